What follows belongs to an exercise in optimizing a design on an open flow for small area; a production flow would make more cautious choices. The RTL was checked by simulation tests, not by an equivalence proof against the original design. Order is by start time. A run may have started before the one above it ended, and the first run may already hold edits. The series may have gaps, and a smaller design here may also do less where the tests do not look. Power figures rest on the tool's default switching activity, not on a simulated workload. The clock port is modelled as an ideal driver; clocking choices that lean on that would not hold on a real chip.

**config.mk**
```make
export PLATFORM = sky130hd
export DESIGN_NAME = reg_file
export DESIGN_NICKNAME = reg_file
export VERILOG_FILES = /design/flow/design.v
export SDC_FILE = /design/flow/constraint.sdc
export NUM_CORES = 4
export LEC_CHECK = 0
export CAP_MARGIN = 20
export CORE_MARGIN = 2
export CORE_UTILIZATION = 40
export SLEW_MARGIN = 20
```
**constraint.sdc**
```tcl
create_clock -name core_clock -period 5.0 [get_ports {clk}]
set_input_delay 1.0000 -clock core_clock [delete_from_list [all_inputs] [get_ports {clk}]]
set_output_delay 1.0000 -clock core_clock [all_outputs]
set_load 0.01 [all_outputs]
```
**design.v**
```verilog
module reg_file (
rst_n,
clk, 
debug_in,
debug_out,
ram_addr,
ram_we,
ram_datain,
ram_enable,
ram_dataout
);
input rst_n;
input clk; 
input   [255:0]   debug_in;
output  [255:0]   debug_out;
input [15:0]    ram_addr;
input           ram_we;
input [31:0]     ram_datain;
input           ram_enable;
output  [31:0]   ram_dataout;
reg [255:0] debug_out;
reg [31:0] ram_dataout;
reg [31:0] ram_dataout_sel;
reg   [255:0]   debug_in_reg1;
reg   [255:0]   debug_in_reg2;
wire wr_sel0 = ram_we && ram_enable && (ram_addr == (16'h8+16'h0));
wire wr_sel1 = ram_we && ram_enable && (ram_addr == (16'h8+16'h1));
wire wr_sel2 = ram_we && ram_enable && (ram_addr == (16'h8+16'h2));
wire wr_sel3 = ram_we && ram_enable && (ram_addr == (16'h8+16'h3));
wire wr_sel4 = ram_we && ram_enable && (ram_addr == (16'h8+16'h4));
wire wr_sel5 = ram_we && ram_enable && (ram_addr == (16'h8+16'h5));
wire wr_sel6 = ram_we && ram_enable && (ram_addr == (16'h8+16'h6));
wire wr_sel7 = ram_we && ram_enable && (ram_addr == (16'h8+16'h7));
always @ (posedge clk)
begin
  if (!rst_n)
    debug_out[32*0+31:32*0] <= 0;
  else if(wr_sel0)
    debug_out[32*0+31:32*0] <= ram_datain;
end
always @ (posedge clk)
begin
  if (!rst_n)
    debug_out[32*1+31:32*1] <= 0;
  else if(wr_sel1)
    debug_out[32*1+31:32*1] <= ram_datain;
end
always @ (posedge clk)
begin
  if (!rst_n)
    debug_out[32*2+31:32*2] <= 0;
  else if(wr_sel2)
    debug_out[32*2+31:32*2] <= ram_datain;
end
always @ (posedge clk)
begin
  if (!rst_n)
    debug_out[32*3+31:32*3] <= 0;
  else if(wr_sel3)
    debug_out[32*3+31:32*3] <= ram_datain;
end
always @ (posedge clk)
begin
  if (!rst_n)
    debug_out[32*4+31:32*4] <= 0;
  else if(wr_sel4)
    debug_out[32*4+31:32*4] <= ram_datain;
end
always @ (posedge clk)
begin
  if (!rst_n)
    debug_out[32*5+31:32*5] <= 0;
  else if(wr_sel5)
    debug_out[32*5+31:32*5] <= ram_datain;
end
always @ (posedge clk)
begin
  if (!rst_n)
    debug_out[32*6+31:32*6] <= 0;
  else if(wr_sel6)
    debug_out[32*6+31:32*6] <= ram_datain;
end
always @ (posedge clk)
begin
  if (!rst_n)
    debug_out[32*7+31:32*7] <= 32'h7;
  else if(wr_sel7)
    debug_out[32*7+31:32*7] <= ram_datain;
end
always @ (posedge clk)
begin
  if (!rst_n)
    debug_in_reg1 <= 0;
  else
    debug_in_reg1 <= debug_in;
end
always @ (posedge clk)
begin
  if (!rst_n)
    debug_in_reg2 <= 0;
  else 
    debug_in_reg2 <= debug_in_reg1;
end
always @ (*)
begin
  case (ram_addr)
    16'h0: ram_dataout_sel = debug_in_reg2[32*0+31:32*0];
    16'h1: ram_dataout_sel = debug_in_reg2[32*1+31:32*1];
    16'h2: ram_dataout_sel = debug_in_reg2[32*2+31:32*2];
    16'h3: ram_dataout_sel = debug_in_reg2[32*3+31:32*3];
    16'h4: ram_dataout_sel = debug_in_reg2[32*4+31:32*4];
    16'h5: ram_dataout_sel = debug_in_reg2[32*5+31:32*5];
    16'h6: ram_dataout_sel = debug_in_reg2[32*6+31:32*6];
    16'h7: ram_dataout_sel = debug_in_reg2[32*7+31:32*7];
    16'd8: ram_dataout_sel = debug_out[32*0+31:32*0];
    16'd9: ram_dataout_sel = debug_out[32*1+31:32*1];
    16'd10: ram_dataout_sel = debug_out[32*2+31:32*2];
    16'd11: ram_dataout_sel = debug_out[32*3+31:32*3];
    16'd12: ram_dataout_sel = debug_out[32*4+31:32*4];
    16'd13: ram_dataout_sel = debug_out[32*5+31:32*5];
    16'd14: ram_dataout_sel = debug_out[32*6+31:32*6];
    16'd15: ram_dataout_sel = debug_out[32*7+31:32*7];
	default: ram_dataout_sel = 32'h0;
	endcase	
end
always @ (posedge clk)
begin
  if (!rst_n)
    ram_dataout <= 0;
  else if(ram_enable)
    ram_dataout <= ram_dataout_sel;
end
endmodule
```
**run.sh**
```bash
#!/bin/bash
# synth_recipe.tcl (not shown) runs the flow's synth.tcl, then flattens the netlist and writes it again
# the make line also repeats each setting of config.mk as NAME=value (left out here)
make -C /OpenROAD-flow-scripts/flow DESIGN_CONFIG=/design/flow/config.mk WORK_HOME=/design/flow/orfs CLKGATE_MAP_FILE= SYNTH_SCRIPT=/design/flow/synth_recipe.tcl finish
```
==> results of run 1 <==
-- state kept, by name (all words and copies together) (netlist names) --
signal and cells:
debug_in_reg1 256, debug_in_reg2 256, debug_out 256, ram_dataout 32
-- worst min path at each step --
stage	cells after the start	start	to	slack [ps]
6_report	1	debug_in_reg1[188]$_SDFF_PN0_	debug_in_reg2[188]$_SDFF_PN0_	420
5_1_grt	1	debug_in_reg1[188]$_SDFF_PN0_	debug_in_reg2[188]$_SDFF_PN0_	420
4_1_cts	1	debug_in_reg1[188]$_SDFF_PN0_	debug_in_reg2[188]$_SDFF_PN0_	430
3_5_place_dp	1	debug_in_reg1[200]$_SDFF_PN0_	debug_in_reg2[200]$_SDFF_PN0_	420
3_3_place_gp	1	debug_in_reg1[188]$_SDFF_PN0_	debug_in_reg2[188]$_SDFF_PN0_	420
2_1_floorplan	1	debug_in_reg1[0]$_SDFF_PN0_	debug_in_reg2[0]$_SDFF_PN0_	410
-- power by group --
part | switching [mW] | total, mW | internal, mW
sequential | 0.0624 | 6.63 | 6.57
clock | 2.71 | 6.89 | 4.18
combinational | 0.321 | 0.690 | 0.369
total | 3.09 | 14.2 | 11.1
-- cell usage after synthesis, drive strengths merged (13+ instances only) --
cell type	n	area [sq um]
a21boi	254	1910
a21oi	37	185
a222oi	41	410
a22o	36	315
a22oi	61	458
a31oi	25	156
a32oi	13	114
and2	523	3270
and3	27	169
buf	107	708
clkbuf	138	519
dfxtp	800	16000
mux2	37	417
mux2i	26	260
nand2	584	2190
nor4	19	245
o21ai	13	65.1
-- cell families (layout without fill, tap and decap cells) --
| logic type | Yosys count | after routing |
|---|---|---|
| simple gates | 1248 | 1248 |
| flops | 800 | 800 |
| compound gates | 527 | 527 |
| buf+inv | 247 | 816 |
| mux | 63 | 63 |
| other cells | 0 | 4 |
-- metal layers --
layer	share of wire	wire length [um]	GRT usage
met2	0.43	46700	0.421
met3	0.093	10200	0.0725
met1	0.44	48200	0.401
met4	0.035	3790	0.106
met5	0	0	0
-- layout make-up --
class,instances,area [sq um]
Fill cell,6315,32800
Sequential cell,800,16000
Multi-Input combinational cell,1838,11400
Timing Repair Buffer,657,6530
Clock buffer,118,2480
Tap cell,950,1190
Clock inverter,39,643
Antenna cell,4,10.0
Inverter,2,7.51
==> summary.txt, run 1 <==
Setup path
  – Worst path top cell family by delay: simple AND/OR/NAND/NOR gates
  – Critical R2R Launch: debug_out[213]$_SDFFE_PN0P_
  – Critical Path Stages: 8
  – Slowest CP cell: or4_2
  – Max stage delay on crit path: 900 ps
  – Startpoint types: input port
  – Crit end category: flop
  – Kind of critical path: input port to flop
  – R2R cell count: 5
  – CP Data Required Time: 5540 ps
  – Setup crit end: debug_out[121]$_SDFFE_PN0P_
  – Critical Path AT: 4270 ps
  – R2R Path End: ram_dataout[21]$_SDFFE_PN0P_
  – Most used cell, CP: buf_4
  – Crit-path cells: clkdlybuf4s50_1 -> or4_2 -> buf_4 -> nor4_4 -> and2_1 -> buf_4 -> nand2_1 -> a21boi_0
  – Buf/Inv on CP: 3
  – CP max FO: 21
  – R2r setup slk: 3050 ps
  – Worst Setup SP: ram_addr[8]

Global routing
  – Largest net degree at the start of global routing: 263
  – GR Util All Layers: 0.286
  – Global-route wire length before repair: 155 mm
  – Initial antenna violation count: 6
  – Overflow after GRT: 0
  – Vias in the first global route: 22200

Layout
  – Layout Nets: about 3700
  – Final instance area: 0.0383 sq mm
  – Final Core Density: 0.538
  – Area grow syn2layout: 33.9%
  – Final std cells w/o fill: 4408
  – Layout cells sized above 1: 0.0816
  – Commonest non-fill, non-tap cell in the layout: dfxtp_1
  – Most frequent cells in the layout: dfxtp_1, clkdlybuf4s50_1, nand2_1

Die
  – Die Footprint: 0.0736 sq mm
  – Site row count: 98
  – DIE WIDTH: 271 um
  – Core Area: about 0.071 sq mm
  – Initial Util: 0.402
  – Die Height: 271 um
  – # IOs: a little under 600

Synth
  – Yosys cell types: 64
  – Syn_area_per_cell: around 9.9 sq um
  – Seq cells post-synth: 800
  – Net Count, Synth: about 3200
  – Synth Area in Simple Gates: 0.232
  – Combinational family with the most area after synthesis: simple AND/OR/NAND/NOR gates
  – Synth Warn #: 1
  – Proportion of synthesized area in mux cells: 0.0237
  – Area of the mapped netlist: 0.0286 sq mm
  – Post-synthesis adder-cell area fraction: 0
  – Number of flops mapped to enable cells by yosys: 0
  – Post-synthesis sequential area ratio: 0.560
  – Asr flop ratio synth: 0
  – Compound-Gate Fraction of Synth Area: 0.141
  – Top_reg_cell synth: dfxtp_1
  – Mapped Cells: 2885
  – Synth Area in XOR/XNOR: 0

Timing
  – Final hold viol count: 0
  – Max Transition Viols Final: 0
  – RSZ-0062 raised after global routing: no
  – Max-slew headroom: 0.292
  – Clock skew: about 25 ps
  – Final critical-path required period: 3720 ps
  – Max Fclk: 269 MHz
  – Post-route setup TNS: 0 ps
  – Worst Tran Pin Value: 1060 ps
  – Final Setup Violations: 0
  – Crit share post-route: 0.745
  – Final Worst Setup Slack: ~1300 ps
  – Hold_ws: 424 ps

Clocking
  – Resize count post-CTS: 0
  – Deepest clock path buffer count: 3
  – Clock Tree Root: clkbuf_16
  – H-tree Lvls: 3
  – Post-CTS Repair Setup Buffers: 0
  – Reg clk slew, reported paths: around 60 ps
  – CTS tree: yes
  – Clock sink count: 800
  – Hold_buf cts: 0
  – Worst-skew pair later-pin latency: 650 ps
  – Num CTS Buffers: 86

Detailed routing
  – DRT Pass-1 Iters: 9
  – Via density: roughly 5.2
  – Detailed Route WL: 109 mm
  – Routed vias: 23100
  – DRC: 0
  – Drt initial violations: 2266
  – Routed wire per std cell: 24.7 um
  – Post-route ant nets: 0

Placed design
  – Pre-CTS WS: 698 ps
  – DP HPWL: 82.8 mm
  – Placed cell count: 4247
  – IO Port Bufs: 595
  – GPL Wtd Cong: roughly 0.98
  – Placed Area: 0.0352 sq mm

Job
  – Maxcap violations: 0

Hold path
  – Tightest Hold Check Type: flop to flop

Power
  – Total power: around 14 mW
  – Pwr per Cell Area: roughly 370 mW/mm^2
  – Lkg Pwr: 13.9 nW
  – Peak VDD IR: 229 uV

Status
  – Status: complete, no violations
==> run 2: changes to the inputs <==
==> design.v (replaced) <==
module reg_file (
rst_n,
clk,
debug_in,
debug_out,
ram_addr,
ram_we,
ram_datain,
ram_enable,
ram_dataout
);
input rst_n;
input clk;
input   [255:0]   debug_in;
output  [255:0]   debug_out;
input [15:0]    ram_addr;
input           ram_we;
input [31:0]     ram_datain;
input           ram_enable;
output  [31:0]   ram_dataout;
reg [255:0] debug_out;
reg [31:0] ram_dataout;
reg   [255:0]   debug_in_reg1;
reg   [255:0]   debug_in_reg2;
reg clr1;
reg clr2;
wire hi_zero = ~|ram_addr[15:4];
wire [31:0] wdata0 = ram_datain & {32{rst_n}};
wire [31:0] wdata7 = {ram_datain[31:3] & {29{rst_n}}, ram_datain[2:0] | {3{~rst_n}}};
wire wr_any = ram_we & ram_enable & hi_zero & ram_addr[3];
genvar gi;
generate
  for (gi = 0; gi < 8; gi = gi + 1) begin : g_word
    wire wr_en = ~rst_n | (wr_any & (ram_addr[2:0] == gi));
    always @ (posedge clk)
      if (wr_en)
        debug_out[32*gi +: 32] <= (gi == 7) ? wdata7 : wdata0;
  end
endgenerate
always @ (posedge clk)
begin
  clr1 <= ~rst_n;
  clr2 <= ~rst_n | clr1;
  debug_in_reg1 <= debug_in;
  debug_in_reg2 <= debug_in_reg1;
end
wire rd_ok = rst_n & hi_zero;
wire [15:0] rsel;
generate
  for (gi = 0; gi < 16; gi = gi + 1) begin : g_rsel
    if (gi < 8) begin : g_lo
      assign rsel[gi] = rd_ok & ~clr2 & (ram_addr[3:0] == gi);
    end else begin : g_hi
      assign rsel[gi] = rd_ok & (ram_addr[3:0] == gi);
    end
  end
endgenerate
reg [31:0] rdata;
integer k;
always @ (*)
begin
  rdata = 32'h0;
  for (k = 0; k < 8; k = k + 1)
    rdata = rdata | ({32{rsel[k]}} & debug_in_reg2[32*k +: 32])
                  | ({32{rsel[k+8]}} & debug_out[32*k +: 32]);
end
wire rd_en = ram_enable | ~rst_n;
always @ (posedge clk)
  if (rd_en)
    ram_dataout <= rdata;
endmodule
==> summary.txt, run 2 <==
Synth
  – Net Count, Synth: 1443 (-55%)
  – Synth Warn #: 1 (unchanged)
  – Post-synthesis adder-cell area fraction: 0 (unchanged)
  – Proportion of synthesized area in mux cells: 0.152 (+0.128)
  – Commonest cells in the netlist: dfxtp_1, edfxtp_1, mux4_2
  – Top_reg_cell synth: dfxtp_1
  – Synth Area in XOR/XNOR: 0 (unchanged)
  – Compound-Gate Fraction of Synth Area: 0.0103 (-0.130)
  – Synth Area in Simple Gates: 0.0145 (-0.218)
  – Syn_area_per_cell: 20.6 sq um (+110%)
  – Mapped Cells: 1135 (-61%)
  – Asr flop ratio synth: 0 (unchanged)
  – Post-synthesis sequential area ratio: 0.811 (+0.251)
  – Top-count cell post-synth: dfxtp_1
  – Synth area leaders: dfxtp_1, edfxtp_1, mux4_2, mux2i_1, and2_1
  – Seq cells post-synth: 802 (+0.25%)
  – Area of the mapped netlist: 0.0233 sq mm (-18%)
  – Top cell type's share of synthesized area: 0.441 (-0.119)
  – Combinational family with the most area after synthesis: multiplexers
  – Number of flops mapped to enable cells by yosys: 288 (+288)
  – Dominant cell type by area after synthesis: dfxtp_1
  – Yosys cell types: 27 (-58%)

Setup path
  – Critical Path AT: 3390 ps (-880 ps)
  – CP Data Required Time: 5290 ps (-250 ps)
  – R2r setup slk: 3330 ps (+280 ps)
  – CP max FO: 32 (+52%)
  – Crit-path cells: clkdlybuf4s50_1 -> or4_4 -> nor4_1 -> buf_4 -> nand2_1 -> o21ai_4 -> buf_12
  – Critical R2R Launch: debug_out[162]$_DFFE_PP_
  – Startpoint types: input port
  – Slowest CP cell: or4_4
  – Crit end category: flop
  – Worst Setup SP: ram_addr[11]
  – Kind of critical path: input port to flop
  – R2R cell count: 3 (-2)
  – Buf/Inv on CP: 3 (unchanged)
  – R2R Path End: ram_dataout[2]$_DFFE_PP_
  – Worst path top cell family by delay: simple AND/OR/NAND/NOR gates
  – Max stage delay on crit path: 580 ps (-320 ps)

Clocking
  – Clock Tree Root: clkbuf_16
  – CTS tree: yes
  – Clock sink count: 802 (+0.25%)
  – Worst-skew pair later-pin latency: 630 ps (-20 ps)
  – Hold_buf cts: 0 (unchanged)
  – H-tree Lvls: 3 (unchanged)
  – Num CTS Buffers: 79 (-8.1%)
  – Reg clk slew, reported paths: 70 ps (about the same)
  – Deepest clock path buffer count: 3 (unchanged)
  – Resize count post-CTS: 0 (unchanged)
  – Post-CTS Repair Setup Buffers: 0 (unchanged)

Hold path
  – HP Start: debug_in_reg1[16]$_DFF_P_
  – Worst Hold Depth: 0 (-1)
  – Tightest Hold Check Type: flop to flop
  – Worst Hold End: debug_in_reg2[16]$_DFF_P_

Die
  – Core Area: 0.0577 sq mm (-19%)
  – Initial Util: 0.405 (+0.00254)
  – DIE WIDTH: 246 um (-9.5%)
  – Site row count: 88 (-10%)
  – Die Height: 246 um (-9.5%)
  – # IOs: 596 (unchanged)
  – Die Footprint: 0.0603 sq mm (-18%)

Global routing
  – Initial antenna violation count: 6 (unchanged)
  – Largest net degree at the start of global routing: 68 (-74%)
  – Global-route wire length before repair: 91.7 mm (-41%)
  – Vias in the first global route: 13400 (-40%)
  – GR Util All Layers: 0.214 (-0.0711)
  – Overflow after GRT: 0 (unchanged)

Status
  – Status: complete, no violations

Layout
  – Layout cells sized above 1: 0.159 (+0.0770)
  – Top flop regs: debug_in_reg1 x256, debug_in_reg2 x256, debug_out x256
  – Filler cells: 4468 (-29%)
  – Most frequent cells in the layout: clkdlybuf4s50_1, dfxtp_1, edfxtp_1
  – Layout Nets: 2090 (-43%)
  – Commonest non-fill, non-tap cell in the layout: clkdlybuf4s50_1
  – Area grow syn2layout: 41.8%

Placed design
  – IO Port Bufs: 595 (unchanged)
  – GPL Wtd Cong: 0.801 (-18%)
  – Pre-CTS WS: 1230 ps (+536 ps)
  – DP HPWL: 46.4 mm (-44%)

Power
  – Pwr per Cell Area: 444 mW/mm^2 (+20%)
  – Peak VDD IR: 315 uV (+37%)
  – Lkg Pwr: 12.4 nW (-11%)

Detailed routing
  – Routed wire per std cell: 25.1 um (+1.7%)
  – DRC: 0 (unchanged)
  – DRT Pass-1 Iters: 5 (-4)
  – Detailed Route WL: 65.6 mm (-40%)
  – Via density: 4.79 (-8.8%)
  – Routed vias: 12500 (-46%)
  – Post-route ant nets: 0 (unchanged)
  – Drt initial violations: 893 (-61%)

Timing
  – Final critical-path required period: 3100 ps (-623 ps)
  – Clock skew: 21.8 ps (-2.92 ps)
  – Worst Tran Pin Value: 1000 ps (-58.7 ps)
  – Max Fclk: 323 MHz (+20%)
  – Final Setup Violations: 0 (unchanged)
  – RSZ-0062 raised after global routing: no
  – Max-slew headroom: 0.329 (+0.0367)
  – Final hold viol count: 0 (unchanged)
  – Max Transition Viols Final: 0 (unchanged)
  – Final Worst Setup Slack: 1900 ps (+623 ps)
  – Post-route setup TNS: 0 ps (unchanged)
  – Crit share post-route: 0.620 (-0.125)

Job
  – Maxcap violations: 0 (unchanged)
==> run 2: cell count changes after synthesis, sizes merged, moves of 41 or more <==
cell	before	now
buf	107	35
a222oi	41	0
a22oi	61	0
and2	523	32
clkbuf	138	13
a21boi	254	0
edfxtp	0	288
dfxtp	800	514
nand2	584	4
mux4	0	128
==> run 2: cells by family after synthesis <==
logic type,Yosys count
flip-flops,802
multiplexers,192
buffers and inverters,49
AND/OR/NAND/NOR,52
AO/OA/AOI/OAI,40
==> run 2: stage by stage <==
stage                     std cells  total power [mW]   util  area [sq um]  hold WS, ps
after CTS                      2612              14.9  0.573         33100          314
after detailed placement       2466              8.77  0.526         30300          312
after floorplan                1135              7.89      -         23300          310
after global placement         2466              8.76  0.526         30300          310
final                          2614              14.7  0.573         33100          315
after global routing           2612              15.2  0.573         33100          327
==> run 2: worst max-delay path by stage <==
stage,to,cells past startpoint,slack (ps)
2_1_floorplan,debug_out[128]$_DFFE_PP_,4,170
3_3_place_gp,debug_out[177]$_DFFE_PP_,7,1310
3_5_place_dp,debug_out[247]$_DFFE_PP_,7,1230
4_1_cts,debug_out[242]$_DFFE_PP_,7,1890
5_1_grt,debug_out[178]$_DFFE_PP_,7,1870
6_report,debug_out[178]$_DFFE_PP_,7,1900
==> run 2: final cells by class <==
type	instances	area (sq um)	area share
inverters	1	3.75	0.000113
diodes	2	5.00	0.000151
repair buffers	614	6220	0.188
well taps	765	957	0.0289
multi-input cells	284	4220	0.127
flip-flops and latches	802	18900	0.572
clock inverters	34	399	0.0121
clock buffers	112	2340	0.0707
==> run 2: worst register-to-register path, delay by kind of cell, from the launching register on <==
family             cells  cell delay [ps]
DFF                    1              440
AOI/OAI and AO/OA      1              140
muxes                  2              770
==> run 2: routing by layer <==
| metal | share of wire | vias up | wire (um) | GRT usage |
|---|---|---|---|---|
| met4 | 0.024 | 8 | 1560 | 0.0574 |
| met2 | 0.52 | 531 | 33900 | 0.382 |
| li1 | - | 5586 | - | - |
| met1 | 0.37 | 6275 | 24200 | 0.242 |
| met5 | 0.00094 | - | 62 | 0 |
| met3 | 0.089 | 109 | 5820 | 0.0766 |
==> run 2: power breakdown <==
group          switching, mW  internal, mW
sequential             0.167          7.18
combinational          0.529         0.736
clock                   2.48          3.61
==> run 3: changes to the inputs <==
==> flow/run.sh (new file) <==
#!/bin/bash
set -euo pipefail
bash standard.sh \
  "BUFFER_PORTS_ARGS=-buffer_cell sky130_fd_sc_hd__buf_1" \
  "CTS_ARGS=-sink_clustering_enable -repair_clock_nets -dont_use_dummy_load" \
  finish > flow_make.log 2>&1
==> standard.sh (new file) <==
#!/bin/bash
# synth_recipe.tcl (not shown) runs the flow's synth.tcl, then flattens the netlist and writes it again
# the make line also repeats each setting of config.mk as NAME=value (left out here)
make -C /OpenROAD-flow-scripts/flow DESIGN_CONFIG=/design/flow/config.mk WORK_HOME=/design/flow/orfs CLKGATE_MAP_FILE= SYNTH_SCRIPT=/design/flow/synth_recipe.tcl "${@:-finish}"
removed: run.sh
==> summary.txt, run 3 <==
Synth
  – Asr flop ratio synth: 0 (unchanged)
  – Post-synthesis sequential area ratio: 0.811 (unchanged)
  – Mapped Cells: 1135 (unchanged)
  – Compound-Gate Fraction of Synth Area: 0.0103 (unchanged)
  – Synth area leaders: dfxtp_1, edfxtp_1, mux4_2, mux2i_1, and2_1
  – Synth Area in Simple Gates: 0.0145 (unchanged)
  – Top_reg_cell synth: dfxtp_1
  – Post-synthesis adder-cell area fraction: 0 (unchanged)
  – Commonest cells in the netlist: dfxtp_1, edfxtp_1, mux4_2
  – Number of flops mapped to enable cells by yosys: 288 (unchanged)
  – Syn_area_per_cell: 20.6 sq um (unchanged)
  – Synth Area in XOR/XNOR: 0 (unchanged)
  – Top cell type's share of synthesized area: 0.441 (unchanged)
  – Top-count cell post-synth: dfxtp_1
  – Proportion of synthesized area in mux cells: 0.152 (unchanged)
  – Area of the mapped netlist: 0.0233 sq mm (unchanged)
  – Yosys cell types: 27 (unchanged)
  – Seq cells post-synth: 802 (unchanged)
  – Synth Warn #: 1 (unchanged)
  – Net Count, Synth: 1443 (unchanged)
  – Dominant cell type by area after synthesis: dfxtp_1
  – Combinational family with the most area after synthesis: multiplexers

Global routing
  – Largest net degree at the start of global routing: 52 (-24%)
  – Vias in the first global route: 13300 (-0.58%)
  – GR Util All Layers: 0.212 (-0.00243)
  – Busiest grt layer: met2
  – Global-route met2 utilization: 0.362 (-0.0195)
  – Overflow after GRT: 0 (unchanged)
  – Met3 usage: 0.0657 (-0.0109)
  – M1 GR Usage: 0.257 (+0.0145)
  – Initial antenna violation count: 4 (-2)
  – Global-route wire length before repair: 90.7 mm (-1.1%)

Die
  – Site row count: 88 (unchanged)
  – Die Footprint: 0.0603 sq mm (unchanged)
  – # IOs: 596 (unchanged)
  – Core Area: 0.0577 sq mm (unchanged)
  – DIE WIDTH: 246 um (unchanged)
  – Initial Util: 0.405 (unchanged)
  – Die Height: 246 um (unchanged)

Layout
  – Diodes inserted: 0 (-2)
  – Top flop regs: debug_in_reg1 x256, debug_in_reg2 x256, debug_out x256
  – Filler cells: 4944 (+11%)
  – Commonest non-fill, non-tap cell in the layout: buf_1
  – Final instance area: 0.0286 sq mm (-14%)
  – Area grow syn2layout: 22.6%
  – Most frequent cells in the layout: buf_1, dfxtp_1, edfxtp_1
  – Final Core Density: 0.496 (-0.0775)
  – Layout Nets: 2094 (+0.19%)
  – Final std cells w/o fill: 2549 (-2.5%)
  – Layout cells sized above 1: 0.136 (-0.0230)

Status
  – Status: complete, no violations

Detailed routing
  – Routed wire per std cell: 25.5 um (+1.5%)
  – Detailed Route WL: 64.9 mm (-1.0%)
  – Drt initial violations: 837 (-6.3%)
  – DRC: 0 (unchanged)
  – Via density: 4.94 (+3.2%)
  – Routed vias: 12600 (+0.63%)
  – Post-route ant nets: 0 (unchanged)
  – DRT Pass-1 Iters: 5 (unchanged)

Clocking
  – Post-CTS Repair Setup Buffers: 0 (unchanged)
  – Hold_buf cts: 0 (unchanged)
  – CTS tree: yes
  – Deepest clock path buffer count: 3 (unchanged)
  – Resize count post-CTS: 0 (unchanged)
  – Worst-skew pair later-pin latency: 610 ps (-20 ps)
  – Num CTS Buffers: 79 (unchanged)
  – Reg clk slew, reported paths: 50 ps (-20 ps)
  – H-tree Lvls: 3 (unchanged)
  – Clock Tree Root: clkbuf_16
  – Clock sink count: 802 (unchanged)

Timing
  – RSZ-0062 raised after global routing: no
  – Clock skew: 58.7 ps (+36.9 ps)
  – Final critical-path required period: 3360 ps (+255 ps)
  – Final Setup Violations: 0 (unchanged)
  – Post-route setup TNS: 0 ps (unchanged)
  – Hold_ws: 292 ps (-23.1 ps)
  – Max Transition Viols Final: 0 (unchanged)
  – Worst Tran Pin Value: 1090 ps (+86.3 ps)
  – Final Worst Setup Slack: 1640 ps (-255 ps)
  – Crit share post-route: 0.671 (+0.0511)
  – Max-slew headroom: 0.271 (-0.0577)
  – Final hold viol count: 0 (unchanged)
  – Max Fclk: 298 MHz (-7.6%)

Power
  – Lkg Pwr: 10.4 nW (-16%)
  – Pwr per Cell Area: 461 mW/mm^2 (+3.8%)
  – Peak VDD IR: 284 uV (-9.8%)
  – Total power: 13.2 mW (-10%)

Setup path
  – Slowest CP cell: o21ai_4
  – Kind of critical path: input port to flop
  – Max stage delay on crit path: 650 ps (+70 ps)
  – Crit end category: flop
  – Startpoint types: input port
  – CP max FO: 17 (-47%)
  – Worst path top cell family by delay: simple AND/OR/NAND/NOR gates
  – CP Data Required Time: 5270 ps (-20 ps)
  – Crit-path cells: buf_1 -> or4_4 -> nor4_1 -> buf_4 -> nand2_1 -> o21ai_4 -> buf_12
  – Buf/Inv on CP: 3 (unchanged)
  – Critical Path AT: 3630 ps (+240 ps)

Placed design
  – Placed Area: 0.0266 sq mm (-12%)
  – Pre-CTS WS: 1020 ps (-216 ps)
  – Placed cell count: 2470 (+0.16%)
  – DP HPWL: 45.9 mm (-1.0%)
  – IO Port Bufs: 595 (unchanged)
  – GPL Wtd Cong: 0.834 (+4.1%)

Hold path
  – Tightest Hold Check Type: flop to flop

Job
  – Maxcap violations: 0 (unchanged)
==> run 3: cell count changes in the layout (fill, tap and decap cells not counted), moves of 6 or more <==
| cell | previous run | this run |
|---|---|---|
| clkbuf_1 | 11 | 0 |
| bufinv_16 | 6 | 0 |
| clkbuf_8 | 15 | 0 |
| buf_1 | 0 | 591 |
| clkdlybuf4s50_1 | 591 | 0 |
| clkinv_2 | 13 | 0 |
==> run 3: kinds of logic after synthesis <==
family	after synthesis
simple gates	52
buf+inv	49
mux	192
compound gates	40
flops	802
==> run 3: final timing paths <==
| check | startpoint | endpoint | slack [ps] | cells after the start |
|---|---|---|---|---|
| setup / recovery | ram_addr[11] | debug_out[154]$_DFFE_PP_ | 1640 | 7 |
| hold / removal | debug_in_reg1[16]$_DFF_P_ | debug_in_reg2[16]$_DFF_P_ | 290 | 0 |
| setup reg to reg | debug_out[49]$_DFFE_PP_ | ram_dataout[17]$_DFFE_PP_ | 3170 | 3 |
| hold reg to reg | debug_in_reg1[16]$_DFF_P_ | debug_in_reg2[16]$_DFF_P_ | 290 | 0 |
==> run 3: routing by layer <==
| layer | up-vias | wire length (um) |
|---|---|---|
| li1 | 5509 | - |
| met1 | 6332 | 24700 |
| met2 | 644 | 32500 |
| met3 | 99 | 6030 |
| met4 | 4 | 1670 |
| met5 | - | 32 |
==> run 3: layout make-up <==
type,instances,area (sq um),area share
Sequential cell,802,18900,0.662
Multi-Input combinational cell,284,4220,0.147
Timing Repair Buffer,618,2520,0.0880
Clock buffer,79,1980,0.0691
Tap cell,765,957,0.0335
Inverter,1,3.75,0.000131
==> run 3: power breakdown <==
part / internal, mW / switching [mW]
logic: 0.370 / 0.508
registers: 7.19 / 0.191
clock network: 2.77 / 2.18
==> run 4: changes to the inputs <==
==> flow/run.sh (replaced) <==
#!/bin/bash
# The standard layout (standard.sh) with these changes:
#  - synthesis: the standard script, but abc uses an area-oriented ABC script
#    (flow/abc_area.script); registers are mapped exactly as in the standard run
#  - port buffers use the smallest buffer cell (buf_1)
#  - CTS clusters up to 30 sinks per leaf buffer and inserts no dummy loads
set -euo pipefail
here=$(pwd)
export MY_ABC_SCRIPT=$here/flow/abc_area.script
bash standard.sh \
  "SYNTH_SCRIPT=$here/flow/synth.tcl" \
  "BUFFER_PORTS_ARGS=-buffer_cell sky130_fd_sc_hd__buf_1" \
  "CTS_ARGS=-sink_clustering_enable -repair_clock_nets -dont_use_dummy_load -sink_clustering_size 30 -sink_clustering_max_diameter 200" \
  finish > flow_make.log 2>&1
==> flow/abc_area.script (new file) <==
strash
&get -n
&st
&nf -p -R 1000
&put
==> flow/synth.tcl (new file) <==
# synth_recipe.tcl (the standard synthesis) with one change: abc maps the
# logic with the ABC script in $::env(MY_ABC_SCRIPT). Registers are mapped
# by dfflibmap before abc, exactly as in the standard synthesis.
proc synth {args} { yosys synth -nofsm -noshare {*}$args }
proc abc {args} {
  set i [lsearch -exact $args -script]
  if { $i >= 0 } {
    set args [lreplace $args [expr {$i+1}] [expr {$i+1}] $::env(MY_ABC_SCRIPT)]
  }
  yosys abc {*}$args
}
source $::env(SCRIPTS_DIR)/synth.tcl
# left out here: clear keep_hierarchy, flatten, clean up, hide names made inside functions, write 1_2_yosys.v
--- a/config.mk
+++ b/config.mk
@@ -9,3 +9,3 @@
 export CORE_MARGIN = 2
-export CORE_UTILIZATION = 40
+export CORE_UTILIZATION = 60
 export SLEW_MARGIN = 20
==> summary.txt, run 4 <==
Die
  – Die Height: 195 um (-21%)
  – Initial Util: 0.612 (+0.208)
  – Core Area: 0.0357 sq mm (-38%)
  – DIE WIDTH: 195 um (-21%)
  – # IOs: 596 (unchanged)
  – Die Footprint: 0.0380 sq mm (-37%)
  – Site row count: 69 (-22%)

Detailed routing
  – Detailed Route WL: 65.5 mm (+0.90%)
  – Via density: 5.78 (+17%)
  – Routed wire per std cell: 28.0 um (+9.8%)
  – DRC: 0 (unchanged)
  – Routed vias: 13600 (+7.7%)
  – Drt initial violations: 1379 (+65%)
  – DRT Pass-1 Iters: 6 (+1)
  – Post-route ant nets: 0 (unchanged)

Placed design
  – GPL Wtd Cong: 0.904 (+8.4%)
  – Placed cell count: 2304 (-6.7%)
  – IO Port Bufs: 595 (unchanged)
  – DP HPWL: 47.8 mm (+4.0%)
  – Pre-CTS WS: 441 ps (-578 ps)
  – Placed Area: 0.0253 sq mm (-5.0%)

Global routing
  – Busiest grt layer: met2
  – Vias in the first global route: 13300 (+0.11%)
  – M1 GR Usage: 0.410 (+0.153)
  – GR Util All Layers: 0.334 (+0.122)
  – Global-route wire length before repair: 90.6 mm (about the same)
  – Overflow after GRT: 0 (unchanged)
  – Met3 usage: 0.0853 (+0.0196)
  – Initial antenna violation count: 11 (+7)
  – Global-route met2 utilization: 0.578 (+0.216)
  – Largest net degree at the start of global routing: 47 (-9.6%)

Synth
  – Asr flop ratio synth: 0 (unchanged)
  – Commonest cells in the netlist: dfxtp_1, edfxtp_1, a221o_1
  – Seq cells post-synth: 802 (unchanged)
  – Top_reg_cell synth: dfxtp_1
  – Top cell type's share of synthesized area: 0.470 (+0.0293)
  – Mapped Cells: 1199 (+5.6%)
  – Synth area leaders: dfxtp_1, edfxtp_1, a221o_1, nand2_1, a222oi_1
  – Net Count, Synth: 1507 (+4.4%)
  – Yosys cell types: 14 (-48%)
  – Area of the mapped netlist: 0.0219 sq mm (-6.2%)
  – Synth Warn #: 1 (unchanged)
  – Syn_area_per_cell: 18.3 sq um (-11%)
  – Post-synthesis sequential area ratio: 0.865 (+0.0540)
  – Number of flops mapped to enable cells by yosys: 288 (unchanged)
  – Top-count cell post-synth: dfxtp_1
  – Dominant cell type by area after synthesis: dfxtp_1

Setup path
  – Critical R2R Launch: clr2$_DFF_P_
  – R2R cell count: 10 (+7)
  – Slowest CP cell: or2_0
  – Startpoint types: input port
  – Most used cell, CP: a221o_1
  – R2r setup slk: 1540 ps (-1630 ps)
  – Critical Path AT: 4350 ps (+720 ps)
  – Kind of critical path: input port to flop
  – Max stage delay on crit path: 470 ps (-180 ps)
  – Crit end category: flop
  – Crit-path cells: buf_1 -> nor4_1 -> and3_1 -> nand2_1 -> or2_0 -> nor4_4 -> buf_4 -> a222oi_1 -> nand4_1 -> a221o_1 -> a221o_1 -> a221o_1 -> a221o_1 -> a221o_1
  – CP max FO: 28 (+11)
  – R2R Path End: ram_dataout[4]$_DFFE_PP_
  – CP Data Required Time: 5360 ps (+90 ps)
  – Setup crit end: ram_dataout[4]$_DFFE_PP_
  – Worst Setup SP: ram_addr[10]

Status
  – Status: complete, no violations

Timing
  – Crit share post-route: 0.799 (+0.128)
  – Max Transition Viols Final: 0 (unchanged)
  – Post-route setup TNS: 0 ps (unchanged)
  – Final hold viol count: 0 (unchanged)
  – Clock skew: 24.1 ps (-34.7 ps)
  – RSZ-0062 raised after global routing: no
  – Max-slew headroom: 0.249 (-0.0215)
  – Final Setup Violations: 0 (unchanged)
  – Final Worst Setup Slack: 1010 ps (-638 ps)
  – Final critical-path required period: 3990 ps (+638 ps)
  – Max Fclk: 250 MHz (-16%)
  – Hold_ws: 307 ps (+14.7 ps)
  – Worst Tran Pin Value: 1120 ps (+30.1 ps)

Clocking
  – Resize count post-CTS: 0 (unchanged)
  – CTS tree: yes
  – Post-CTS Repair Setup Buffers: 0 (unchanged)
  – Deepest clock path buffer count: 3 (unchanged)
  – Worst-skew pair later-pin latency: 600 ps (about the same)
  – Clock sink count: 802 (unchanged)
  – Clock Tree Root: clkbuf_16
  – Hold_buf cts: 0 (unchanged)
  – Reg clk slew, reported paths: 110 ps (+60 ps)
  – H-tree Lvls: 1 (-2)
  – Num CTS Buffers: 30 (-62%)

Layout
  – Commonest non-fill, non-tap cell in the layout: buf_1
  – Top flop regs: debug_in_reg1 x256, debug_in_reg2 x256, debug_out x256
  – Filler cells: 2430 (-51%)
  – Final std cells w/o fill: 2343 (-8.1%)
  – Layout Nets: 2183 (+4.3%)
  – Most frequent cells in the layout: buf_1, dfxtp_1, edfxtp_1
  – Layout cells sized above 1: 0.0561 (-0.0796)
  – Final instance area: 0.0261 sq mm (-8.9%)
  – Area grow syn2layout: 19.2%

Hold path
  – Tightest Hold Check Type: flop to flop

Job
  – Maxcap violations: 0 (unchanged)

Power
  – Lkg Pwr: 9.46 nW (-9.1%)
  – Peak VDD IR: 417 uV (+47%)
  – Pwr per Cell Area: 411 mW/mm^2 (-11%)
-- run 4: cell count changes in the layout (fill, tap and decap cells not counted), sizes merged, moves of 33 or more --
cell / before / now
clkbuf: 82 / 31
mux4: 128 / 0
a221o: 0 / 160
nand4: 0 / 33
mux2i: 64 / 0
nand2: 4 / 100
-- run 4: critical path, delay by kind of cell --
kind | cells | cell delay (ps)
AOI/OAI and AO/OA | 6 | 1810
buffers and inverters | 2 | 420
and+or+nand+nor | 6 | 1100
-- run 4: worst min path at each step --
stage                          startpoint                         end  slack, ps  cells past startpoint
5_1_grt         debug_in_reg1[68]$_DFF_P_   debug_in_reg2[68]$_DFF_P_        320                      0
3_5_place_dp   debug_in_reg1[115]$_DFF_P_  debug_in_reg2[115]$_DFF_P_        310                      0
3_3_place_gp    debug_in_reg1[78]$_DFF_P_   debug_in_reg2[78]$_DFF_P_        310                      0
2_1_floorplan    debug_in_reg1[0]$_DFF_P_    debug_in_reg2[0]$_DFF_P_        310                      0
4_1_cts         debug_in_reg1[68]$_DFF_P_   debug_in_reg2[68]$_DFF_P_        310                      0
6_report        debug_in_reg1[68]$_DFF_P_   debug_in_reg2[68]$_DFF_P_        310                      0
-- run 4: kinds of logic (layout without fill, tap and decap cells) --
family	Yosys count	in the layout	share of synthesized area
flops	802	802	0.865
compound gates	200	200	0.0906
simple gates	195	195	0.0436
buf+inv	2	676	0.000343
other cells	0	9	0
-- run 4: final cells by class --
cell class | count | area [sq um] | share of cell area
Sequential cell | 802 | 18900 | 0.726
Tap cell | 461 | 577 | 0.0221
Multi-Input combinational cell | 395 | 3170 | 0.122
Antenna cell | 9 | 22.5 | 0.000864
Clock buffer | 30 | 751 | 0.0288
Timing Repair Buffer | 644 | 2620 | 0.100
Inverter | 2 | 7.51 | 0.000288
-- run 4: layer usage --
| metal | up-vias | share of wire |
|---|---|---|
| li1 | 5996 | - |
| met1 | 6647 | 0.36 |
| met2 | 803 | 0.50 |
| met3 | 103 | 0.10 |
| met4 | 4 | 0.029 |
| met5 | - | 0.00041 |
-- run 4: per-stage QoR --
step / utilization / power, mW
2_1_floorplan: - / 7.60
3_3_place_gp: 0.708 / 8.00
3_5_place_dp: 0.708 / 8.01
4_1_cts: 0.729 / 10.7
5_1_grt: 0.730 / 11.0
6_report: 0.730 / 10.7
-- run 4: report_power, final --
group / internal [mW] / leakage, nW / switching, mW
Combinational: 0.146 / 1.93 / 0.383
Sequential: 7.17 / 7.16 / 0.168
Clock: 1.08 / 0.370 / 1.78
==> run 5: changes to the inputs <==
==> flow/abc_area.script (replaced) <==
strash
&get -n
&st
&dch -f
&nf -p -R 1000
&put
--- a/config.mk
+++ b/config.mk
@@ -9,3 +9,3 @@
 export CORE_MARGIN = 2
-export CORE_UTILIZATION = 60
+export CORE_UTILIZATION = 80
 export SLEW_MARGIN = 20
==> summary.txt, run 5 <==
Synth
  – Commonest cells in the netlist: dfxtp_1, edfxtp_1, a22oi_1
  – Post-synthesis sequential area ratio: 0.869 (+0.00383)
  – Top cell type's share of synthesized area: 0.472 (+0.00208)
  – Asr flop ratio synth: 0 (unchanged)
  – Seq cells post-synth: 802 (unchanged)
  – Synth area leaders: dfxtp_1, edfxtp_1, a22oi_1, a221oi_1, a222oi_1
  – Top-count cell post-synth: dfxtp_1
  – Dominant cell type by area after synthesis: dfxtp_1
  – Area of the mapped netlist: 0.0218 sq mm (-0.44%)
  – Number of flops mapped to enable cells by yosys: 288 (unchanged)
  – Syn_area_per_cell: 18.1 sq um (-0.61%)
  – Yosys cell types: 23 (+9)
  – Net Count, Synth: 1509 (+0.13%)
  – Top_reg_cell synth: dfxtp_1
  – Synth Warn #: 1 (unchanged)
  – Mapped Cells: 1201 (+0.17%)

Die
  – Initial Util: 0.811 (+0.198)
  – # IOs: 596 (unchanged)
  – Site row count: 60 (-13%)
  – Die Height: 169 um (-13%)
  – DIE WIDTH: 169 um (-13%)

Placed design
  – IO Port Bufs: 595 (unchanged)
  – GPL Wtd Cong: 0.966 (+6.8%)
  – DP HPWL: 53.4 mm (+12%)
  – Pre-CTS WS: 720 ps (+280 ps)

Clocking
  – Deepest clock path buffer count: 3 (unchanged)
  – Post-CTS Repair Setup Buffers: 0 (unchanged)
  – Clock sink count: 802 (unchanged)
  – Clock Tree Root: clkbuf_16
  – Resize count post-CTS: 0 (unchanged)
  – Num CTS Buffers: 30 (unchanged)
  – H-tree Lvls: 1 (unchanged)
  – Hold_buf cts: 0 (unchanged)

Global routing
  – GR Util All Layers: 0.775
  – Overflow after GRT: 54
  – Largest net degree at the start of global routing: 47
  – Initial antenna violation count: 33

Status
  – Status: did not finish
  – Stopped at: global routing (5_1_grt)
  – Err: [ERROR GRT-0232] Routing congestion too high. Check the congestion heatmap in the GUI.
==> run 5: layer usage <==
metal | GRT overflow | global-route usage
met1 | 1 | 0.757
met2 | 21 | 0.943
met3 | 1 | 0.645
met4 | 31 | 0.794
met5 | 0 | 0.207
==> run 5: per-stage QoR <==
stage | power [mW] | std cells | cell area [sq um]
2_1_floorplan | 7.60 | 1201 | 21800
3_3_place_gp | 7.96 | 2181 | 25100
3_5_place_dp | 8.02 | 2181 | 25100
4_1_cts | 10.8 | 2211 | 25800
==> run 5: how the worst max path moves through the flow <==
| stage | startpoint | to | slack, ps | depth (start not counted) |
|---|---|---|---|---|
| 4_1_cts | ram_addr[14] | ram_dataout[28]$_DFFE_PP_ | 1110 | 11 |
| 3_5_place_dp | ram_addr[15] | ram_dataout[25]$_DFFE_PP_ | 720 | 9 |
| 3_3_place_gp | ram_addr[7] | ram_dataout[9]$_DFFE_PP_ | 950 | 9 |
| 2_1_floorplan | ram_addr[7] | ram_dataout[0]$_DFFE_PP_ | 80 | 7 |
==> run 5: cell families after synthesis <==
kind of cell           synth area share
DFF                               0.869
AOI/OAI and AO/OA                0.0887
and+or+nand+nor                  0.0418
buffers and inverters          0.000172
==> run 5: power by group through the flow <==
stage          sequential [mW]  combinational (mW)  clock [mW]
2_1_floorplan             7.53              0.0632           0
3_5_place_dp              7.50               0.518           0
3_3_place_gp              7.47               0.497           0
4_1_cts                   7.39               0.536        2.86
==> run 6: changes to the inputs <==
--- a/config.mk
+++ b/config.mk
@@ -9,3 +9,3 @@
 export CORE_MARGIN = 2
-export CORE_UTILIZATION = 80
+export CORE_UTILIZATION = 70
 export SLEW_MARGIN = 20
==> summary.txt, run 6 <==
Power
  – Pwr per Cell Area: 414 mW/mm^2
  – Total power: 10.7 mW
  – Lkg Pwr: 9.31 nW
  – Peak VDD IR: roughly 450 uV

Clocking
  – Hold_buf cts: 0 (unchanged)
  – Clock Tree Root: clkbuf_16
  – Resize count post-CTS: 0 (unchanged)
  – Reg clk slew, reported paths: 110 ps
  – Post-CTS Repair Setup Buffers: 0 (unchanged)
  – Num CTS Buffers: 30 (unchanged)
  – Deepest clock path buffer count: 3 (unchanged)
  – CTS tree: yes
  – H-tree Lvls: 1 (unchanged)
  – Worst-skew pair later-pin latency: 600 ps
  – Clock sink count: 802 (unchanged)

Die
  – Initial Util: 0.712 (-0.0984)
  – Die Height: 180 um (+6.7%)
  – Die Footprint: 0.0325 sq mm
  – # IOs: 596 (unchanged)
  – DIE WIDTH: 180 um (+6.7%)
  – Site row count: 64 (+6.7%)
  – Core Area: 0.0306 sq mm

Setup path
  – Critical Path AT: 4170 ps
  – Crit-path cells: buf_1 -> nor4_1 -> and3_1 -> nand2_1 -> or2_0 -> nor3_2 -> buf_4 -> a222oi_1 -> nand4_1
  – Startpoint types: input port
  – R2R Path End: ram_dataout[19]$_DFFE_PP_
  – Slowest CP cell: or2_0
  – Kind of critical path: input port to flop
  – Setup crit end: ram_dataout[19]$_DFFE_PP_
  – R2r setup slk: 2690 ps
  – CP Data Required Time: 5450 ps
  – R2R cell count: 5
  – CP max FO: 32
  – Critical R2R Launch: clr2$_DFF_P_
  – Crit end category: flop
  – Worst Setup SP: ram_addr[7]
  – Max stage delay on crit path: 600 ps

Detailed routing
  – DRT Pass-1 Iters: 5
  – Routed wire per std cell: approximately 30 um
  – Post-route ant nets: 0
  – DRC: 0
  – Drt initial violations: 2193
  – Detailed Route WL: between 60 and 70 mm
  – Routed vias: 14500
  – Via density: 6.33

Synth
  – Mapped Cells: 1201 (unchanged)
  – Yosys cell types: 23 (unchanged)
  – Synth Warn #: 1 (unchanged)
  – Synth area leaders: dfxtp_1, edfxtp_1, a22oi_1, a221oi_1, a222oi_1
  – Top cell type's share of synthesized area: 0.472 (unchanged)
  – Number of flops mapped to enable cells by yosys: 288 (unchanged)
  – Area of the mapped netlist: 0.0218 sq mm (unchanged)
  – Asr flop ratio synth: 0 (unchanged)
  – Top-count cell post-synth: dfxtp_1
  – Dominant cell type by area after synthesis: dfxtp_1
  – Post-synthesis sequential area ratio: 0.869 (unchanged)
  – Net Count, Synth: 1509 (unchanged)
  – Commonest cells in the netlist: dfxtp_1, edfxtp_1, a22oi_1
  – Top_reg_cell synth: dfxtp_1
  – Seq cells post-synth: 802 (unchanged)
  – Syn_area_per_cell: 18.1 sq um (unchanged)

Timing
  – Final Setup Violations: 0
  – Final critical-path required period: 3720 ps
  – Worst Tran Pin Value: 953 ps
  – Max Fclk: 269 MHz
  – Final hold viol count: 0
  – Hold_ws: 325 ps
  – Max Transition Viols Final: 0
  – Max-slew headroom: 0.363
  – Final Worst Setup Slack: about 1300 ps
  – Crit share post-route: 0.743
  – RSZ-0062 raised after global routing: no
  – Post-route setup TNS: 0 ps
  – Clock skew: 17.1 ps

Placed design
  – Placed cell count: 2238 (+2.6%)
  – GPL Wtd Cong: 0.900 (-6.8%)
  – Pre-CTS WS: 787 ps (+66.7 ps)
  – DP HPWL: 48.7 mm (-8.9%)
  – IO Port Bufs: 595 (unchanged)

Layout
  – Commonest non-fill, non-tap cell in the layout: buf_1
  – Filler cells: 1499
  – Area grow syn2layout: 19.0%
  – Layout cells sized above 1: 0.0545
  – Top flop regs: debug_in_reg1 x256, debug_in_reg2 x256, debug_out x256
  – Layout Nets: 2182
  – Most frequent cells in the layout: buf_1, dfxtp_1, edfxtp_1
  – Final std cells w/o fill: 2288

Hold path
  – Tightest Hold Check Type: flop to flop
  – Worst Hold Depth: 0

Global routing
  – Initial antenna violation count: 24
  – Vias in the first global route: 14300
  – GR Util All Layers: 0.410
  – Overflow after GRT: 0
  – Largest net degree at the start of global routing: 47
  – Global-route wire length before repair: slightly below 100 mm

Job
  – Maxcap violations: 0

Status
  – Status: complete, no violations
==> run 6: cell counts after synthesis <==
No cell type changed its count.
==> run 6: stage by stage <==
step           cell area, sq um  utilization
3_5_place_dp              25100        0.821
5_1_grt                   25900        0.847
4_1_cts                   25900        0.846
3_3_place_gp              25100        0.821
6_report                  25900        0.847
2_1_floorplan             21800            -
==> run 6: layout make-up <==
class                           instances  area, sq um  area share
Antenna cell                           20         50.0     0.00193
Timing Repair Buffer                  641         2610       0.100
Sequential cell                       802        18900       0.731
Inverter                                1         3.75    0.000145
Tap cell                              396          495      0.0191
Clock buffer                           30          751      0.0290
Multi-Input combinational cell        398         3080       0.119
==> run 6: worst max-delay path: cells and delay by family <==
| family | cells | cell delay [ps] |
|---|---|---|
| AO/OA/AOI/OAI | 1 | 260 |
| buffers and inverters | 2 | 610 |
| AND/OR/NAND/NOR | 6 | 2280 |
==> run 6: layer usage <==
metal  share of wire  track usage
met5         0.00079            0
met3            0.13        0.117
met2            0.49        0.675
met1            0.32        0.493
met4           0.062        0.225
==> run 6: logic make-up (layout without fill, tap and decap cells) <==
group,count (synthesis),in the layout,share of synthesized area
buffers and inverters,1,672,0.000172
flip-flops,802,802,0.869
AND/OR/NAND/NOR,166,166,0.0418
other,0,20,0
AO/OA/AOI/OAI,232,232,0.0887
==> run 6: how the worst min path moves through the flow <==
| stage | startpoint | to |
|---|---|---|
| finish | debug_in_reg1[136]$_DFF_P_ | debug_in_reg2[136]$_DFF_P_ |
| global route | debug_in_reg1[136]$_DFF_P_ | debug_in_reg2[136]$_DFF_P_ |
| CTS | debug_in_reg1[136]$_DFF_P_ | debug_in_reg2[136]$_DFF_P_ |
| detailed placement | debug_in_reg1[124]$_DFF_P_ | debug_in_reg2[124]$_DFF_P_ |
| global placement | debug_in_reg1[219]$_DFF_P_ | debug_in_reg2[219]$_DFF_P_ |
| floorplan | debug_in_reg1[0]$_DFF_P_ | debug_in_reg2[0]$_DFF_P_ |
==> run 6: power by group <==
group	switching [mW]	total, mW	internal, mW
Sequential	0.187	7.36	7.17
Combinational	0.373	0.518	0.146
Clock	1.77	2.85	1.08
Total	2.33	10.7	8.40
==> run 7: changes to the inputs <==
--- a/design.v
+++ b/design.v
@@ -46,3 +46,3 @@
 end
-wire rd_ok = rst_n & hi_zero;
+wire rd_ok = rst_n & ram_enable & hi_zero;
 wire [15:0] rsel;
@@ -57,2 +57,3 @@
 endgenerate
+wire hold = rst_n & ~ram_enable;
 reg [31:0] rdata;
@@ -61,3 +62,3 @@
 begin
-  rdata = 32'h0;
+  rdata = {32{hold}} & ram_dataout;
   for (k = 0; k < 8; k = k + 1)
@@ -66,6 +67,4 @@
 end
-wire rd_en = ram_enable | ~rst_n;
 always @ (posedge clk)
-  if (rd_en)
-    ram_dataout <= rdata;
+  ram_dataout <= rdata;
 endmodule
--- a/config.mk
+++ b/config.mk
@@ -9,3 +9,3 @@
 export CORE_MARGIN = 2
-export CORE_UTILIZATION = 70
+export CORE_UTILIZATION = 60
 export SLEW_MARGIN = 20
==> summary.txt, run 7 <==
Power
  – Internal power: 8.34 mW (-0.66%)
  – Total power: 10.6 mW (-0.88%)
  – Sequential power share: 0.685 (about the same)
  – P_sw: 2.29 mW (-1.7%)
  – Net Sw Frac: 0.216 (-0.00172)
  – Comb pwr share: 0.046 (-0.002)
  – Pwr per Cell Area: 413 mW/mm^2 (-0.31%)
  – Clk pwr share: 0.268 (+0.002)
  – Lkg Pwr: 9.18 nW (-1.4%)
  – Peak VDD IR: 473 uV (+4.7%)

Status
  – Status: complete, no violations

Setup path
  – Critical Path AT: 4130 ps (-40 ps)
  – CP max FO: 32 (unchanged)
  – CP Data Required Time: 5560 ps (+110 ps)
  – Kind of critical path: input port to flop
  – Crit end category: flop
  – Startpoint types: input port

Clocking
  – Hold_buf cts: 0 (unchanged)
  – Clock sink count: 802 (unchanged)
  – Num CTS Buffers: 30 (unchanged)
  – H-tree Lvls: 1 (unchanged)
  – Deepest clock path buffer count: 3 (unchanged)
  – Resize count post-CTS: 0 (unchanged)
  – Reg clk slew, reported paths: 110 ps (about the same)
  – Post-CTS Repair Setup Buffers: 0 (unchanged)
  – Worst-skew pair later-pin latency: 620 ps (+20 ps)
  – CTS tree: yes
  – Clock Tree Root: clkbuf_16

Layout
  – Commonest non-fill, non-tap cell in the layout: buf_1
  – Area grow syn2layout: 19.4%
  – Top flop regs: debug_in_reg1 x256, debug_in_reg2 x256, debug_out x256
  – Most frequent cells in the layout: buf_1, dfxtp_1, edfxtp_1
  – Layout Nets: 2178 (-0.18%)
  – Final Core Density: 0.726 (-0.121)
  – Final std cells w/o fill: 2352 (+2.8%)
  – Layout cells sized above 1: 0.0514 (-0.00310)
  – Final instance area: 0.0258 sq mm (-0.56%)
  – Filler cells: 2447 (+63%)

Synth
  – Top cell type's share of synthesized area: 0.506 (+0.0342)
  – Seq cells post-synth: 802 (unchanged)
  – Top_reg_cell synth: dfxtp_1
  – Asr flop ratio synth: 0 (unchanged)
  – Area of the mapped netlist: 0.0216 sq mm (-0.94%)
  – Syn_area_per_cell: 17.9 sq um (-1.1%)
  – Synth Warn #: 1 (unchanged)
  – Net Count, Synth: 1511 (+0.13%)
  – Top-count cell post-synth: dfxtp_1
  – Dominant cell type by area after synthesis: dfxtp_1
  – Synth area leaders: dfxtp_1, edfxtp_1, a222oi_1, a22oi_1, nand4_1
  – Commonest cells in the netlist: dfxtp_1, edfxtp_1, a22oi_1
  – Post-synthesis sequential area ratio: 0.863 (-0.00658)
  – Mapped Cells: 1203 (+0.17%)
  – Yosys cell types: 21 (-8.7%)
  – Number of flops mapped to enable cells by yosys: 256 (-11%)

Detailed routing
  – DRC: 0 (unchanged)
  – Post-route ant nets: 0 (unchanged)
  – DRT Pass-1 Iters: 8 (+3)
  – Drt initial violations: 1749 (-20%)
  – Routed wire per std cell: 29.1 um (-2.9%)
  – Via density: 5.91 (-6.7%)
  – Detailed Route WL: 68.4 mm (-0.17%)
  – Routed vias: 13900 (-4.1%)

Timing
  – Final Setup Violations: 0 (unchanged)
  – Final critical-path required period: 3570 ps (-149 ps)
  – Worst Tran Pin Value: 935 ps (-18.1 ps)
  – Crit share post-route: 0.713 (-0.0299)
  – Post-route setup TNS: 0 ps (unchanged)
  – Max-slew headroom: 0.377 (+0.0142)
  – Clock skew: 24.0 ps (+6.84 ps)
  – Max Fclk: 280 MHz (+4.2%)
  – Final hold viol count: 0 (unchanged)
  – Max Transition Viols Final: 0 (unchanged)
  – RSZ-0062 raised after global routing: no

Die
  – Core Area: 0.0355 sq mm (+16%)
  – Die Height: 194 um (+7.3%)
  – Die Footprint: 0.0375 sq mm (+15%)
  – DIE WIDTH: 194 um (+7.3%)
  – # IOs: 596 (unchanged)
  – Initial Util: 0.608 (-0.104)
  – Site row count: 69 (+7.8%)

Global routing
  – GR Util All Layers: 0.353 (-0.0574)
  – Vias in the first global route: 13800 (-3.6%)
  – Global-route wire length before repair: 95.5 mm (-0.59%)
  – Largest net degree at the start of global routing: 46 (-2.1%)
  – Initial antenna violation count: 28 (+17%)
  – Overflow after GRT: 0 (unchanged)

Hold path
  – Tightest Hold Check Type: flop to flop

Placed design
  – Placed cell count: 2299 (+2.7%)
  – GPL Wtd Cong: 0.904 (+0.43%)
  – IO Port Bufs: 595 (unchanged)
  – DP HPWL: 48.0 mm (-1.3%)
  – Placed Area: 0.0250 sq mm (-0.61%)

Job
  – Maxcap violations: 0 (unchanged)
-- run 7: logic make-up (layout without fill, tap and decap cells) --
group	Yosys count	after routing	share of synthesized area
flip-flops	802	802	0.863
AO/OA/AOI/OAI	232	232	0.0913
AND/OR/NAND/NOR	168	168	0.0459
buffers and inverters	1	666	0.000174
other	0	23	0
-- run 7: critical path, cell delays in order --
cell and delay, ps:
buf_1 120, nor4_1 660, and3_1 320, nand3_1 90, buf_4 210, or2_0 460, nor4_2 230, buf_4 530
a222oi_1 220, nand3_1 140, or2_0 120
-- run 7: stage by stage --
stage,hold slack (ps),setup WS [ps]
after floorplan,310,31.8
after global placement,310,998
after detailed placement,312,924
after CTS,309,1540
after global routing,315,1370
final,306,1430
-- run 7: cell type report --
type	instances	area (sq um)	area share
Timing Repair Buffer	635	2600	0.101
Multi-Input combinational cell	400	3170	0.123
Antenna cell	23	57.6	0.00223
Clock buffer	30	751	0.0291
Tap cell	461	577	0.0224
Sequential cell	802	18600	0.722
Inverter	1	3.75	0.000146
-- run 7: power by group through the flow --
stage,Sequential (mW),Combinational [mW],Clock (mW)
finish,7.29,0.492,2.85
global route,7.32,0.516,3.09
CTS,7.28,0.492,2.86
detailed placement,7.43,0.489,0
global placement,7.42,0.487,0
floorplan,7.47,0.0615,0
-- run 7: final timing paths --
kind	start	to	slack, ps	cells after the start
worst max-delay path	ram_addr[9]	ram_dataout[23]$_DFF_P_	1430	11
worst min-delay path	debug_in_reg1[76]$_DFF_P_	debug_in_reg2[76]$_DFF_P_	310	0
worst max register to register	clr2$_DFF_P_	ram_dataout[21]$_DFF_P_	2750	6
worst min register to register	debug_in_reg1[76]$_DFF_P_	debug_in_reg2[76]$_DFF_P_	310	0
-- run 7: per-layer routing --
metal	part of all wire	wire length [um]	track usage
met1	0.36	24600	0.446
met2	0.50	34000	0.594
met3	0.11	7370	0.0880
met4	0.034	2310	0.133
met5	0.0013	89	0
==> run 8: changes to the inputs <==
--- a/flow/run.sh
+++ b/flow/run.sh
@@ -5,3 +5,3 @@
 #  - port buffers use the smallest buffer cell (buf_1)
-#  - CTS clusters up to 30 sinks per leaf buffer and inserts no dummy loads
+#  - CTS clusters up to 20 sinks within 60 um per clkbuf_8 leaf buffer and inserts no dummy loads
 set -euo pipefail
@@ -12,3 +12,3 @@
   "BUFFER_PORTS_ARGS=-buffer_cell sky130_fd_sc_hd__buf_1" \
-  "CTS_ARGS=-sink_clustering_enable -repair_clock_nets -dont_use_dummy_load -sink_clustering_size 30 -sink_clustering_max_diameter 200" \
+  "CTS_ARGS=-sink_clustering_enable -repair_clock_nets -dont_use_dummy_load -sink_clustering_size 20 -sink_clustering_max_diameter 60 -buf_list sky130_fd_sc_hd__clkbuf_8" \
   finish > flow_make.log 2>&1
==> summary.txt, run 8 <==
Clocking
  – Clock sink count: 802 (unchanged)
  – Deepest clock path buffer count: 3 (unchanged)
  – Hold_buf cts: 0 (unchanged)
  – Clock Tree Root: clkbuf_8
  – Reg clk slew, reported paths: 110 ps (about the same)
  – Worst-skew pair later-pin latency: 650 ps (+30 ps)
  – Post-CTS Repair Setup Buffers: 0 (unchanged)
  – Resize count post-CTS: 0 (unchanged)
  – CTS tree: yes
  – H-tree Lvls: 2 (+1)
  – Num CTS Buffers: 47 (+57%)

Synth
  – Top_reg_cell synth: dfxtp_1
  – Synth Warn #: 1 (unchanged)
  – Dominant cell type by area after synthesis: dfxtp_1
  – Net Count, Synth: 1511 (unchanged)
  – Yosys cell types: 21 (unchanged)
  – Proportion of synthesized area in mux cells: 0 (unchanged)
  – Area of the mapped netlist: 0.0216 sq mm (unchanged)
  – Top cell type's share of synthesized area: 0.506 (unchanged)
  – Asr flop ratio synth: 0 (unchanged)
  – Post-synthesis adder-cell area fraction: 0 (unchanged)
  – Synth Area in Simple Gates: 0.0459 (unchanged)
  – Seq cells post-synth: 802 (unchanged)
  – Syn_area_per_cell: 17.9 sq um (unchanged)
  – Top-count cell post-synth: dfxtp_1
  – Commonest cells in the netlist: dfxtp_1, edfxtp_1, a22oi_1
  – Compound-Gate Fraction of Synth Area: 0.0913 (unchanged)
  – Synth Area in XOR/XNOR: 0 (unchanged)
  – Post-synthesis sequential area ratio: 0.863 (unchanged)
  – Synth area leaders: dfxtp_1, edfxtp_1, a222oi_1, a22oi_1, nand4_1
  – Number of flops mapped to enable cells by yosys: 256 (unchanged)
  – Mapped Cells: 1203 (unchanged)
  – Combinational family with the most area after synthesis: compound AO/OA/AOI/OAI gates

Timing
  – Max Transition Viols Final: 0 (unchanged)
  – Final hold viol count: 0 (unchanged)
  – Worst Tran Pin Value: 924 ps (-10.2 ps)
  – Hold_ws: 304 ps (-2.11 ps)
  – Final Setup Violations: 0 (unchanged)
  – Clock skew: 27.5 ps (+3.51 ps)
  – RSZ-0062 raised after global routing: no
  – Final critical-path required period: 3500 ps (-65.5 ps)
  – Max Fclk: 286 MHz (+1.9%)
  – Crit share post-route: 0.700 (-0.0131)
  – Post-route setup TNS: 0 ps (unchanged)
  – Max-slew headroom: 0.384 (+0.00680)

Detailed routing
  – Detailed Route WL: 68.7 mm (+0.44%)
  – Drt initial violations: 1653 (-5.5%)
  – DRC: 0 (unchanged)
  – DRT Pass-1 Iters: 7 (-1)
  – Via density: 5.89 (-0.35%)
  – Routed vias: 13900 (+0.32%)
  – Routed wire per std cell: 29.0 um (-0.24%)
  – Post-route ant nets: 0 (unchanged)

Die
  – Site row count: 69 (unchanged)
  – Die Footprint: 0.0375 sq mm (unchanged)
  – Initial Util: 0.608 (unchanged)
  – Die Height: 194 um (unchanged)
  – DIE WIDTH: 194 um (unchanged)
  – # IOs: 596 (unchanged)
  – Core Area: 0.0355 sq mm (unchanged)

Power
  – Lkg Pwr: 9.15 nW (-0.35%)
  – Pwr per Cell Area: 406 mW/mm^2 (-1.5%)
  – Peak VDD IR: 351 uV (-26%)

Hold path
  – Tightest Hold Check Type: flop to flop

Global routing
  – Initial antenna violation count: 24 (-14%)
  – Largest net degree at the start of global routing: 46 (unchanged)
  – Overflow after GRT: 0 (unchanged)
  – Vias in the first global route: 13900 (+0.69%)
  – GR Util All Layers: 0.356 (+0.00260)
  – Global-route wire length before repair: 95.5 mm (about the same)

Layout
  – Multi-input gate area: 0.00317 sq mm (unchanged)
  – Filler cells: 2483 (+1.5%)
  – Commonest non-fill, non-tap cell in the layout: buf_1
  – Most frequent cells in the layout: buf_1, dfxtp_1, edfxtp_1
  – FF/Latch Area: 0.0186 sq mm (unchanged)
  – Layout Nets: 2195 (+0.78%)
  – Final instance area: 0.0257 sq mm (-0.41%)
  – Area grow syn2layout: 18.9%
  – Top flop regs: debug_in_reg1 x256, debug_in_reg2 x256, debug_out x256
  – Layout cells sized above 1: 0.0599 (+0.00856)

Setup path
  – CP max FO: 32 (unchanged)
  – Slowest CP cell: nor4_1
  – CP Data Required Time: 5610 ps (+50 ps)
  – Worst path top cell family by delay: simple AND/OR/NAND/NOR gates
  – Crit end category: flop
  – Kind of critical path: input port to flop
  – Crit-path cells: buf_1 -> nor4_1 -> and3_1 -> nand3_1 -> buf_4 -> or2_0 -> nor4_2 -> buf_4 -> a222oi_1 -> nand3_1 -> or2_0
  – Max stage delay on crit path: 620 ps (-40 ps)
  – Startpoint types: input port
  – Critical Path AT: 4110 ps (-20 ps)
  – Buf/Inv on CP: 3 (unchanged)

Placed design
  – Placed Area: 0.0250 sq mm (unchanged)
  – DP HPWL: 48.0 mm (unchanged)
  – IO Port Bufs: 595 (unchanged)
  – GPL Wtd Cong: 0.904 (unchanged)

Status
  – Status: complete, no violations

Job
  – Maxcap violations: 0 (unchanged)
-- run 8: report_power, final --
| part | leakage (nW) | internal [mW] | switching (mW) | total, mW |
|---|---|---|---|---|
| registers | 7.06 | 7.12 | 0.165 | 7.29 |
| logic | 1.74 | 0.142 | 0.351 | 0.492 |
| clock network | 0.338 | 0.852 | 1.80 | 2.65 |
| total | 9.15 | 8.12 | 2.31 | 10.4 |
-- run 8: logic make-up (layout without fill, tap and decap cells) --
kind of cell	count (synthesis)	count (layout)
AOI/OAI and AO/OA	232	232
and+or+nand+nor	168	168
DFF	802	802
buffers and inverters	1	683
other	0	22
-- run 8: final timing paths --
check                                  from                         to  slack (ps)  depth (start not counted)
hold / removal    debug_in_reg1[76]$_DFF_P_  debug_in_reg2[76]$_DFF_P_         300                          0
setup / recovery                ram_addr[9]    ram_dataout[23]$_DFF_P_        1500                         11
hold reg to reg   debug_in_reg1[76]$_DFF_P_  debug_in_reg2[76]$_DFF_P_         300                          0
setup reg to reg               clr2$_DFF_P_    ram_dataout[28]$_DFF_P_        2750                          6
-- run 8: per-stage QoR --
stage,setup WS [ps],instances,util,total power [mW]
final,1500,2368,0.723,10.4
after global routing,1430,2364,0.723,10.7
after CTS,1620,2346,0.722,10.4
after detailed placement,924,2299,0.704,7.92
after global placement,998,2299,0.704,7.91
after floorplan,31.8,1203,-,7.53
-- run 8: cell type report --
type / instances / area share
clock buffer: 47 / 0.0252
inverter: 1 / 0.000146
sequential: 802 / 0.725
timing repair buffer: 635 / 0.101
multi-input combinational: 400 / 0.124
tap: 461 / 0.0225
antenna: 22 / 0.00214
-- run 8: worst reg2reg max path, cell delays in order, from the launching register on --
cell	delay [ps]
dfxtp_1	330
or2_0	590
nor3_2	120
buf_4	280
a222oi_1	460
nand4_1	150
or2_0	230
-- run 8: metal layers --
| metal | GRT usage | part of all wire | vias up | wire [um] |
|---|---|---|---|---|
| li1 | - | - | 6065 | - |
| met1 | 0.445 | 0.37 | 6792 | 25100 |
| met2 | 0.589 | 0.49 | 917 | 33500 |
| met3 | 0.0948 | 0.11 | 158 | 7300 |
| met4 | 0.151 | 0.039 | 8 | 2670 |
| met5 | 0 | 0.00080 | - | 55 |
==> run 9: changes to the inputs <==
--- a/design.v
+++ b/design.v
@@ -58,11 +58,22 @@
 wire hold = rst_n & ~ram_enable;
-reg [31:0] rdata;
-integer k;
-always @ (*)
-begin
-  rdata = {32{hold}} & ram_dataout;
-  for (k = 0; k < 8; k = k + 1)
-    rdata = rdata | ({32{rsel[k]}} & debug_in_reg2[32*k +: 32])
-                  | ({32{rsel[k+8]}} & debug_out[32*k +: 32]);
-end
+wire [31:0] tsel [0:16];
+wire [16:0] tgate = {hold, rsel};
+genvar gj;
+generate
+  for (gj = 0; gj < 8; gj = gj + 1) begin : g_terms
+    assign tsel[gj]   = debug_in_reg2[32*gj +: 32];
+    assign tsel[gj+8] = debug_out[32*gj +: 32];
+  end
+endgenerate
+assign tsel[16] = ram_dataout;
+wire [31:0] grp [0:5];
+generate
+  for (gj = 0; gj < 5; gj = gj + 1) begin : g_grp
+    assign grp[gj] = ~(({32{tgate[3*gj]}}   & tsel[3*gj])
+                     | ({32{tgate[3*gj+1]}} & tsel[3*gj+1])
+                     | ({32{tgate[3*gj+2]}} & tsel[3*gj+2]));
+  end
+endgenerate
+assign grp[5] = ~(({32{tgate[15]}} & tsel[15]) | ({32{tgate[16]}} & tsel[16]));
+wire [31:0] rdata = ~(grp[0] & grp[1] & grp[2]) | ~(grp[3] & grp[4] & grp[5]);
 always @ (posedge clk)
==> flow/abc_area.script (replaced) <==
strash
&get -n
&st
&nf -p -R 1000
&put
==> summary.txt, run 9 <==
Setup path
  – Most used cell, CP: nand2_1
  – Critical Path AT: 3950 ps (-160 ps)
  – Kind of critical path: input port to flop
  – Worst path top cell family by delay: buffers and inverters
  – Worst Setup SP: ram_addr[2]
  – Max stage delay on crit path: 610 ps (about the same)
  – R2r setup slk: 2920 ps (+170 ps)
  – Critical R2R Launch: clr2$_DFF_P_
  – Buf/Inv on CP: 3 (unchanged)
  – Startpoint types: input port
  – Crit end category: flop
  – CP Data Required Time: 5520 ps (-90 ps)
  – CP max FO: 20 (-38%)
  – Slowest CP cell: buf_1
  – Crit-path cells: buf_1 -> clkinv_1 -> nand2_1 -> nor3_2 -> buf_4 -> a222oi_1 -> nand2_1 -> a221oi_1 -> nand4_1

Detailed routing
  – Via density: 6.05 (+2.8%)
  – DRT Pass-1 Iters: 12 (+5)
  – Routed wire per std cell: 29.7 um (+2.5%)
  – Routed vias: 13800 (-0.72%)
  – Drt initial violations: 2023 (+22%)
  – Detailed Route WL: 67.9 mm (-1.1%)
  – DRC: 0 (unchanged)
  – Post-route ant nets: 0 (unchanged)

Synth
  – Synth Warn #: 1 (unchanged)
  – Seq cells post-synth: 802 (unchanged)
  – Top cell type's share of synthesized area: 0.514 (+0.00715)
  – Dominant cell type by area after synthesis: dfxtp_1
  – Area of the mapped netlist: 0.0213 sq mm (-1.4%)
  – Synth Area in Simple Gates: 0.0335 (-0.0123)
  – Top_reg_cell synth: dfxtp_1
  – Synth Area in XOR/XNOR: 0 (unchanged)
  – Mapped Cells: 1135 (-5.7%)
  – Synth area leaders: dfxtp_1, edfxtp_1, a222oi_1, a221oi_1, nand4_1
  – Top-count cell post-synth: dfxtp_1
  – Commonest cells in the netlist: dfxtp_1, edfxtp_1, a222oi_1
  – Compound-Gate Fraction of Synth Area: 0.0913 (about the same)
  – Number of flops mapped to enable cells by yosys: 256 (unchanged)
  – Combinational family with the most area after synthesis: compound AO/OA/AOI/OAI gates
  – Yosys cell types: 16 (-24%)
  – Syn_area_per_cell: 18.7 sq um (+4.5%)
  – Net Count, Synth: 1443 (-4.5%)
  – Proportion of synthesized area in mux cells: 0 (unchanged)
  – Post-synthesis sequential area ratio: 0.875 (+0.0122)
  – Asr flop ratio synth: 0 (unchanged)
  – Post-synthesis adder-cell area fraction: 0 (unchanged)

Clocking
  – Resize count post-CTS: 0 (unchanged)
  – Post-CTS Repair Setup Buffers: 0 (unchanged)
  – Hold_buf cts: 0 (unchanged)
  – Clock Tree Root: clkbuf_8
  – H-tree Lvls: 2 (unchanged)
  – Reg clk slew, reported paths: 110 ps (about the same)
  – Worst-skew pair later-pin latency: 640 ps (about the same)
  – Clock sink count: 802 (unchanged)
  – Num CTS Buffers: 46 (-2.1%)
  – CTS tree: yes
  – Deepest clock path buffer count: 3 (unchanged)

Timing
  – Post-route setup TNS: 0 ps (unchanged)
  – Worst Tran Pin Value: 976 ps (+51.6 ps)
  – Clock skew: 49.9 ps (+22.5 ps)
  – Final hold viol count: 0 (unchanged)
  – Max-slew headroom: 0.348 (-0.0360)
  – Final critical-path required period: 3430 ps (-67.9 ps)
  – Crit share post-route: 0.687 (-0.0136)
  – Max Transition Viols Final: 0 (unchanged)
  – Final Setup Violations: 0 (unchanged)
  – Max Fclk: 291 MHz (+2.0%)
  – RSZ-0062 raised after global routing: no

Placed design
  – GPL Wtd Cong: 0.892 (-1.3%)
  – Placed Area: 0.0247 sq mm (-1.3%)
  – DP HPWL: 47.6 mm (-0.85%)
  – IO Port Bufs: 595 (unchanged)

Power
  – Peak VDD IR: 320 uV (-8.9%)
  – Total power: 10.4 mW (unchanged)
  – Pwr per Cell Area: 412 mW/mm^2 (+1.4%)
  – Lkg Pwr: 9.15 nW (about the same)

Die
  – Core Area: 0.0347 sq mm (-2.2%)
  – Die Height: 192 um (-0.68%)
  – Die Footprint: 0.0370 sq mm (-1.4%)
  – Site row count: 68 (-1.4%)
  – # IOs: 596 (unchanged)
  – DIE WIDTH: 192 um (-0.68%)
  – Initial Util: 0.613 (+0.00483)

Layout
  – Commonest non-fill, non-tap cell in the layout: buf_1
  – Layout cells sized above 1: 0.0653 (+0.00533)
  – Layout Nets: 2133 (-2.8%)
  – Most frequent cells in the layout: buf_1, dfxtp_1, edfxtp_1
  – Final instance area: 0.0253 sq mm (-1.4%)
  – Top flop regs: debug_in_reg1 x256, debug_in_reg2 x256, debug_out x256
  – Area grow syn2layout: 18.9% (about the same)

Global routing
  – Vias in the first global route: 13700 (-1.5%)
  – Largest net degree at the start of global routing: 46 (unchanged)
  – Overflow after GRT: 0 (unchanged)
  – Initial antenna violation count: 9 (-63%)
  – Global-route wire length before repair: 92.1 mm (-3.5%)
  – GR Util All Layers: 0.359 (+0.00386)

Status
  – Status: complete, no violations

Hold path
  – Tightest Hold Check Type: flop to flop
  – HP Start: debug_in_reg1[111]$_DFF_P_

Job
  – Maxcap violations: 0 (unchanged)
==> run 9: where the power goes <==
part	switching [mW]	leakage, nW	internal [mW]
combinational	0.364	1.76	0.140
clock	1.79	0.331	0.834
sequential	0.172	7.06	7.12
==> run 9: cell type report <==
class                      instances  area, sq um
sequential                       802        18600
fill                            2363         9410
multi-input combinational        331         2860
timing repair buffer             642         2600
clock buffer                      46          633
tap                              455          569
antenna                            8         20.0
inverter                           2         7.51
==> run 9: cells by family (layout without fill, tap and decap cells) <==
| logic type | Yosys count | count (layout) |
|---|---|---|
| DFF | 802 | 802 |
| other | 0 | 8 |
| buffers and inverters | 2 | 690 |
| and+or+nand+nor | 131 | 131 |
| AOI/OAI and AO/OA | 200 | 200 |
==> run 9: worst paths after layout <==
path / cells after the start / end
hold / removal: 0 / debug_in_reg2[111]$_DFF_P_
hold reg to reg: 0 / debug_in_reg2[111]$_DFF_P_
setup reg to reg: 5 / ram_dataout[7]$_DFF_P_
setup / recovery: 9 / ram_dataout[15]$_DFF_P_
==> run 9: per-stage QoR <==
step / worst slack, ps / util / std cells / hold slack (ps)
floorplan: 122 / - / 1135 / 310
global placement: 1140 / 0.710 / 2232 / 310
detailed placement: 976 / 0.710 / 2232 / 312
CTS: 1650 / 0.728 / 2278 / 280
global route: 1380 / 0.729 / 2284 / 268
finish: 1570 / 0.729 / 2286 / 276
==> run 9: routing by layer <==
metal | global-route usage | part of all wire
met1 | 0.430 | 0.34
met2 | 0.607 | 0.49
met3 | 0.114 | 0.13
met4 | 0.143 | 0.040
met5 | 0 | 0.00015
==> run 10: changes to the inputs <==
==> flow/run.sh (replaced) <==
#!/bin/bash
# The standard layout (standard.sh) with these changes:
#  - synthesis: the standard script, but abc uses an area-oriented ABC script
#    (flow/abc_area.script); registers are mapped exactly as in the standard run
#  - port buffers use the smallest buffer cell (buf_1)
#  - CTS clusters up to 18 sinks within 50 um per clkbuf_8 leaf buffer and inserts no dummy loads
set -euo pipefail
here=$(pwd)
export MY_ABC_SCRIPT=$here/flow/abc_area.script
bash standard.sh \
  "SYNTH_SCRIPT=$here/flow/synth.tcl" \
  "BUFFER_PORTS_ARGS=-buffer_cell sky130_fd_sc_hd__buf_1" \
  "CTS_ARGS=-sink_clustering_enable -repair_clock_nets -dont_use_dummy_load -sink_clustering_size 18 -sink_clustering_max_diameter 50 -buf_list sky130_fd_sc_hd__clkbuf_8" \
  finish > flow_make.log 2>&1
==> summary.txt, run 10 <==
Timing
  – Clock skew: 25.8 ps (-24.1 ps)
  – Final Setup Violations: 0 (unchanged)
  – Max-slew headroom: 0.345 (-0.00302)
  – Post-route setup TNS: 0 ps (unchanged)
  – Final critical-path required period: 3410 ps (-23.2 ps)
  – Hold_ws: 309 ps (+33.0 ps)
  – Crit share post-route: 0.682 (-0.00464)
  – Final hold viol count: 0 (unchanged)
  – Final Worst Setup Slack: 1590 ps (+23.2 ps)
  – Max Transition Viols Final: 0 (unchanged)
  – RSZ-0062 raised after global routing: no
  – Worst Tran Pin Value: 981 ps (+4.52 ps)
  – Max Fclk: 293 MHz (+0.68%)

Global routing
  – Global-route wire length before repair: 92.3 mm (+0.25%)
  – GR Util All Layers: 0.360 (+0.000737)
  – Largest net degree at the start of global routing: 46 (unchanged)
  – Overflow after GRT: 0 (unchanged)
  – Vias in the first global route: 13800 (+0.71%)
  – Initial antenna violation count: 12 (+3)

Clocking
  – Hold_buf cts: 0 (unchanged)
  – Clock Tree Root: clkbuf_8
  – Reg clk slew, reported paths: 100 ps (about the same)
  – Deepest clock path buffer count: 3 (unchanged)
  – Worst-skew pair later-pin latency: 680 ps (+40 ps)
  – CTS tree: yes
  – Clock sink count: 802 (unchanged)
  – H-tree Lvls: 2 (unchanged)
  – Resize count post-CTS: 0 (unchanged)
  – Post-CTS Repair Setup Buffers: 0 (unchanged)
  – Num CTS Buffers: 52 (+13%)

Detailed routing
  – Via density: 6.09 (+0.54%)
  – Detailed Route WL: 68.1 mm (+0.21%)
  – Drt initial violations: 1897 (-6.2%)
  – Routed vias: 14000 (+0.98%)
  – Post-route ant nets: 0 (unchanged)
  – DRC: 0 (unchanged)
  – DRT Pass-1 Iters: 9 (-3)
  – Routed wire per std cell: 29.7 um (-0.23%)

Hold path
  – Tightest Hold Check Type: flop to flop

Synth
  – Compound-Gate Fraction of Synth Area: 0.0913 (unchanged)
  – Net Count, Synth: 1443 (unchanged)
  – Dominant cell type by area after synthesis: dfxtp_1
  – Number of flops mapped to enable cells by yosys: 256 (unchanged)
  – Commonest cells in the netlist: dfxtp_1, edfxtp_1, a222oi_1
  – Synth Area in Simple Gates: 0.0335 (unchanged)
  – Asr flop ratio synth: 0 (unchanged)
  – Syn_area_per_cell: 18.7 sq um (unchanged)
  – Synth Area in XOR/XNOR: 0 (unchanged)
  – Mapped Cells: 1135 (unchanged)
  – Combinational family with the most area after synthesis: compound AO/OA/AOI/OAI gates
  – Synth Warn #: 1 (unchanged)
  – Yosys cell types: 16 (unchanged)
  – Post-synthesis adder-cell area fraction: 0 (unchanged)
  – Synth area leaders: dfxtp_1, edfxtp_1, a222oi_1, a221oi_1, nand4_1
  – Top cell type's share of synthesized area: 0.514 (unchanged)
  – Proportion of synthesized area in mux cells: 0 (unchanged)
  – Top_reg_cell synth: dfxtp_1
  – Post-synthesis sequential area ratio: 0.875 (unchanged)
  – Seq cells post-synth: 802 (unchanged)
  – Top-count cell post-synth: dfxtp_1
  – Area of the mapped netlist: 0.0213 sq mm (unchanged)

Power
  – Peak VDD IR: 312 uV (-2.3%)
  – Net Sw Frac: 0.224 (about the same)
  – P_sw: 2.36 mW (+1.3%)
  – Pwr per Cell Area: 416 mW/mm^2 (+0.87%)
  – Clk pwr share: 0.261 (+0.009)
  – Comb pwr share: 0.048 (about the same)
  – Lkg Pwr: 9.19 nW (+0.47%)
  – Sequential power share: 0.691 (-0.009)
  – Internal power: 8.20 mW (+1.2%)

Layout
  – Filler cells: 2342 (-0.89%)
  – Area grow syn2layout: 19.3%
  – Most frequent cells in the layout: buf_1, dfxtp_1, edfxtp_1
  – Layout Nets: 2139 (+0.28%)
  – Final Core Density: 0.732 (+0.00267)
  – Layout cells sized above 1: 0.0683 (+0.00307)
  – Commonest non-fill, non-tap cell in the layout: buf_1
  – FF/Latch Area: 0.0186 sq mm (unchanged)
  – Top flop regs: debug_in_reg1 x256, debug_in_reg2 x256, debug_out x256
  – Final instance area: 0.0254 sq mm (+0.37%)
  – Multi-input gate area: 0.00286 sq mm (unchanged)

Placed design
  – Pre-CTS WS: 976 ps (unchanged)
  – IO Port Bufs: 595 (unchanged)
  – DP HPWL: 47.6 mm (unchanged)
  – GPL Wtd Cong: 0.892 (unchanged)
  – Placed Area: 0.0247 sq mm (unchanged)

Die
  – Die Height: 192 um (unchanged)
  – Core Area: 0.0347 sq mm (unchanged)
  – # IOs: 596 (unchanged)
  – DIE WIDTH: 192 um (unchanged)
  – Site row count: 68 (unchanged)
  – Initial Util: 0.613 (unchanged)
  – Die Footprint: 0.0370 sq mm (unchanged)

Setup path
  – Kind of critical path: input port to flop
  – CP Data Required Time: 5530 ps (about the same)
  – Crit end category: flop
  – CP max FO: 20 (unchanged)
  – Critical Path AT: 3940 ps (about the same)
  – Startpoint types: input port

Status
  – Status: complete, no violations

Job
  – Maxcap violations: 0 (unchanged)
-- run 10: metrics by stage --
stage               power, mW  instances
finish                   10.6       2296
global route             10.9       2292
CTS                      10.6       2284
detailed placement       7.94       2232
global placement         7.93       2232
floorplan                7.53       1135
-- run 10: cells by family after synthesis --
group,after synthesis
buf+inv,2
compound gates,200
simple gates,131
flops,802
-- run 10: routing by layer --
metal | vias to the layer above | track usage | part of all wire
li1 | 5923 | - | -
met1 | 6876 | 0.429 | 0.34
met2 | 1014 | 0.603 | 0.49
met3 | 159 | 0.115 | 0.13
met4 | 2 | 0.157 | 0.043
met5 | - | 0 | 0.00016
-- run 10: critical path, stage by stage --
cell and delay (ps):
buf_1 620, clkinv_1 560, nand2_1 350, nor3_2 190
buf_4 320, a222oi_1 370, nand2_1 100, a221oi_1 270
nand4_1 140
-- run 10: layout make-up --
cell class                 count  share of cell area
antenna                       12             0.00118
clock buffer                  52              0.0282
tap                          455              0.0224
inverter                       2            0.000296
sequential                   802               0.733
multi-input combinational    331               0.113
timing repair buffer         642               0.102
-- run 10: power by group through the flow --
stage	sequential [mW]	combinational, mW	clock [mW]
detailed placement	7.44	0.505	0
global placement	7.43	0.502	0
floorplan	7.47	0.0631	0
finish	7.29	0.505	2.76
CTS	7.29	0.507	2.77
global route	7.33	0.530	3.01
-- run 10: path summary, 6_finish.rpt --
| path | startpoint | to | slack, ps | cells past startpoint |
|---|---|---|---|---|
| min | debug_in_reg1[146]$_DFF_P_ | debug_in_reg2[146]$_DFF_P_ | 310 | 0 |
| min reg2reg | debug_in_reg1[146]$_DFF_P_ | debug_in_reg2[146]$_DFF_P_ | 310 | 0 |
| max | ram_addr[2] | ram_dataout[8]$_DFF_P_ | 1590 | 9 |
| max reg2reg | clr2$_DFF_P_ | ram_dataout[7]$_DFF_P_ | 2910 | 5 |
==> run 11: changes to the inputs <==
==> flow/run.sh (replaced) <==
#!/bin/bash
# The standard layout (standard.sh) with these changes:
#  - synthesis: the standard script, but abc uses an area-oriented ABC script
#    (flow/abc_area.script); registers are mapped exactly as in the standard run
#  - port buffers use the smallest buffer cell (buf_1)
#  - after global placement, flow/fixbuf.tcl replaces the buffer trees that
#    placement's repair built on the high-fanout nets with one buf_4 per net
#    (the rest of the flow, including repair_design, then runs as standard)
#  - CTS clusters up to 20 sinks within 60 um per clkbuf_8 leaf buffer and
#    inserts no dummy loads
set -euo pipefail
here=$(pwd)
export MY_ABC_SCRIPT=$here/flow/abc_area.script
args=(
  "SYNTH_SCRIPT=$here/flow/synth.tcl"
  "BUFFER_PORTS_ARGS=-buffer_cell sky130_fd_sc_hd__buf_1"
  "CTS_ARGS=-sink_clustering_enable -repair_clock_nets -dont_use_dummy_load -sink_clustering_size 20 -sink_clustering_max_diameter 60 -buf_list sky130_fd_sc_hd__clkbuf_8"
)
res=$here/orfs/results/$FLOW_PLATFORM/reg_file/base
bash standard.sh "${args[@]}" "$res/3_3_place_gp.odb" > flow_make_place.log 2>&1
LIB=$FLOW_HOME/platforms/$FLOW_PLATFORM/lib/sky130_fd_sc_hd__tt_025C_1v80.lib \
PLATFORM_DIR=$FLOW_HOME/platforms/$FLOW_PLATFORM \
FIX_ODB=$res/3_3_place_gp.odb FIX_SDC=$res/2_floorplan.sdc \
MIN_FANOUT=16 BUF_CELL=sky130_fd_sc_hd__buf_4 \
  openroad -no_init -exit flow/fixbuf.tcl > fixbuf.log 2>&1
bash standard.sh "${args[@]}" finish > flow_make.log 2>&1
==> flow/fixbuf.tcl (new file) <==
# Replace the buffer trees that global placement's repair_design built on
# high-fanout nets by a single buffer per net, placed at the centroid of
# the net's loads, and return the net's driver to its smallest size.
# In: $::env(FIX_ODB) (3_3_place_gp.odb), written back in place.
read_liberty $::env(LIB)
read_db $::env(FIX_ODB)
read_sdc $::env(FIX_SDC)
source $::env(PLATFORM_DIR)/setRC.tcl
set db [ord::get_db]
set block [ord::get_db_block]
proc area {} { set a 0; foreach i [[ord::get_db_block] getInsts] { set m [$i getMaster]; if {![string match "*tap*" [$m getName]]} { set a [expr {$a + [$m getWidth]*[$m getHeight]/1e6}] } }; return $a }
puts "area before: [area]"
# 1. remove the buffers placement repair inserted (named place*)
set nrm 0
foreach inst [$block getInsts] {
  if {![string match "place*" [$inst getName]]} { continue }
  if {![regexp {__(buf|clkbuf)_[0-9]+$} [[$inst getMaster] getName]]} { continue }
  set in ""; set out ""
  foreach it [$inst getITerms] {
    if {[$it isInputSignal]} { set in [$it getNet] }
    if {[$it isOutputSignal]} { set out [$it getNet] }
  }
  if {$in == "" || $out == "" || [llength [$out getBTerms]] > 0} { continue }
  foreach it [$out getITerms] {
    if {[$it getInst] == $inst} { continue }
    $it disconnect
    $it connect $in
  }
  odb::dbInst_destroy $inst
  odb::dbNet_destroy $out
  incr nrm
}
puts "removed $nrm buffers; area [area]"
# 2. one buffer per high-fanout signal net, and the driver back to size 1
set nb 0
foreach net [$block getNets] {
  if {[$net getSigType] != "SIGNAL"} { continue }
  set its [$net getITerms]
  set isclk 0
  foreach it $its { if {[[$it getMTerm] getName] == "CLK"} { set isclk 1 } }
  if {$isclk} { continue }
  set nl 0; set sx 0.0; set sy 0.0; set drv ""
  foreach it $its {
    if {[$it isInputSignal]} {
      incr nl
      set bb [[$it getInst] getBBox]
      set sx [expr {$sx + [$bb xMin]}]; set sy [expr {$sy + [$bb yMin]}]
    } elseif {[$it isOutputSignal]} { set drv [$it getInst] }
  }
  if {$nl < $::env(MIN_FANOUT)} { continue }
  set x [expr {$sx / $nl / 1000.0}]; set y [expr {$sy / $nl / 1000.0}]
  insert_buffer -buffer_cell $::env(BUF_CELL) -net [sta::find_net [$net getName]] -location [list $x $y]
  incr nb
  if {$drv != ""} {
    set m [[$drv getMaster] getName]
    if {[regexp {^(sky130_fd_sc_hd__[a-z0-9]+)_([0-9]+)$} $m -> base sz] && $sz > 1 && ![string match "*df*" $m] && ![string match "*buf*" $m]} {
      set small [$db findMaster ${base}_1]
      if {$small != "NULL"} { $drv swapMaster $small; puts "downsize [$drv getName] $m -> ${base}_1" }
    }
  }
}
puts "inserted $nb buffers; area [area]"
estimate_parasitics -placement
report_check_types -max_slew -max_capacitance -violators -format end
write_db $::env(FIX_ODB)
==> summary.txt, run 11 <==
Timing
  – Max Fclk: 290 MHz (-0.94%)
  – Max-slew headroom: 0.551 (+0.206)
  – Final Setup Violations: 0 (unchanged)
  – Crit share post-route: 0.689 (+0.00651)
  – Final Worst Setup Slack: 1560 ps (-32.5 ps)
  – Final critical-path required period: 3440 ps (+32.5 ps)
  – Post-route setup TNS: 0 ps (unchanged)
  – Final hold viol count: 0 (unchanged)
  – Max Transition Viols Final: 0 (unchanged)
  – Worst Tran Pin Value: 674 ps (-307 ps)
  – Clock skew: 53.5 ps (+27.7 ps)
  – RSZ-0062 raised after global routing: no

Setup path
  – Startpoint types: input port
  – Slowest CP cell: buf_4
  – R2R cell count: 5 (unchanged)
  – Critical Path AT: 4040 ps (+100 ps)
  – Max stage delay on crit path: 650 ps (+30 ps)
  – CP Data Required Time: 5600 ps (+70 ps)
  – Most used cell, CP: buf_4
  – Kind of critical path: input port to flop
  – R2R Path End: ram_dataout[8]$_DFF_P_
  – R2r setup slk: 2750 ps (-160 ps)
  – Crit-path cells: clkbuf_2 -> buf_4 -> nand3_1 -> or2_0 -> nor4_1 -> buf_4 -> a222oi_1 -> nand4_1
  – Critical R2R Launch: clr2$_DFF_P_
  – CP max FO: 46 (+130%)
  – Crit end category: flop

Die
  – Die Footprint: 0.0370 sq mm (unchanged)
  – DIE WIDTH: 192 um (unchanged)
  – Die Height: 192 um (unchanged)
  – # IOs: 596 (unchanged)
  – Site row count: 68 (unchanged)
  – Initial Util: 0.613 (unchanged)
  – Core Area: 0.0347 sq mm (unchanged)

Synth
  – Synth area leaders: dfxtp_1, edfxtp_1, a222oi_1, a221oi_1, nand4_1
  – Net Count, Synth: 1443 (unchanged)
  – Number of flops mapped to enable cells by yosys: 256 (unchanged)
  – Commonest cells in the netlist: dfxtp_1, edfxtp_1, a222oi_1
  – Synth Warn #: 1 (unchanged)
  – Top_reg_cell synth: dfxtp_1
  – Top-count cell post-synth: dfxtp_1
  – Area of the mapped netlist: 0.0213 sq mm (unchanged)
  – Mapped Cells: 1135 (unchanged)
  – Yosys cell types: 16 (unchanged)
  – Dominant cell type by area after synthesis: dfxtp_1
  – Post-synthesis sequential area ratio: 0.875 (unchanged)
  – Top cell type's share of synthesized area: 0.514 (unchanged)
  – Syn_area_per_cell: 18.7 sq um (unchanged)
  – Seq cells post-synth: 802 (unchanged)
  – Asr flop ratio synth: 0 (unchanged)

Detailed routing
  – DR WL met2: 32.9 mm (-1.1%)
  – Detailed Route WL: 67.4 mm (-1.0%)
  – DR WL met3: 8.49 mm (-6.1%)
  – Post-route ant nets: 0 (unchanged)
  – WL met1: 22.9 mm (+0.10%)
  – Drt initial violations: 1861 (-1.9%)
  – Routed vias: 13800 (-1.5%)
  – Routed wire per std cell: 29.6 um (about the same)
  – DRC: 0 (unchanged)
  – Via density: 6.05 (-0.58%)
  – Top layer in use: met5
  – DRT Pass-1 Iters: 10 (+1)

Clocking
  – Num CTS Buffers: 46 (-12%)
  – Deepest clock path buffer count: 3 (unchanged)
  – Hold_buf cts: 0 (unchanged)
  – Resize count post-CTS: 0 (unchanged)
  – Clock Tree Root: clkbuf_8
  – CTS tree: yes
  – H-tree Lvls: 2 (unchanged)
  – Worst-skew pair later-pin latency: 630 ps (-50 ps)
  – Clock sink count: 802 (unchanged)
  – Post-CTS Repair Setup Buffers: 0 (unchanged)
  – Reg clk slew, reported paths: 120 ps (+20 ps)

Status
  – Status: complete, no violations

Global routing
  – Vias in the first global route: 13400 (-3.0%)
  – Global-route wire length before repair: 90.8 mm (-1.7%)
  – Overflow after GRT: 0 (unchanged)
  – Largest net degree at the start of global routing: 47 (+2.2%)
  – Initial antenna violation count: 17 (+5)
  – GR Util All Layers: 0.354 (-0.00670)

Hold path
  – Tightest Hold Check Type: flop to flop
  – HP Start: debug_in_reg1[208]$_DFF_P_
  – Worst Hold End: debug_in_reg2[208]$_DFF_P_
  – Worst Hold Depth: 0 (unchanged)

Placed design
  – GPL Wtd Cong: 0.892 (unchanged)
  – DP HPWL: 44.0 mm (-7.5%)
  – Pre-CTS WS: 1090 ps (+114 ps)
  – IO Port Bufs: 595 (unchanged)

Layout
  – Commonest non-fill, non-tap cell in the layout: buf_1
  – Top flop regs: debug_in_reg1 x256, debug_in_reg2 x256, debug_out x256
  – Layout Nets: 2112 (-1.3%)
  – Layout cells sized above 1: 0.0405 (-0.0278)
  – Filler cells: 2384 (+1.8%)
  – Most frequent cells in the layout: buf_1, dfxtp_1, edfxtp_1
  – Area grow syn2layout: 17.3%

Power
  – Peak VDD IR: 354 uV (+13%)
  – Pwr per Cell Area: 417 mW/mm^2 (+0.39%)
  – Lkg Pwr: 9.01 nW (-1.9%)

Job
  – Maxcap violations: 0 (unchanged)
==> run 11: cell counts after synthesis <==
No cell type changed its count.
==> run 11: worst max path at each step <==
stage | start | end | slack [ps] | cells after the start
global route | rst_n | ram_dataout[5]$_DFF_P_ | 1490 | 8
CTS | rst_n | ram_dataout[7]$_DFF_P_ | 1800 | 8
finish | rst_n | ram_dataout[8]$_DFF_P_ | 1560 | 8
detailed placement | rst_n | ram_dataout[7]$_DFF_P_ | 1090 | 8
global placement | ram_addr[2] | ram_dataout[15]$_DFF_P_ | 1140 | 9
floorplan | ram_addr[7] | ram_dataout[0]$_DFF_P_ | 120 | 7
==> run 11: power breakdown <==
group          total (mW)  leakage [nW]  internal [mW]  switching, mW
combinational       0.488          1.62          0.132          0.356
sequential           7.30          7.06           7.12          0.172
clock                2.63         0.331          0.835           1.79
==> run 11: cell type report <==
cell class	count	area, sq um	share of cell area
Sequential cell	802	18600	0.746
Multi-Input combinational cell	331	2660	0.106
Timing Repair Buffer	621	2430	0.0974
Clock buffer	46	633	0.0254
Tap cell	455	569	0.0228
Antenna cell	17	42.5	0.00170
Inverter	2	7.51	0.000301
==> run 11: kinds of logic after synthesis <==
kind of cell / count (synthesis) / share of synthesized area
flip-flops: 802 / 0.875
AO/OA/AOI/OAI: 200 / 0.0913
buffers and inverters: 2 / 0.000353
AND/OR/NAND/NOR: 131 / 0.0335
==> run 11: worst max-delay path, delay by kind of cell <==
kind | cells | cell delay [ps]
compound gates | 1 | 220
simple gates | 4 | 1500
buf+inv | 3 | 1290
==> run 11: per-layer routing <==
layer  GRT usage  up-vias
met2       0.594      965
met1       0.417     6730
met5           0        -
met3       0.109      182
met4       0.164        6
li1            -     5877
==> run 11: stage by stage <==
stage / area (sq um) / hold slack [ps] / instances / util / power (mW)
4_1_cts: 24900 / 324 / 2257 / 0.718 / 10.4
3_3_place_gp: 24700 / 310 / 2232 / 0.710 / 7.93
5_1_grt: 24900 / 330 / 2267 / 0.718 / 10.7
2_1_floorplan: 21300 / 310 / 1135 / - / 7.53
6_report: 25000 / 324 / 2274 / 0.719 / 10.4
3_5_place_dp: 24300 / 312 / 2211 / 0.699 / 7.92
==> run 12: changes to the inputs <==
--- a/flow/run.sh
+++ b/flow/run.sh
@@ -6,3 +6,3 @@
 #  - after global placement, flow/fixbuf.tcl replaces the buffer trees that
-#    placement's repair built on the high-fanout nets with one buf_4 per net
+#    placement's repair built on the high-fanout nets with one buf_2 per net
 #    (the rest of the flow, including repair_design, then runs as standard)
@@ -23,3 +23,3 @@
 FIX_ODB=$res/3_3_place_gp.odb FIX_SDC=$res/2_floorplan.sdc \
-MIN_FANOUT=16 BUF_CELL=sky130_fd_sc_hd__buf_4 \
+MIN_FANOUT=16 BUF_CELL=sky130_fd_sc_hd__buf_2 \
   openroad -no_init -exit flow/fixbuf.tcl > fixbuf.log 2>&1
==> summary.txt, run 12 <==
Power
  – Peak VDD IR: 331 uV (-6.4%)
  – Net Sw Frac: 0.221 (-0.00174)
  – Total power: 10.4 mW (-0.25%)
  – Comb pwr share: 0.047 (about the same)
  – Sequential power share: 0.703 (+0.002)
  – Pwr per Cell Area: 417 mW/mm^2 (about the same)
  – Internal power: 8.09 mW (about the same)
  – Lkg Pwr: 9.01 nW (about the same)
  – P_sw: 2.30 mW (-1.0%)
  – Clk pwr share: 0.251 (about the same)

Clocking
  – Worst-skew pair later-pin latency: 620 ps (about the same)
  – Deepest clock path buffer count: 3 (unchanged)
  – Clock Tree Root: clkbuf_8
  – H-tree Lvls: 2 (unchanged)
  – Reg clk slew, reported paths: 110 ps (about the same)
  – Post-CTS Repair Setup Buffers: 0 (unchanged)
  – Num CTS Buffers: 46 (unchanged)
  – Clock sink count: 802 (unchanged)
  – Resize count post-CTS: 0 (unchanged)
  – Hold_buf cts: 0 (unchanged)
  – CTS tree: yes

Status
  – Status: complete, no violations

Detailed routing
  – WL met1: 22.7 mm (-1.0%)
  – Routed wire per std cell: 29.6 um (about the same)
  – Top layer in use: met5
  – Detailed Route WL: 67.3 mm (-0.15%)
  – DR WL met2: 33.2 mm (+1.1%)
  – DRT Pass-1 Iters: 9 (-1)
  – Post-route ant nets: 0 (unchanged)
  – DRC: 0 (unchanged)
  – Drt initial violations: 1897 (+1.9%)
  – Routed vias: 13800 (+0.022%)
  – Via density: 6.06 (+0.15%)
  – DR WL met3: 8.64 mm (+1.8%)

Hold path
  – Worst Hold Depth: 0 (unchanged)
  – HP Start: debug_in_reg1[246]$_DFF_P_
  – Tightest Hold Check Type: flop to flop

Timing
  – Clock skew: 46.5 ps (-7.05 ps)
  – Final critical-path required period: 4220 ps (+779 ps)
  – Max Transition Viols Final: 0 (unchanged)
  – Final Setup Violations: 0 (unchanged)
  – Post-route setup TNS: 0 ps (unchanged)
  – Worst Tran Pin Value: 1200 ps (+530 ps)
  – Max-slew headroom: 0.197 (-0.354)
  – RSZ-0062 raised after global routing: no
  – Crit share post-route: 0.844 (+0.156)
  – Final Worst Setup Slack: 778 ps (-779 ps)
  – Final hold viol count: 0 (unchanged)
  – Max Fclk: 237 MHz (-18%)

Synth
  – Post-synthesis adder-cell area fraction: 0 (unchanged)
  – Area of the mapped netlist: 0.0213 sq mm (unchanged)
  – Synth Area in XOR/XNOR: 0 (unchanged)
  – Synth Warn #: 1 (unchanged)
  – Yosys cell types: 16 (unchanged)
  – Syn_area_per_cell: 18.7 sq um (unchanged)
  – Combinational family with the most area after synthesis: compound AO/OA/AOI/OAI gates
  – Number of flops mapped to enable cells by yosys: 256 (unchanged)
  – Top_reg_cell synth: dfxtp_1
  – Synth Area in Simple Gates: 0.0335 (unchanged)
  – Net Count, Synth: 1443 (unchanged)
  – Proportion of synthesized area in mux cells: 0 (unchanged)
  – Seq cells post-synth: 802 (unchanged)
  – Asr flop ratio synth: 0 (unchanged)
  – Compound-Gate Fraction of Synth Area: 0.0913 (unchanged)
  – Post-synthesis sequential area ratio: 0.875 (unchanged)
  – Dominant cell type by area after synthesis: dfxtp_1
  – Top-count cell post-synth: dfxtp_1
  – Commonest cells in the netlist: dfxtp_1, edfxtp_1, a222oi_1
  – Synth area leaders: dfxtp_1, edfxtp_1, a222oi_1, a221oi_1, nand4_1
  – Mapped Cells: 1135 (unchanged)
  – Top cell type's share of synthesized area: 0.514 (unchanged)

Global routing
  – Initial antenna violation count: 18 (+1)
  – Largest net degree at the start of global routing: 47 (unchanged)
  – GR Util All Layers: 0.352 (-0.00160)
  – Global-route wire length before repair: 90.7 mm (-0.11%)
  – Overflow after GRT: 0 (unchanged)
  – Vias in the first global route: 13600 (+1.8%)

Layout
  – Commonest non-fill, non-tap cell in the layout: buf_1
  – Final Core Density: 0.717 (-0.00209)
  – Layout cells sized above 1: 0.0405 (unchanged)
  – Final instance area: 0.0249 sq mm (-0.29%)
  – Layout Nets: 2112 (unchanged)
  – Top flop regs: debug_in_reg1 x256, debug_in_reg2 x256, debug_out x256
  – Most frequent cells in the layout: buf_1, dfxtp_1, edfxtp_1
  – Area grow syn2layout: 16.9%

Placed design
  – Placed Area: 0.0242 sq mm (-0.27%)
  – DP HPWL: 44.0 mm (about the same)
  – Pre-CTS WS: 289 ps (-801 ps)
  – GPL Wtd Cong: 0.892 (unchanged)
  – IO Port Bufs: 595 (unchanged)

Setup path
  – Critical R2R Launch: clr2$_DFF_P_
  – CP max FO: 46 (unchanged)
  – Critical Path AT: 4790 ps (+750 ps)
  – Crit end category: flop
  – Worst Setup SP: rst_n
  – R2R cell count: 5 (unchanged)
  – CP Data Required Time: 5570 ps (-30 ps)
  – Startpoint types: input port
  – Kind of critical path: input port to flop

Die
  – # IOs: 596 (unchanged)
  – Site row count: 68 (unchanged)
  – Core Area: 0.0347 sq mm (unchanged)
  – Die Height: 192 um (unchanged)
  – Die Footprint: 0.0370 sq mm (unchanged)
  – Initial Util: 0.613 (unchanged)
  – DIE WIDTH: 192 um (unchanged)

Job
  – Maxcap violations: 0 (unchanged)
==> run 12: cell counts after synthesis <==
Identical to the previous run, type by type.
==> run 12: kinds of logic (layout without fill, tap and decap cells) <==
logic type | count (synthesis) | after routing
buf+inv | 2 | 669
other cells | 0 | 14
flops | 802 | 802
compound gates | 200 | 200
simple gates | 131 | 131
==> run 12: final cells by class <==
cell class / count / area (sq um)
sequential: 802 / 18600
fill: 2407 / 9830
multi-input combinational: 331 / 2660
timing repair buffer: 621 / 2360
clock buffer: 46 / 633
tap: 455 / 569
antenna: 14 / 35.0
inverter: 2 / 7.51
==> run 12: power by group through the flow <==
stage / registers [mW] / logic (mW) / clock network (mW)
6_report: 7.30 / 0.485 / 2.60
3_5_place_dp: 7.44 / 0.484 / 0
4_1_cts: 7.29 / 0.486 / 2.62
3_3_place_gp: 7.43 / 0.502 / 0
5_1_grt: 7.33 / 0.508 / 2.85
2_1_floorplan: 7.47 / 0.0631 / 0
==> run 12: metal layers <==
layer | global-route usage | vias to the layer above
met5 | 0 | -
met4 | 0.150 | 8
met3 | 0.113 | 179
met2 | 0.598 | 969
met1 | 0.413 | 6731
li1 | - | 5876
==> run 12: path summary, 6_finish.rpt <==
kind	slack, ps	to
worst max-delay path	780	ram_dataout[7]$_DFF_P_
worst min-delay path	330	debug_in_reg2[246]$_DFF_P_
worst max register to register	2470	ram_dataout[7]$_DFF_P_
worst min register to register	330	debug_in_reg2[246]$_DFF_P_
==> run 12: worst max-delay path, cell delays in order <==
cell	delay, ps
clkbuf_2	90
buf_2	910
nand3_1	500
or2_0	460
nor4_1	310
buf_2	960
a222oi_1	340
nand4_1	180
==> run 12: through the flow <==
stage / std cells / hold WS [ps]
3_3_place_gp: 2232 / 310
4_1_cts: 2257 / 332
2_1_floorplan: 1135 / 310
3_5_place_dp: 2211 / 312
5_1_grt: 2268 / 339
6_report: 2271 / 331
==> run 13: changes to the inputs <==
--- a/flow/run.sh
+++ b/flow/run.sh
@@ -8,3 +8,3 @@
 #    (the rest of the flow, including repair_design, then runs as standard)
-#  - CTS clusters up to 20 sinks within 60 um per clkbuf_8 leaf buffer and
+#  - CTS clusters up to 20 sinks within 60 um per clkbuf_8 leaf buffer, uses clkbuf_16 above the leaves, and
 #    inserts no dummy loads
@@ -16,3 +16,3 @@
   "BUFFER_PORTS_ARGS=-buffer_cell sky130_fd_sc_hd__buf_1"
-  "CTS_ARGS=-sink_clustering_enable -repair_clock_nets -dont_use_dummy_load -sink_clustering_size 20 -sink_clustering_max_diameter 60 -buf_list sky130_fd_sc_hd__clkbuf_8"
+  "CTS_ARGS=-sink_clustering_enable -repair_clock_nets -dont_use_dummy_load -sink_clustering_size 20 -sink_clustering_max_diameter 60 -buf_list sky130_fd_sc_hd__clkbuf_8 -root_buf sky130_fd_sc_hd__clkbuf_16 -tree_buf sky130_fd_sc_hd__clkbuf_16"
 )
==> summary.txt, run 13 <==
Synth
  – Mapped Cells: 1135 (unchanged)
  – Top_reg_cell synth: dfxtp_1
  – Post-synthesis sequential area ratio: 0.875 (unchanged)
  – Net Count, Synth: 1443 (unchanged)
  – Top cell type's share of synthesized area: 0.514 (unchanged)
  – Synth area leaders: dfxtp_1, edfxtp_1, a222oi_1, a221oi_1, nand4_1
  – Commonest cells in the netlist: dfxtp_1, edfxtp_1, a222oi_1
  – Synth Warn #: 1 (unchanged)
  – Yosys cell types: 16 (unchanged)
  – Top-count cell post-synth: dfxtp_1
  – Area of the mapped netlist: 0.0213 sq mm (unchanged)
  – Seq cells post-synth: 802 (unchanged)
  – Asr flop ratio synth: 0 (unchanged)
  – Syn_area_per_cell: 18.7 sq um (unchanged)
  – Dominant cell type by area after synthesis: dfxtp_1
  – Number of flops mapped to enable cells by yosys: 256 (unchanged)

Setup path
  – Critical R2R Launch: clr2$_DFF_P_
  – R2R Path End: ram_dataout[7]$_DFF_P_
  – CP max FO: 46 (unchanged)
  – Kind of critical path: input port to flop
  – Critical Path AT: 4800 ps (about the same)
  – Crit end category: flop
  – R2R cell count: 5 (unchanged)
  – R2r setup slk: 2460 ps (about the same)
  – CP Data Required Time: 5490 ps (-80 ps)
  – Startpoint types: input port

Detailed routing
  – Detailed Route WL: 67.3 mm (about the same)
  – Routed wire per std cell: 29.6 um (about the same)
  – DRC: 0 (unchanged)
  – Drt initial violations: 1883 (-0.74%)
  – Post-route ant nets: 0 (unchanged)
  – Routed vias: 13800 (+0.30%)
  – DRT Pass-1 Iters: 9 (unchanged)
  – Via density: 6.07 (+0.21%)

Clocking
  – Worst-skew pair later-pin latency: 540 ps (-80 ps)
  – Post-CTS Repair Setup Buffers: 0 (unchanged)
  – Num CTS Buffers: 46 (unchanged)
  – H-tree Lvls: 2 (unchanged)
  – Reg clk slew, reported paths: 110 ps (about the same)
  – Resize count post-CTS: 0 (unchanged)
  – Deepest clock path buffer count: 3 (unchanged)
  – Hold_buf cts: 0 (unchanged)
  – CTS tree: yes
  – Clock sink count: 802 (unchanged)
  – Clock Tree Root: clkbuf_16

Timing
  – Max Fclk: 232 MHz (-1.9%)
  – Final critical-path required period: 4300 ps (+82.4 ps)
  – Max-slew headroom: 0.187 (-0.0102)
  – Crit share post-route: 0.861 (+0.0165)
  – Final hold viol count: 0 (unchanged)
  – Worst Tran Pin Value: 1220 ps (+15.3 ps)
  – Final Setup Violations: 0 (unchanged)
  – Post-route setup TNS: 0 ps (unchanged)
  – Clock skew: 43.6 ps (-2.93 ps)
  – Max Transition Viols Final: 0 (unchanged)
  – RSZ-0062 raised after global routing: no

Power
  – Pwr per Cell Area: 421 mW/mm^2 (+0.74%)
  – P_sw: 2.30 mW (+0.26%)
  – Net Sw Frac: 0.220 (-0.00160)
  – Internal power: 8.19 mW (+1.2%)
  – Peak VDD IR: 345 uV (+4.0%)
  – Sequential power share: 0.696 (-0.007)
  – Comb pwr share: 0.046 (about the same)
  – Clk pwr share: 0.258 (+0.007)
  – Lkg Pwr: 9.03 nW (+0.29%)

Layout
  – Commonest non-fill, non-tap cell in the layout: buf_1
  – Layout Nets: 2112 (unchanged)
  – Top flop regs: debug_in_reg1 x256, debug_in_reg2 x256, debug_out x256
  – Most frequent cells in the layout: buf_1, dfxtp_1, edfxtp_1
  – Layout cells sized above 1: 0.0405 (unchanged)
  – Final std cells w/o fill: 2273 (+0.088%)
  – Area grow syn2layout: 17.2%
  – Final instance area: 0.0249 sq mm (+0.25%)

Global routing
  – Vias in the first global route: 13600 (-0.11%)
  – GR Util All Layers: 0.352 (about the same)
  – Overflow after GRT: 0 (unchanged)
  – Global-route wire length before repair: 90.6 mm (about the same)
  – Largest net degree at the start of global routing: 47 (unchanged)
  – Initial antenna violation count: 18 (unchanged)

Die
  – Die Height: 192 um (unchanged)
  – Site row count: 68 (unchanged)
  – DIE WIDTH: 192 um (unchanged)
  – Die Footprint: 0.0370 sq mm (unchanged)
  – Core Area: 0.0347 sq mm (unchanged)
  – # IOs: 596 (unchanged)
  – Initial Util: 0.613 (unchanged)

Status
  – Status: complete, no violations

Hold path
  – Worst Hold Depth: 0 (unchanged)
  – HP Start: debug_in_reg1[246]$_DFF_P_
  – Tightest Hold Check Type: flop to flop
  – Worst Hold End: debug_in_reg2[246]$_DFF_P_

Placed design
  – DP HPWL: 44.0 mm (unchanged)
  – GPL Wtd Cong: 0.892 (unchanged)
  – IO Port Bufs: 595 (unchanged)
  – Placed cell count: 2211 (unchanged)
  – Placed Area: 0.0242 sq mm (unchanged)

Job
  – Maxcap violations: 0 (unchanged)
## run 13: changes by cell type in the layout (fill, tap and decap cells not counted)
cell       delta
clkbuf_8      -5
diode_2       +2
clkbuf_16     +5
## run 13: how the worst max path moves through the flow
stage                              endpoint  slack [ps]         from
floorplan            ram_dataout[0]$_DFF_P_         120  ram_addr[7]
global placement    ram_dataout[15]$_DFF_P_        1140  ram_addr[2]
detailed placement   ram_dataout[7]$_DFF_P_         290        rst_n
CTS                  ram_dataout[2]$_DFF_P_         850        rst_n
global route         ram_dataout[2]$_DFF_P_         690        rst_n
finish               ram_dataout[7]$_DFF_P_         700        rst_n
## run 13: critical path, stage by stage
cell,delay (ps)
clkbuf_2,90
buf_2,900
nand3_1,500
or2_0,460
nor4_1,330
buf_2,950
a222oi_1,340
nand4_1,180
## run 13: metrics by stage
step / setup WS, ps / hold WS [ps] / total power [mW] / util
final: 695 / 331 / 10.5 / 0.719
after global routing: 694 / 339 / 10.8 / 0.718
after CTS: 847 / 331 / 10.5 / 0.717
after detailed placement: 289 / 312 / 7.92 / 0.698
after global placement: 1140 / 310 / 7.93 / 0.710
after floorplan: 122 / 310 / 7.53 / -
## run 13: area by class of cell
cell class | count | area [sq um]
inverters | 2 | 7.51
multi-input cells | 331 | 2660
diodes | 16 | 40.0
flip-flops and latches | 802 | 18600
repair buffers | 621 | 2360
clock buffers | 46 | 689
well taps | 455 | 569
fillers | 2396 | 9770
## run 13: logic make-up after synthesis
family / after synthesis / share of synthesized area
flops: 802 / 0.875
compound gates: 200 / 0.0913
simple gates: 131 / 0.0335
buf+inv: 2 / 0.000353
## run 13: power by group through the flow
stage	registers, mW	logic, mW	clock network [mW]
floorplan	7.47	0.0631	0
global placement	7.43	0.502	0
detailed placement	7.44	0.484	0
CTS	7.29	0.486	2.73
global route	7.33	0.509	2.96
finish	7.30	0.485	2.71
## run 13: routing by layer
layer | share of wire | track usage | wire [um]
met3 | 0.13 | 0.112 | 8580
met2 | 0.49 | 0.596 | 33000
met5 | 0.00095 | 0 | 64
met4 | 0.043 | 0.153 | 2900
met1 | 0.34 | 0.414 | 22800
==> run 14: changes to the inputs <==
--- a/flow/run.sh
+++ b/flow/run.sh
@@ -8,3 +8,3 @@
 #    (the rest of the flow, including repair_design, then runs as standard)
-#  - CTS clusters up to 20 sinks within 60 um per clkbuf_8 leaf buffer, uses clkbuf_16 above the leaves, and
+#  - CTS clusters up to 20 sinks within 60 um per clkbuf_8 leaf buffer and
 #    inserts no dummy loads
@@ -16,3 +16,3 @@
   "BUFFER_PORTS_ARGS=-buffer_cell sky130_fd_sc_hd__buf_1"
-  "CTS_ARGS=-sink_clustering_enable -repair_clock_nets -dont_use_dummy_load -sink_clustering_size 20 -sink_clustering_max_diameter 60 -buf_list sky130_fd_sc_hd__clkbuf_8 -root_buf sky130_fd_sc_hd__clkbuf_16 -tree_buf sky130_fd_sc_hd__clkbuf_16"
+  "CTS_ARGS=-sink_clustering_enable -repair_clock_nets -dont_use_dummy_load -sink_clustering_size 20 -sink_clustering_max_diameter 60 -buf_list sky130_fd_sc_hd__clkbuf_8"
 )
--- a/config.mk
+++ b/config.mk
@@ -9,3 +9,3 @@
 export CORE_MARGIN = 2
-export CORE_UTILIZATION = 60
+export CORE_UTILIZATION = 70
 export SLEW_MARGIN = 20
==> summary.txt, run 14 <==
Detailed routing
  – WL met1: 21.8 mm (-4.3%)
  – Routed wire per std cell: 31.0 um (+4.8%)
  – Via density: 6.56 (+8.1%)
  – DR WL met3: 9.78 mm (+14%)
  – Top layer in use: met5
  – Drt initial violations: 2893 (+54%)
  – Post-route ant nets: 0 (unchanged)
  – Routed vias: 14500 (+5.0%)
  – Detailed Route WL: 68.5 mm (+1.8%)
  – DRC: 0 (unchanged)
  – DR WL met2: 32.5 mm (-1.3%)
  – DRT Pass-1 Iters: 11 (+2)

Setup path
  – Critical Path AT: 4600 ps (-200 ps)
  – Kind of critical path: input port to flop
  – Startpoint types: input port
  – Crit end category: flop
  – R2r setup slk: 2520 ps (+60 ps)
  – CP max FO: 46 (unchanged)
  – CP Data Required Time: 5540 ps (+50 ps)

Clocking
  – Num CTS Buffers: 46 (unchanged)
  – H-tree Lvls: 2 (unchanged)
  – CTS tree: yes
  – Resize count post-CTS: 0 (unchanged)
  – Clock sink count: 802 (unchanged)
  – Post-CTS Repair Setup Buffers: 0 (unchanged)
  – Clock Tree Root: clkbuf_8
  – Worst-skew pair later-pin latency: 600 ps (+60 ps)
  – Deepest clock path buffer count: 3 (unchanged)
  – Hold_buf cts: 0 (unchanged)
  – Reg clk slew, reported paths: 110 ps (about the same)

Placed design
  – DP HPWL: 44.4 mm (+0.82%)
  – IO Port Bufs: 595 (unchanged)
  – GPL Wtd Cong: 0.905 (+1.5%)
  – Placed cell count: 2146 (-2.9%)

Status
  – Status: complete, no violations

Global routing
  – Largest net degree at the start of global routing: 47 (unchanged)
  – Vias in the first global route: 14100 (+4.1%)
  – Initial antenna violation count: 12 (-6)
  – Overflow after GRT: 0 (unchanged)
  – Global-route wire length before repair: 92.7 mm (+2.3%)
  – GR Util All Layers: 0.417 (+0.0648)

Timing
  – Max-slew headroom: 0.203 (+0.0164)
  – Max Fclk: 246 MHz (+6.1%)
  – Max Transition Viols Final: 0 (unchanged)
  – Post-route setup TNS: 0 ps (unchanged)
  – Final hold viol count: 0 (unchanged)
  – RSZ-0062 raised after global routing: no
  – Final critical-path required period: 4060 ps (-247 ps)
  – Clock skew: 57.6 ps (+14.1 ps)
  – Hold_ws: 266 ps (-65.0 ps)
  – Worst Tran Pin Value: 1190 ps (-24.6 ps)
  – Final Setup Violations: 0 (unchanged)
  – Crit share post-route: 0.812 (-0.0494)

Synth
  – Seq cells post-synth: 802 (unchanged)
  – Mapped Cells: 1135 (unchanged)
  – Dominant cell type by area after synthesis: dfxtp_1
  – Syn_area_per_cell: 18.7 sq um (unchanged)
  – Yosys cell types: 16 (unchanged)
  – Top-count cell post-synth: dfxtp_1
  – Top cell type's share of synthesized area: 0.514 (unchanged)
  – Area of the mapped netlist: 0.0213 sq mm (unchanged)
  – Number of flops mapped to enable cells by yosys: 256 (unchanged)
  – Top_reg_cell synth: dfxtp_1
  – Synth area leaders: dfxtp_1, edfxtp_1, a222oi_1, a221oi_1, nand4_1
  – Net Count, Synth: 1443 (unchanged)
  – Commonest cells in the netlist: dfxtp_1, edfxtp_1, a222oi_1
  – Asr flop ratio synth: 0 (unchanged)
  – Post-synthesis sequential area ratio: 0.875 (unchanged)
  – Synth Warn #: 1 (unchanged)

Die
  – DIE WIDTH: 178 um (-7.3%)
  – Die Footprint: 0.0318 sq mm (-14%)
  – Die Height: 178 um (-7.3%)
  – # IOs: 596 (unchanged)
  – Core Area: 0.0298 sq mm (-14%)
  – Site row count: 63 (-7.4%)
  – Initial Util: 0.714 (+0.101)

Layout
  – Final std cells w/o fill: 2209 (-2.8%)
  – Top flop regs: debug_in_reg1 x256, debug_in_reg2 x256, debug_out x256
  – Layout Nets: 2112 (unchanged)
  – Area grow syn2layout: 16.6%
  – Most frequent cells in the layout: buf_1, dfxtp_1, edfxtp_1
  – Layout cells sized above 1: 0.0405 (unchanged)
  – Commonest non-fill, non-tap cell in the layout: buf_1

Power
  – Pwr per Cell Area: 421 mW/mm^2 (about the same)
  – Peak VDD IR: 435 uV (+26%)
  – Lkg Pwr: 9.01 nW (-0.28%)

Hold path
  – Tightest Hold Check Type: flop to flop

Job
  – Maxcap violations: 0 (unchanged)
run 14: kinds of logic after synthesis:
family / after synthesis / synth area share
buf+inv: 2 / 0.000353
compound gates: 200 / 0.0913
simple gates: 131 / 0.0335
flops: 802 / 0.875
run 14: where the power goes:
part | total (mW) | switching [mW] | leakage (nW) | internal [mW]
logic | 0.497 | 0.367 | 1.62 | 0.130
clock network | 2.63 | 1.80 | 0.331 | 0.834
registers | 7.31 | 0.186 | 7.06 | 7.13
run 14: routing by layer:
metal	GRT usage	vias to the layer above
li1	-	5875
met1	0.483	6909
met2	0.674	1430
met3	0.147	282
met4	0.246	4
met5	0	-
run 14: critical path: stages:
cell	delay, ps
clkbuf_2	90
buf_2	810
nand3_1	490
or2_0	480
nor4_1	220
buf_2	930
a222oi_1	380
nand4_1	180
run 14: cell type report:
type                    instances  area (sq um)
repair buffers                621          2360
fillers                      1562          4990
clock buffers                  46           633
flip-flops and latches        802         18600
inverters                       2          7.51
multi-input cells             331          2660
diodes                         17          42.5
well taps                     390           488
run 14: final timing paths:
path,startpoint,to,cells after the start
setup / recovery,rst_n,ram_dataout[10]$_DFF_P_,8
hold / removal,debug_in_reg1[190]$_DFF_P_,debug_in_reg2[190]$_DFF_P_,0
setup reg to reg,clr2$_DFF_P_,ram_dataout[10]$_DFF_P_,5
hold reg to reg,debug_in_reg1[190]$_DFF_P_,debug_in_reg2[190]$_DFF_P_,0
run 14: through the flow:
step	worst slack (ps)	cell area, sq um	utilization	total power, mW
6_report	942	24800	0.833	10.4
5_1_grt	868	24800	0.832	10.7
3_3_place_gp	1100	24600	0.825	7.92
3_5_place_dp	557	24100	0.810	7.92
2_1_floorplan	122	21300	-	7.53
4_1_cts	1170	24800	0.831	10.4

static timing again, ports no longer ideal:
The flow's constraints put no driver on any port. The routed layouts listed below were extracted and timed again, unchanged, in two steps.
Step 1 (the two cells are an assumption about what drives the block):
set clk [get_ports {clk}]
set_driving_cell -lib_cell sky130_fd_sc_hd__clkbuf_16 $clk
set_driving_cell -lib_cell sky130_fd_sc_hd__buf_2 [delete_from_list [all_inputs] $clk]
Step 2 moves the port delays by t, midway between the first and last clock arrival at a register: inputs arrive t later, outputs are due t later. That takes back most of the time a late clock gives input paths.
Three values: ideal ports, drivers, drivers and shift; two values: the first two.
run	t, ns	slack for setup (ns)	worst setup path at the end	slew at the worst register clock pin (ns)
run 1	0.702	1.277 / 1.314 / 0.611	input to register	0.06 / 0.06
run 2	0.676	1.900 / 1.937 / 1.260	input to register	0.07 / 0.07
run 3	0.645	1.645 / 1.683 / 1.038	input to register	0.06 / 0.06
run 4	0.647	1.006 / 1.022 / 0.375	input to register	0.11 / 0.11
run 6	0.645	1.284 / 1.302 / 0.657	input to register	0.12 / 0.12
run 7	0.663	1.433 / 1.465 / 0.802	input to register	0.11 / 0.11
run 8	0.685	1.499 / 1.507 / 0.821	input to register	0.12 / 0.12
run 9	0.674	1.567 / 1.533 / 0.859	input to register	0.12 / 0.12
run 10	0.708	1.590 / 1.542 / 0.835	input to register	0.11 / 0.11
run 11	0.674	1.557 / 1.505 / 0.831	input to register	0.12 / 0.12
run 12	0.655	0.778 / 0.719 / 0.064	input to register	0.12 / 0.12
run 13	0.588	0.695 / 0.642 / 0.055	input to register	0.12 / 0.12
run 14	0.643	0.942 / 0.887 / 0.244	input to register	0.12 / 0.12
After both steps setup and hold are still met in every run listed. For run 10, which loses most, drivers alone change the setup slack by -0.048 ns; drivers and shift together by -0.755 ns.
